Context: an optimization exercise on an open-source flow, tuned for small area and a short achievable clock period. The choices shown serve that exercise and are no tape-out recipe. RTL that was checked went through simulation tests only; none was proved equivalent to the original. Order is by start time. A run may have started before the one above it ended, and the first run may already hold edits. Not every run is shown, and edits may drop behaviour that the tests do not exercise. Only the layout flow was run in runs 2, 6, 8 and 9; the RTL was not checked for function there.

$ cat design/flow/config.mk
export PLATFORM = sky130hd
export DESIGN_NAME = top_FPU
export DESIGN_NICKNAME = top_FPU
export VERILOG_FILES = /design/flow/design.v
export SDC_FILE = /design/flow/constraint.sdc
export NUM_CORES = 8
export LEC_CHECK = 0
export ABC_AREA = 1
export ABC_CLOCK_PERIOD_IN_PS = 1000000
export CAP_MARGIN = 20
export CORE_MARGIN = 2
export CORE_UTILIZATION = 45
export GPL_ROUTABILITY_DRIVEN = 0
export GPL_TIMING_DRIVEN = 0
export SLEW_MARGIN = 20
export SYNTH_HIERARCHICAL = 1
$ cat design/flow/constraint.sdc
create_clock -name core_clock -period 1000.0 [get_ports {clk}]
set_input_delay 200.0000 -clock core_clock [delete_from_list [all_inputs] [get_ports {clk}]]
set_output_delay 200.0000 -clock core_clock [all_outputs]
set_load 0.01 [all_outputs]
$ cat design/flow/design.v
`timescale 1ns / 1ps
module top_FPU ( clk, rst, operation, a_fpn, b_fpn, out );
  input  logic        clk;
  input  logic        rst;
  input  logic [1:0]  operation;
  input  logic [31:0] a_fpn;
  input  logic [31:0] b_fpn;
  output logic [31:0] out;
  localparam W = 27;    
  logic        sa, sb, ha, hb;
  logic [7:0]  ea, eb;
  logic [22:0] ma, mb;
  logic [23:0] Ma, Mb;
  assign sa = a_fpn[31];    assign sb = b_fpn[31];
  assign ea = a_fpn[30:23]; assign eb = b_fpn[30:23];
  assign ma = a_fpn[22:0];  assign mb = b_fpn[22:0];
  assign ha = |ea;          assign hb = |eb;
  assign Ma = {ha, ma};     assign Mb = {hb, mb};
  logic op_add, op_sub, op_mul, op_div;
  assign op_add = (operation == 2'd0);
  assign op_sub = (operation == 2'd1);
  assign op_mul = (operation == 2'd2);
  assign op_div = (operation == 2'd3);
  logic zero_a, zero_b, inf_a, inf_b, nan_a, nan_b;
  assign zero_a = (a_fpn[30:0] == 31'd0);
  assign zero_b = (b_fpn[30:0] == 31'd0);
  assign inf_a  = (ea == 8'd255) && (ma == 23'd0);
  assign inf_b  = (eb == 8'd255) && (mb == 23'd0);
  assign nan_a  = (ea == 8'd255) && (ma != 23'd0);
  assign nan_b  = (eb == 8'd255) && (mb != 23'd0);
  logic a_lt_b, mag_eq, e_lt, flag;
  assign a_lt_b = (a_fpn[30:0] < b_fpn[30:0]);
  assign mag_eq = (a_fpn[30:0] == b_fpn[30:0]);
  assign e_lt   = (ea < eb);
  assign flag   = (ma < mb);
  logic [7:0] d;    
  assign d = e_lt ? (eb - ea) : (ea - eb);
  function automatic [4:0] lzc24(input [23:0] v);
    integer j;
    begin
      lzc24 = 5'd23;
      for (j = 0; j < 24; j = j + 1)
        if (v[j]) lzc24 = 5'd23 - j[4:0];
    end
  endfunction
  logic [4:0] zb;
  assign zb = lzc24(Mb);
  logic [23:0] Msmall;
  assign Msmall = a_lt_b ? Ma : Mb;
  logic [23:0] V;
  logic [4:0]  sh;
  assign V  = op_div ? Ma : ((op_mul || d > 8'd24) ? 24'd0 : Msmall);
  assign sh = op_div ? (zb + {4'd0, flag}) : (5'd24 - d[4:0]);
  logic [47:0] X;
  assign X = {24'd0, V} << sh;
  logic [30:0] big;
  logic        sbig, ssmall;
  assign big    = a_lt_b ? b_fpn[30:0] : a_fpn[30:0];
  assign sbig   = a_lt_b ? sb : sa;
  assign ssmall = a_lt_b ? sa : sb;
  logic [7:0]  e_big;
  logic [23:0] Mbig;
  assign e_big = big[30:23];
  assign Mbig  = {|big[30:23], big[22:0]};
  logic sign_a_as, sign_b_as, eff_sub, sign_as;
  assign sign_a_as = sbig   ^ (op_sub &  e_lt);
  assign sign_b_as = ssmall ^ (op_sub & ~e_lt);
  assign eff_sub   = sign_a_as ^ sign_b_as;
  assign sign_as   = (mag_eq && eff_sub) ? 1'b0 : sign_a_as;
  logic [24:0] sum;
  assign sum = eff_sub ? ({1'b0, Mbig} - {1'b0, X[47:24]}) : ({1'b0, Mbig} + {1'b0, X[47:24]});
  logic [23:0] U, Un;
  logic [4:0]  zu;
  assign U  = op_div ? Mb : sum[23:0];
  assign zu = lzc24(U);
  assign Un = U << zu;
  logic [31:0] res_as;
  always_comb begin
    if (inf_a || inf_b) begin
      res_as = {(!a_lt_b && !mag_eq) ? sa : sb, 8'd255, 23'd0};
    end else if (sum[24]) begin
      res_as = {sign_as, e_big + 8'd1, sum[23:1]};
    end else if ((e_big >= 8'd127) && ((e_big - 8'd127) < {3'd0, zu})) begin
      res_as = {sign_as, 31'd0};
    end else begin
      res_as = {sign_as, e_big - {3'd0, zu}, Un[22:0]};
    end
  end
  logic [5:0] t;
  always_comb begin
    case (d)
      8'd24: t = 6'd3;
      8'd25: t = 6'd6;
      8'd26: t = 6'd9;
      8'd27: t = 6'd12;
      8'd28: t = 6'd15;
      8'd29: t = 6'd18;
      default: t = 6'd0;
    endcase
  end
  logic [5:0] mclr;
  assign mclr = {1'b0, zu} + t;
  logic [23:0] Nd;
  genvar gi, gb;
  generate
    for (gi = 0; gi < 24; gi = gi + 1) begin : g_nd
      assign Nd[gi] = Un[gi] & (mclr <= gi);
    end
  endgenerate
  logic bz;    
  assign bz = (mclr >= 6'd24);
  logic [23:0] Np;    
  assign Np = op_mul ? Ma : Nd;
  logic [W-1:0] S [0:48];
  logic [W-1:0] C [0:48];
  logic [47:0]  qp_r, qn_r;
  logic [47:0]  so, co, mo;
  assign S[0] = {4'd0, X[47:25]};
  assign C[0] = '0;
  generate
    for (gi = 0; gi < 48; gi = gi + 1) begin : g_row
      logic          inj;
      logic [W-1:0]  Ss, Cs, Mv, mj, sm;
      logic [3:0]    y;
      logic          pos, neg, qp, qn;
      if (gi <= 24) begin : g_inj
        assign inj = X[24 - gi];
      end else begin : g_noinj
        assign inj = 1'b0;
      end
      assign y   = S[gi][W-2:W-5] + C[gi][W-2:W-5];
      assign pos = ~y[3];
      assign neg = y[3] & ~(&y[2:0]);
      if (gi >= 24) begin : g_mul
        assign qp = op_mul ? 1'b0 : pos;
        assign qn = op_mul ? Mb[47 - gi] : neg;
      end else begin : g_div
        assign qp = ~op_mul & pos;
        assign qn = ~op_mul & neg;
      end
      assign Ss = {S[gi][W-2:0], qp};
      assign Cs = {C[gi][W-2:0], inj};
      assign Mv = {{(W-24){qp}}, (Np & {24{qn}}) | (~Np & {24{qp}})};
      for (gb = 0; gb < W; gb = gb + 1) begin : g_bit
        if ((gi == 0 && gb >= 24)) begin : g_w
          assign sm[gb] = Mv[gb];
          assign mj[gb] = 1'b0;
        end else if ((gb == 1 && gi > 0) || (gi == 0 && gb >= 1) || (gb == 0 && gi > 24)) begin : g_h
          fpu_ha u_ha (.a(Ss[gb]), .b(Mv[gb]), .s(sm[gb]), .co(mj[gb]));
        end else begin : g_f
          fpu_fa u_fa (.a(Ss[gb]), .b(Cs[gb]), .c(Mv[gb]), .s(sm[gb]), .co(mj[gb]));
        end
      end
      assign S[gi+1] = sm;
      assign C[gi+1] = {mj[W-2:0], 1'b0};
      assign so[gi] = S[gi][W-1];
      assign co[gi] = C[gi][W-1];
      assign mo[gi] = mj[W-1];
      assign qp_r[gi] = qp;
      assign qn_r[gi] = qn;
    end
  endgenerate
  logic [20:0] H1, H2, H3, Hx, Hy;
  generate
    for (gi = 0; gi < 21; gi = gi + 1) begin : g_h
      assign H1[gi] = so[47 - gi];
      assign H2[gi] = co[47 - gi];
      assign H3[gi] = mo[47 - gi];
    end
  endgenerate
  logic [20:0] hmj;
  generate
    for (gi = 0; gi < 21; gi = gi + 1) begin : g_hcsa
      fpu_fa u_fa (.a(H1[gi]), .b(H2[gi]), .c(H3[gi]), .s(Hx[gi]), .co(hmj[gi]));
    end
  endgenerate
  assign Hy = {hmj[19:0], 1'b0};
  logic [47:0] P;
  assign P = {Hx, S[48]} + {Hy, C[48]};
  logic [22:0] Qp, Qn, Wq, Wd;
  generate
    for (gi = 0; gi < 23; gi = gi + 1) begin : g_q
      assign Qp[gi] = qp_r[47 - gi];
      assign Qn[gi] = qn_r[47 - gi];
    end
  endgenerate
  assign Wq = Qp - Qn - {22'd0, P[W-1]};
  logic [5:0] cnt;
  assign cnt = 6'd23 + {5'd0, flag} - {d[4:0], 1'b0} - {1'b0, d[4:0]};
  generate
    for (gi = 0; gi < 23; gi = gi + 1) begin : g_wd
      assign Wd[gi] = bz | (Wq[gi] & ((d == 8'd0) ? 1'b0 : (d > 8'd7) ? 1'b1 : (cnt <= gi)));
    end
  endgenerate
  logic [31:0] res_div;
  always_comb begin
    if (zero_a) begin
      res_div = zero_b ? 32'hffffffff : 32'h0;
    end else if (inf_a) begin
      res_div = (zero_b || inf_b) ? 32'hffffffff : {sa, 8'd255, 23'd0};
    end else if (zero_b) begin
      res_div = {sa, 8'd255, 23'd0};
    end else if (inf_b) begin
      res_div = {sa ^ sb, 31'd0};
    end else if (d > 8'd29) begin
      res_div = 32'h0;
    end else begin
      res_div = {sa ^ sb, ea - eb + 8'd127 - {7'd0, flag}, Wd};
    end
  end
  logic [8:0]  em;
  logic [22:0] mant_m;
  assign em = {1'b0, ea} + {1'b0, eb} + {8'd0, P[47]} - 9'd127;
  assign mant_m = P[47] ? P[46:24] : P[45:23];
  logic [31:0] res_mul;
  always_comb begin
    if (zero_a || zero_b) begin
      res_mul = 32'h0;
    end else if (inf_a || inf_b) begin
      res_mul = {sa ^ sb, 8'd255, 23'd0};
    end else if (em[8] & !em[7]) begin
      res_mul = {sa ^ sb, 8'hFF, 23'd0};
    end else if (em[8] & em[7]) begin
      res_mul = {sa ^ sb, 31'd0};
    end else if (ma == 23'd0 && mb == 23'd0) begin
      res_mul = {sa ^ sb, em[7:0], 23'd0};
    end else begin
      res_mul = {sa ^ sb, em[7:0], mant_m};
    end
  end
  always_ff @(posedge clk) begin
    if (rst)
      out <= 32'h0;
    else if (nan_a || nan_b)
      out <= 32'hffffffff;
    else if (op_mul)
      out <= res_mul;
    else if (op_div)
      out <= res_div;
    else
      out <= res_as;
  end
endmodule
module fpu_fa (input logic a, input logic b, input logic c, output logic s, output logic co);
  assign s  = a ^ b ^ c;
  assign co = (a & b) | (a & c) | (b & c);
endmodule
module fpu_ha (input logic a, input logic b, output logic s, output logic co);
  assign s  = a ^ b;
  assign co = a & b;
endmodule
$ cat design/flow/run.sh
#!/bin/bash
# synth_recipe.tcl (not shown) runs the flow's synth.tcl, then flattens the netlist and writes it again
# the make line also repeats each setting of config.mk as NAME=value (left out here)
make -C /OpenROAD-flow-scripts/flow DESIGN_CONFIG=/design/flow/config.mk WORK_HOME=/design/flow/orfs CLKGATE_MAP_FILE= SYNTH_SCRIPT=/design/flow/synth_recipe.tcl finish
==> reports/metrics.cfg, run 1 <==
[status]
run_status = complete, no violations

[detailed_routing]
ant_nets = 0
via_count = 60490
drt_iter0_markers = 7794
via_per_inst = 6.177
wl_um = 261200
drt-pass1-iter-count = 9
remaining_drc_errors = 0
wl_per_cell_um = 26.67

[critical_path]
crit_buf_inv = 91
cp_slowest_cell = clkdlybuf4s50_1
cp_max_fo = 10
worstSetupEndpointType = register
crit_top_cell = fa_1
critPathKind = in -> reg
cp.arrival_ns = 345.26
start_kind = input pin
critical_path.max_stage_delay_ns = 1.06
crit_family = adder cells
crit_required_ns = 1000.19

[logic_synthesis]
synth_area_um2 = 60680
synthArstFlopShare_pct = 0
syn_avg_cell_area_um2 = 7.677
synth_edf_count = 0
synth.top_cells.by_count = 2,095 x nand2_1, 1,252 x fa_1, 1,069 x o21ai_0
synthFlopType = dfxtp_1
yosysMostFrequentCell = nand2_1
ys_types = 72
syn_inst = 7904
netlist_top_cells_area = fa_1 41%, nand2_1 13%, ha_1 9.1%, o21ai_0 8.8%, nand3_1 4.4%
yosys.area.top_type = fa_1
synth_top_area_share_pct = 41.31
ys_ff_latch = 32
synth_seq_area_share_pct = 1.056
yosysWarnings = 9

[global_routing]
grt_usage_pct = 37.70
gr-total-overflow = 0
grt_pass1_wl_um = 386400
grt_max_degree = 14
grt_pass1_vias = 58880
antenna_found_initial = 15

[floorplan]
dieArea_um2 = 137800
rows = 134
coreArea_um2 = 133600
fp.dieW_um = 371.2
die_h_um = 371.2
pin_count = 100
initial_core_util_pct = 45.41

[timing]
slew_viol_final = 0
finalSetupViolations = 0
slew_headroom_pct = 13.12
tns_ns = 0
hold_viol_final = 0
max_freq_mhz = 2.898
min_period_ns = 345.06
rsz0062_at_grt = false
tightest_slew_ns = 1.303
finalCritPeriodShare_pct = 34.51

[place]
place_hpwl_um = 221200
io_buffers = 99

[hold_path]
hold_path.class = in -> reg

[finish]
drive_above_1_share_pct = 6.291
top_register = out
fin_nets = 9774
syn2layout_area_growth_pct = 5.646
nFillCells = 13470
register_area_um2 = 640.6
top_regs = out: 32 flops
largest_reg_flops = 32
multiInputGateArea_um2 = 55160

[clock_tree]
cts_resized = 0
cts_hold_buffers = 0
cts-buffers-inserted = 5
path_clk_slew_ns = 0.05
postCtsSetupRepairBufs = 0
cts_tree = built
clock-sinks = 32
cts_max_level = 2
cts_buffer_depth = 2
root_buffer = clkbuf_16

[job]
drv_cap = 0

==> metal layers <==
layer / wire length [µm] / vias up / global-route usage [%]
met5: 107 / - / 0
met4: 19850 / 16 / 22.96
met3: 35480 / 813 / 12.69
met2: 107900 / 4153 / 54.39
met1: 97790 / 29450 / 48.69
li1: - / 26060 / -
==> area by class of cell <==
cell class / count / share of cell area, %
sequential: 32 / 0.9994
antenna: 14 / 0.05465
multi-input combinational: 6808 / 86.05
timing repair buffer: 100 / 1.558
inverter: 520 / 3.053
clock buffer: 7 / 0.2381
tap: 1768 / 3.451
buffer: 544 / 4.597
==> per-module statistics from Yosys, one instance, submodules excluded <==
module	flip-flops and latches	cell area, µm²
fpu_ha	0	12.51
top_FPU	32	35570
fpu_fa	0	20.02
==> final timing paths <==
path	start	end	slack, ns	depth (start not counted)
max	b_fpn[22]	out[8]$_SDFF_PP0_	654.94	551
min	rst	out[30]$_SDFF_PP0_	200.39	2
==> metrics by stage <==
stage | std cells | setup WS, ns | area, µm² | util, % | hold slack [ns]
CTS | 9779 | 658.10 | 64070 | 47.94 | 200.40
detailed placement | 9772 | 658.31 | 63910 | 47.83 | 200.66
global placement | 9771 | 659.02 | 63880 | 47.80 | 200.67
finish | 9793 | 654.94 | 64100 | 47.97 | 200.39
floorplan | 7904 | 691.89 | 60680 | - | 200.07
global route | 9779 | 648.73 | 64070 | 47.94 | 200.41
==> logic make-up (layout without fill, tap and decap cells) <==
logic type      count (synthesis)  after routing  share of synthesized area [%]
fa+ha+maj                    1695           1695                          50.44
other cells                     0             14                              0
buf+inv                      1064           1171                          8.063
compound gates               1783           1783                          15.75
flops                          32             32                          1.056
simple gates                 3117           3117                          21.60
xor+xnor                      213            213                          3.087
==> layout by cell type, fill, tap and decap left out, types with 6 or more instances in the layout <==
cell	Yosys	layout
or2_2	13	13
nand2_1	2095	2095
a211oi_1	12	12
fa_1	1252	1252
o21ai_2	60	60
buf_6	54	54
nand4_1	41	41
clkdlybuf4s50_1	0	99
clkbuf_1	262	257
o221ai_1	7	7
o211ai_1	15	15
nor3_2	7	9
inv_1	488	488
clkinv_1	9	9
xor2_1	121	121
buf_4	63	64
o31ai_1	8	8
diode_2	0	14
inv_2	21	21
nand3b_1	21	21
buf_1	12	8
a21oi_1	260	260
dfxtp_1	32	32
nor2_2	8	8
ha_1	443	443
o22ai_1	13	13
a31oi_1	18	18
a22oi_1	9	9
o21a_1	6	6
buf_2	136	140
nand3_2	19	19
xnor2_1	91	91
clkbuf_2	13	18
nor4_1	14	13
o21ai_0	1069	1069
nor3_1	21	19
nand2_2	56	56
nor2_1	264	264
nand3_1	539	539
o21ai_1	269	269
Power of run 1 is left out: the tool's default activity adds up to more than one toggle a clock period on the data nets, which glitch-free logic cannot reach.
==> run 2: changes to the inputs <==
--- a/design/flow/design.v
+++ b/design/flow/design.v
@@ -101,7 +101,7 @@
   logic [5:0] mclr;
   assign mclr = {1'b0, zu} + t;
   logic [23:0] Nd;
-  genvar gi, gb;
+  genvar gi;
   generate
     for (gi = 0; gi < 24; gi = gi + 1) begin : g_nd
       assign Nd[gi] = Un[gi] & (mclr <= gi);
@@ -120,7 +120,7 @@
   generate
     for (gi = 0; gi < 48; gi = gi + 1) begin : g_row
       logic          inj;
-      logic [W-1:0]  Ss, Cs, Mv, mj, sm;
+      logic [W-1:0]  Ss, Cs, Mv, mj;
       logic [3:0]    y;
       logic          pos, neg, qp, qn;
       if (gi <= 24) begin : g_inj
@@ -141,17 +141,8 @@
       assign Ss = {S[gi][W-2:0], qp};
       assign Cs = {C[gi][W-2:0], inj};
       assign Mv = {{(W-24){qp}}, (Np & {24{qn}}) | (~Np & {24{qp}})};
-      for (gb = 0; gb < W; gb = gb + 1) begin : g_bit
-        if ((gi == 0 && gb >= 24)) begin : g_w
-          assign sm[gb] = Mv[gb];
-          assign mj[gb] = 1'b0;
-        end else if ((gb == 1 && gi > 0) || (gi == 0 && gb >= 1) || (gb == 0 && gi > 24)) begin : g_h
-          fpu_ha u_ha (.a(Ss[gb]), .b(Mv[gb]), .s(sm[gb]), .co(mj[gb]));
-        end else begin : g_f
-          fpu_fa u_fa (.a(Ss[gb]), .b(Cs[gb]), .c(Mv[gb]), .s(sm[gb]), .co(mj[gb]));
-        end
-      end
-      assign S[gi+1] = sm;
+      assign mj = (Ss & Cs) | (Ss & Mv) | (Cs & Mv);
+      assign S[gi+1] = Ss ^ Cs ^ Mv;
       assign C[gi+1] = {mj[W-2:0], 1'b0};
       assign so[gi] = S[gi][W-1];
       assign co[gi] = C[gi][W-1];
@@ -168,13 +159,8 @@
       assign H3[gi] = mo[47 - gi];
     end
   endgenerate
-  logic [20:0] hmj;
-  generate
-    for (gi = 0; gi < 21; gi = gi + 1) begin : g_hcsa
-      fpu_fa u_fa (.a(H1[gi]), .b(H2[gi]), .c(H3[gi]), .s(Hx[gi]), .co(hmj[gi]));
-    end
-  endgenerate
-  assign Hy = {hmj[19:0], 1'b0};
+  assign Hx = H1 ^ H2 ^ H3;
+  assign Hy = {((H1[19:0] & H2[19:0]) | (H1[19:0] & H3[19:0]) | (H2[19:0] & H3[19:0])), 1'b0};
   logic [47:0] P;
   assign P = {Hx, S[48]} + {Hy, C[48]};
   logic [22:0] Qp, Qn, Wq, Wd;
@@ -241,11 +227,3 @@
       out <= res_as;
   end
 endmodule
-module fpu_fa (input logic a, input logic b, input logic c, output logic s, output logic co);
-  assign s  = a ^ b ^ c;
-  assign co = (a & b) | (a & c) | (b & c);
-endmodule
-module fpu_ha (input logic a, input logic b, output logic s, output logic co);
-  assign s  = a ^ b;
-  assign co = a & b;
-endmodule
--- a/design/flow/config.mk
+++ b/design/flow/config.mk
@@ -13,4 +13,3 @@
 export GPL_ROUTABILITY_DRIVEN = 0
 export GPL_TIMING_DRIVEN = 0
 export SLEW_MARGIN = 20
-export SYNTH_HIERARCHICAL = 1
==> run 2 against run 1 <==
Still clean on timing, DRC and antenna. Maximum frequency decreased by 4.5%. First-iteration DRC count rose by 7.8%. Utilization about the same. Area after synthesis increased by 0.99%. Largest cell class unchanged.
==> reports/metrics.cfg, run 2 <==
[timing]
slew_viol_final = 0  ; unchanged
min_period_ns = 361.24  ; +16.18 ns
finalCritPeriodShare_pct = 36.12  ; +1.6 points
rsz0062_at_grt = false
slew_headroom_pct = 10.25  ; -2.9 points
hold_viol_final = 0  ; unchanged
tns_ns = 0  ; unchanged
tightest_slew_ns = 1.346  ; +0.04308 ns
max_freq_mhz = 2.768  ; -4.5%
finalSetupViolations = 0  ; unchanged

[job]
drv_cap = 0  ; unchanged

[clock_tree]
cts_buffer_depth = 2  ; unchanged
path_clk_slew_ns = 0.06  ; about the same
cts_max_level = 2  ; unchanged
cts-buffers-inserted = 5  ; unchanged
postCtsSetupRepairBufs = 0  ; unchanged
cts_hold_buffers = 0  ; unchanged
clock-sinks = 32  ; unchanged
cts_tree = built
root_buffer = clkbuf_16
cts_resized = 0  ; unchanged

[global_routing]
grt_pass1_vias = 61010  ; +3.6%
grt_pass1_wl_um = 409700  ; +6.0%
gr-total-overflow = 0  ; unchanged
grt_usage_pct = 39.69  ; +2.0 points
grt_max_degree = 13  ; -1
antenna_found_initial = 24  ; +9

[hold_path]
hold_path.class = in -> reg
min-delay-start = rst
worstHoldEndpoint = out[9]$_SDFF_PP0_
holdPathStages = 2  ; unchanged

[floorplan]
fp.dieW_um = 373.0  ; +0.49%
rows = 135  ; +0.75%
coreArea_um2 = 135300  ; +1.3%
die_h_um = 373.0  ; +0.49%
dieArea_um2 = 139100  ; +0.98%
initial_core_util_pct = 45.29  ; -0.12 points
pin_count = 100  ; unchanged

[finish]
most-common-layout-cells = 1,873 x nand2_1, 1,379 x o21ai_0, 1,222 x fa_1
top_register = out
nFillCells = 13650  ; +1.3%
final_common_cell = nand2_1
drive_above_1_share_pct = 2.940  ; -3.4 points
finalInstanceArea_um2 = 64950  ; +1.3%
fin_nets = 10220  ; +4.6%
syn2layout_area_growth_pct = 5.993
largest_reg_flops = 32  ; unchanged
top_regs = out: 32 flops

[logic_synthesis]
ys_types = 67  ; -6.9%
yosys.area.top_type = fa_1
netlist_top_cells_area = fa_1 40%, nand2_1 11%, o21ai_0 11%, ha_1 9.5%, inv_1 7.3%
synthArstFlopShare_pct = 0  ; unchanged
synth_edf_count = 0  ; unchanged
yosysMostFrequentCell = nand2_1
synth.top_cells.by_count = 1,873 x nand2_1, 1,379 x o21ai_0, 1,222 x fa_1
synth_area_um2 = 61280  ; +0.99%
synthFlopType = dfxtp_1
synth_seq_area_share_pct = 1.045  ; -0.010 points
syn_avg_cell_area_um2 = 7.339  ; -4.4%
ys_ff_latch = 32  ; unchanged
synth_top_area_share_pct = 39.92  ; -1.4 points
syn_inst = 8349  ; +5.6%
yosysWarnings = 3  ; -6

[critical_path]
crit_family = adder cells
cp_slowest_cell = nor2_2
critical_path.max_stage_delay_ns = 0.99  ; -0.07 ns
cp.arrival_ns = 361.45  ; +16.19 ns
crit_buf_inv = 148  ; +63%
cp_max_fo = 12  ; +2
critPathKind = in -> reg
crit_required_ns = 1000.21  ; +0.02 ns
cp-startpoint = b_fpn[2]
path_depth = 614  ; +11%
worstSetupEndpointType = register
endpoint = out[22]$_SDFF_PP0_
start_kind = input pin
crit_top_cell = inv_1

[place]
io_buffers = 99  ; unchanged
dpl-instance-area_um2 = 64710  ; +1.2%
place_hpwl_um = 237800  ; +7.5%

[detailed_routing]
via_count = 63500  ; +5.0%
remaining_drc_errors = 0  ; unchanged
wl_um = 282300  ; +8.1%
drt_iter0_markers = 8405  ; +7.8%
drt-pass1-iter-count = 10  ; +1
wl_per_cell_um = 27.49  ; +3.1%
ant_nets = 0  ; unchanged
via_per_inst = 6.183  ; about the same

[status]
run_status = complete, no violations

run 2: kinds of logic after synthesis:
| logic type | share of synthesized area (%) |
|---|---|
| compound gates | 18.70 |
| xor+xnor | 2.514 |
| fa+ha+maj | 49.40 |
| buf+inv | 10.86 |
| flops | 1.045 |
| mux | 0.3267 |
| simple gates | 17.15 |
run 2: final cells by class:
type                       instances  area [µm²]  share of cell area (%)
multi-input combinational       6573       54050                   83.23
inverter                        1213        4553                   7.010
tap                             1781        2228                   3.431
buffer                           531        2132                   3.283
timing repair buffer             112        1122                   1.728
sequential                        32       640.6                  0.9863
clock buffer                       5       125.1                  0.1926
antenna                           20       50.05                 0.07706
clock inverter                     3       42.54                 0.06550
run 2: metal layers:
layer  track usage [%]  share of wire [%]  vias up
met5                 0              0.096        -
met2             56.26                 40     4787
li1                  -                  -    26960
met3             15.67                 15      986
met1             51.30                 37    30740
met4             22.27                7.3       28
run 2: stage by stage:
| step | hold WS [ns] | worst slack [ns] | cells | utilization (%) |
|---|---|---|---|---|
| floorplan | 200.07 | 684.79 | 8349 | - |
| global placement | 200.70 | 644.28 | 10230 | 47.67 |
| detailed placement | 200.70 | 644.24 | 10240 | 47.83 |
| CTS | 200.42 | 644.17 | 10250 | 47.95 |
| global route | 200.44 | 630.55 | 10250 | 47.97 |
| finish | 200.41 | 638.76 | 10270 | 48.00 |
Power of run 2 is not shown: the default activity estimate is doubtful for this run.
--- run 3: outline of the changes from run 2 ---
design/flow/design.v: 229 -> 4368 lines; modules unchanged: 0
  top_FPU: edited, 228 -> 4289 lines, shown in part
  hd_fa_1: new, 4 lines
  hd_fa_2: new, 4 lines
  hd_ha_1: new, 4 lines
  hd_o22ai_1: new, 3 lines
  hd_xor2_1: new, 3 lines
  hd_and2_1: new, 3 lines
  hd_maj3_1: new, 3 lines
  hd_nand4_1: new, 3 lines
  hd_nor2_1: new, 3 lines
  hd_nor2_4: new, 3 lines
  hd_nand2_1: new, 3 lines
  hd_nand2_4: new, 3 lines
  hd_or2_1: new, 3 lines
  hd_or2_4: new, 3 lines
  hd_xnor2_1: new, 3 lines
  hd_xnor2_4: new, 3 lines
  hd_inv_1: new, 3 lines
  hd_inv_2: new, 3 lines
  hd_inv_4: new, 3 lines
  hd_buf_2: new, 3 lines
  hd_buf_4: new, 3 lines
  hd_and4_1: new, 3 lines
  hd_o21ai_1: new, 3 lines
  hd_a21oi_1: new, 3 lines
  hd_a32oi_4: new, 3 lines
==> module top_FPU, changes in run 3, first 53 of 4248 lines <==
@@ -5,7 +5,6 @@
   input  logic [31:0] a_fpn;
   input  logic [31:0] b_fpn;
   output logic [31:0] out;
-  localparam W = 27;    
   logic        sa, sb, ha, hb;
   logic [7:0]  ea, eb;
   logic [22:0] ma, mb;
@@ -27,19 +26,22 @@
   assign inf_b  = (eb == 8'd255) && (mb == 23'd0);
   assign nan_a  = (ea == 8'd255) && (ma != 23'd0);
   assign nan_b  = (eb == 8'd255) && (mb != 23'd0);
-  logic a_lt_b, mag_eq, e_lt, flag;
-  assign a_lt_b = (a_fpn[30:0] < b_fpn[30:0]);
-  assign mag_eq = (a_fpn[30:0] == b_fpn[30:0]);
+  logic a_lt_b, mag_eq, e_lt, e_eq, flag, m_eq;
   assign e_lt   = (ea < eb);
+  assign e_eq   = (ea == eb);
   assign flag   = (ma < mb);
+  assign m_eq   = (ma == mb);
+  assign a_lt_b = e_lt | (e_eq & flag);      
+  assign mag_eq = e_eq & m_eq;               
   logic [7:0] d;    
   assign d = e_lt ? (eb - ea) : (ea - eb);
+  genvar gi;
   function automatic [4:0] lzc24(input [23:0] v);
     integer j;
     begin
       lzc24 = 5'd23;
       for (j = 0; j < 24; j = j + 1)
-        if (v[j]) lzc24 = 5'd23 - j[4:0];
+        if (v[j]) lzc24 = 23 - j;
     end
   endfunction
   logic [4:0] zb;
@@ -67,12 +69,20 @@
   assign eff_sub   = sign_a_as ^ sign_b_as;
   assign sign_as   = (mag_eq && eff_sub) ? 1'b0 : sign_a_as;
   logic [24:0] sum;
-  assign sum = eff_sub ? ({1'b0, Mbig} - {1'b0, X[47:24]}) : ({1'b0, Mbig} + {1'b0, X[47:24]});
-  logic [23:0] U, Un;
+  logic [24:0] as_c;
+  logic [23:0] as_y;
+  assign as_y = X[47:24] ^ {24{eff_sub}};
+  assign as_c[0] = eff_sub;
+  generate
+    for (gi = 0; gi < 24; gi = gi + 1) begin : g_as
+      hd_fa_1 u_fa (.A(Mbig[gi]), .B(as_y[gi]), .CIN(as_c[gi]), .COUT(as_c[gi+1]), .SUM(sum[gi]));
+    end
+  endgenerate
+  assign sum[24] = as_c[24] ^ eff_sub;
+  logic [23:0] Un;
   logic [4:0]  zu;
==> module hd_fa_1 as of run 3 <==
module hd_fa_1 (input logic A, input logic B, input logic CIN, output logic COUT, output logic SUM);
  assign SUM = A ^ B ^ CIN;
  assign COUT = (A & B) | (A & CIN) | (B & CIN);
endmodule
==> module hd_fa_2 as of run 3 <==
module hd_fa_2 (input logic A, input logic B, input logic CIN, output logic COUT, output logic SUM);
  assign SUM = A ^ B ^ CIN;
  assign COUT = (A & B) | (A & CIN) | (B & CIN);
endmodule
==> module hd_ha_1 as of run 3 <==
module hd_ha_1 (input logic A, input logic B, output logic COUT, output logic SUM);
  assign SUM = A ^ B;
  assign COUT = A & B;
endmodule
==> module hd_o22ai_1 as of run 3 <==
module hd_o22ai_1 (input logic A1, input logic A2, input logic B1, input logic B2, output logic Y);
  assign Y = ~((A1 | A2) & (B1 | B2));
endmodule
==> module hd_xor2_1 as of run 3 <==
module hd_xor2_1 (input logic A, input logic B, output logic X);
  assign X = A ^ B;
endmodule
==> module hd_and2_1 as of run 3 <==
module hd_and2_1 (input logic A, input logic B, output logic X);
  assign X = A & B;
endmodule
==> module hd_maj3_1 as of run 3 <==
module hd_maj3_1 (input logic A, input logic B, input logic C, output logic X);
  assign X = (A & B) | (A & C) | (B & C);
endmodule
==> module hd_nand4_1 as of run 3 <==
module hd_nand4_1 (input logic A, input logic B, input logic C, input logic D, output logic Y);
  assign Y = ~(A & B & C & D);
endmodule
==> module hd_nor2_1 as of run 3 <==
module hd_nor2_1 (input logic A, input logic B, output logic Y);
  assign Y = ~(A | B);
endmodule
==> module hd_nor2_4 as of run 3 <==
module hd_nor2_4 (input logic A, input logic B, output logic Y);
  assign Y = ~(A | B);
endmodule
==> module hd_nand2_1 as of run 3 <==
module hd_nand2_1 (input logic A, input logic B, output logic Y);
  assign Y = ~(A & B);
endmodule
==> module hd_nand2_4 as of run 3 <==
module hd_nand2_4 (input logic A, input logic B, output logic Y);
  assign Y = ~(A & B);
endmodule
==> module hd_or2_1 as of run 3 <==
module hd_or2_1 (input logic A, input logic B, output logic X);
  assign X = A | B;
endmodule
==> module hd_or2_4 as of run 3 <==
module hd_or2_4 (input logic A, input logic B, output logic X);
  assign X = A | B;
endmodule
==> module hd_xnor2_1 as of run 3 <==
module hd_xnor2_1 (input logic A, input logic B, output logic Y);
  assign Y = ~(A ^ B);
endmodule
==> module hd_xnor2_4 as of run 3 <==
module hd_xnor2_4 (input logic A, input logic B, output logic Y);
  assign Y = ~(A ^ B);
endmodule
==> module hd_inv_1 as of run 3 <==
module hd_inv_1 (input logic A, output logic Y);
  assign Y = ~A;
endmodule
==> module hd_inv_2 as of run 3 <==
module hd_inv_2 (input logic A, output logic Y);
  assign Y = ~A;
endmodule
==> module hd_inv_4 as of run 3 <==
module hd_inv_4 (input logic A, output logic Y);
  assign Y = ~A;
endmodule
==> module hd_buf_2 as of run 3 <==
module hd_buf_2 (input logic A, output logic X);
  assign X = A;
endmodule
==> module hd_buf_4 as of run 3 <==
module hd_buf_4 (input logic A, output logic X);
  assign X = A;
endmodule
==> module hd_and4_1 as of run 3 <==
module hd_and4_1 (input logic A, input logic B, input logic C, input logic D, output logic X);
  assign X = A & B & C & D;
endmodule
==> module hd_o21ai_1 as of run 3 <==
module hd_o21ai_1 (input logic A1, input logic A2, input logic B1, output logic Y);
  assign Y = ~((A1 | A2) & B1);
endmodule
==> module hd_a21oi_1 as of run 3 <==
module hd_a21oi_1 (input logic A1, input logic A2, input logic B1, output logic Y);
  assign Y = ~((A1 & A2) | B1);
endmodule
==> module hd_a32oi_4 as of run 3 <==
module hd_a32oi_4 (input logic A1, input logic A2, input logic A3, input logic B1, input logic B2, output logic Y);
  assign Y = ~((A1 & A2 & A3) | (B1 & B2));
endmodule
removed: design/flow/run.sh
==> design/flow/flow/run.sh (new file) <==
#!/bin/bash
set -euo pipefail
here=$(cd "$(dirname "${BASH_SOURCE[0]}")" && pwd)
work=$(cd "$here/.." && pwd)
cd "$work"
bash "$work/standard.sh" "SYNTH_CANONICALIZE_TCL=$here/canon.tcl" synth > "$work/synth.log" 2>&1
bash "$work/standard.sh" > "$work/layout.log" 2>&1
==> design/flow/flow/canon.tcl (new file) <==
# Hook run in ORFS's canonicalize step (SYNTH_CANONICALIZE_TCL): each hd_* leaf
# module of the design is one standard cell; replace its behavioural body by an
# instance of that cell, so that synthesis keeps the cell as chosen.
set my_flow_dir [file dirname [file normalize [info script]]]
delete hd_*
read_verilog -sv $my_flow_dir/cells.v
hierarchy -check -top $::env(DESIGN_NAME)
==> design/flow/flow/cells.v (new file) <==
module hd_fa_1 (input A, input B, input CIN, output COUT, output SUM);
  sky130_fd_sc_hd__fa_1 u (.A(A), .B(B), .CIN(CIN), .COUT(COUT), .SUM(SUM));
endmodule
module hd_fa_2 (input A, input B, input CIN, output COUT, output SUM);
  sky130_fd_sc_hd__fa_2 u (.A(A), .B(B), .CIN(CIN), .COUT(COUT), .SUM(SUM));
endmodule
module hd_ha_1 (input A, input B, output COUT, output SUM);
  sky130_fd_sc_hd__ha_1 u (.A(A), .B(B), .COUT(COUT), .SUM(SUM));
endmodule
module hd_o22ai_1 (input A1, input A2, input B1, input B2, output Y);
  sky130_fd_sc_hd__o22ai_1 u (.A1(A1), .A2(A2), .B1(B1), .B2(B2), .Y(Y));
endmodule
module hd_xor2_1 (input A, input B, output X);
  sky130_fd_sc_hd__xor2_1 u (.A(A), .B(B), .X(X));
endmodule
module hd_and2_1 (input A, input B, output X);
  sky130_fd_sc_hd__and2_1 u (.A(A), .B(B), .X(X));
endmodule
module hd_maj3_1 (input A, input B, input C, output X);
  sky130_fd_sc_hd__maj3_1 u (.A(A), .B(B), .C(C), .X(X));
endmodule
module hd_nand4_1 (input A, input B, input C, input D, output Y);
  sky130_fd_sc_hd__nand4_1 u (.A(A), .B(B), .C(C), .D(D), .Y(Y));
endmodule
module hd_nor2_1 (input A, input B, output Y);
  sky130_fd_sc_hd__nor2_1 u (.A(A), .B(B), .Y(Y));
endmodule
module hd_nor2_4 (input A, input B, output Y);
  sky130_fd_sc_hd__nor2_4 u (.A(A), .B(B), .Y(Y));
endmodule
module hd_nand2_1 (input A, input B, output Y);
  sky130_fd_sc_hd__nand2_1 u (.A(A), .B(B), .Y(Y));
endmodule
module hd_nand2_4 (input A, input B, output Y);
  sky130_fd_sc_hd__nand2_4 u (.A(A), .B(B), .Y(Y));
endmodule
module hd_or2_1 (input A, input B, output X);
  sky130_fd_sc_hd__or2_1 u (.A(A), .B(B), .X(X));
endmodule
module hd_or2_4 (input A, input B, output X);
  sky130_fd_sc_hd__or2_4 u (.A(A), .B(B), .X(X));
endmodule
module hd_xnor2_1 (input A, input B, output Y);
  sky130_fd_sc_hd__xnor2_1 u (.A(A), .B(B), .Y(Y));
endmodule
module hd_xnor2_4 (input A, input B, output Y);
  sky130_fd_sc_hd__xnor2_4 u (.A(A), .B(B), .Y(Y));
endmodule
module hd_inv_1 (input A, output Y);
  sky130_fd_sc_hd__inv_1 u (.A(A), .Y(Y));
endmodule
module hd_inv_2 (input A, output Y);
  sky130_fd_sc_hd__inv_2 u (.A(A), .Y(Y));
endmodule
module hd_inv_4 (input A, output Y);
  sky130_fd_sc_hd__inv_4 u (.A(A), .Y(Y));
endmodule
module hd_buf_2 (input A, output X);
  sky130_fd_sc_hd__buf_2 u (.A(A), .X(X));
endmodule
module hd_buf_4 (input A, output X);
  sky130_fd_sc_hd__buf_4 u (.A(A), .X(X));
endmodule
module hd_and4_1 (input A, input B, input C, input D, output X);
  sky130_fd_sc_hd__and4_1 u (.A(A), .B(B), .C(C), .D(D), .X(X));
endmodule
module hd_o21ai_1 (input A1, input A2, input B1, output Y);
  sky130_fd_sc_hd__o21ai_1 u (.A1(A1), .A2(A2), .B1(B1), .Y(Y));
endmodule
module hd_a21oi_1 (input A1, input A2, input B1, output Y);
  sky130_fd_sc_hd__a21oi_1 u (.A1(A1), .A2(A2), .B1(B1), .Y(Y));
endmodule
module hd_a32oi_4 (input A1, input A2, input A3, input B1, input B2, output Y);
  sky130_fd_sc_hd__a32oi_4 u (.A1(A1), .A2(A2), .A3(A3), .B1(B1), .B2(B2), .Y(Y));
endmodule
==> design/flow/standard.sh (new file) <==
#!/bin/bash
# synth_recipe.tcl (not shown) runs the flow's synth.tcl, then flattens the netlist and writes it again
# the make line also repeats each setting of config.mk as NAME=value (left out here)
make -C /OpenROAD-flow-scripts/flow DESIGN_CONFIG=/design/flow/config.mk WORK_HOME=/design/flow/orfs CLKGATE_MAP_FILE= SYNTH_SCRIPT=/design/flow/synth_recipe.tcl "${@:-finish}"
--- a/design/flow/config.mk
+++ b/design/flow/config.mk
@@ -9,7 +9,7 @@
 export ABC_CLOCK_PERIOD_IN_PS = 1000000
 export CAP_MARGIN = 20
 export CORE_MARGIN = 2
-export CORE_UTILIZATION = 45
+export CORE_UTILIZATION = 65
 export GPL_ROUTABILITY_DRIVEN = 0
 export GPL_TIMING_DRIVEN = 0
 export SLEW_MARGIN = 20
==> run 3 against run 2 <==
Routed wire length is 33% lower. First-iteration DRC count decreased by 22%. Utilization grew 21 points. Sequential cell count is the same. Cell count down 31%. Hold slack improved by 0.094 ns. Critical path type unchanged.
==> reports/metrics.cfg, run 3 <==
[clock_tree]
path_clk_slew_ns = 0.05  ; about the same
cts_max_level = 2  ; unchanged
cts_buffer_depth = 2  ; unchanged
cts_resized = 0  ; unchanged
clock-sinks = 32  ; unchanged
postCtsSetupRepairBufs = 0  ; unchanged
cts_hold_buffers = 0  ; unchanged
cts-buffers-inserted = 5  ; unchanged
root_buffer = clkbuf_16
cts_tree = built

[logic_synthesis]
synth.top_cells.by_count = 1,230 x fa_1, 1,171 x o22ai_1, 697 x nand2_1
ys_ff_latch = 32  ; unchanged
yosysWarnings = 1  ; -2
syn_inst = 5892  ; -29%
synth_area_um2 = 52280  ; -15%
synthArstFlopShare_pct = 0  ; unchanged
yosysMostFrequentCell = fa_1
ys_types = 63  ; -6.0%
yosys.area.top_type = fa_1
synth_seq_area_share_pct = 1.225  ; +0.18 points
synth_edf_count = 0  ; unchanged
synthFlopType = dfxtp_1
netlist_top_cells_area = fa_1 47%, o22ai_1 14%, ha_1 5.1%, nand2_1 5.0%, xor2_1 4.5%
synth_top_area_share_pct = 47.10  ; +7.2 points
syn_avg_cell_area_um2 = 8.873  ; +21%

[global_routing]
grtUsageMet2_pct = 69.47  ; +13 points
grt_pass1_vias = 50540  ; -17%
grt_max_degree = 37  ; +24
top_usage_layer = met2
gr-total-overflow = 0  ; unchanged
grt_pass1_wl_um = 291200  ; -29%
grt_usage_pct = 45.58  ; +5.9 points
antenna_found_initial = 8  ; -67%
grt_use_met3_pct = 13.33  ; -2.3 points
groute.layer.met1.usage_pct = 57.26  ; +6.0 points

[timing]
tightest_slew_ns = 1.145  ; -0.2013 ns
rsz0062_at_grt = false
tns_ns = 0  ; unchanged
finalCritPeriodShare_pct = 29.30  ; -6.8 points
hold_viol_final = 0  ; unchanged
slew_viol_final = 0  ; unchanged
min_period_ns = 292.95  ; -68.29 ns
slew_headroom_pct = 22.86  ; +13 points
timing.hold.ws_ns = 200.51  ; +0.09400 ns
max_freq_mhz = 3.414  ; +23%
finalSetupViolations = 0  ; unchanged

[finish]
nFillCells = 6722  ; -51%
most-common-layout-cells = 1,230 x fa_1, 1,168 x o22ai_1, 697 x nand2_1
top_regs = out: 32 flops
top_register = out
drive_above_1_share_pct = 7.176  ; +4.2 points
syn2layout_area_growth_pct = 5.686
final_util_pct = 69.04  ; +21 points
largest_reg_flops = 32  ; unchanged
final_common_cell = fa_1
fin_nets = 7532  ; -26%

[detailed_routing]
via_per_inst = 7.165  ; +16%
ant_nets = 0  ; unchanged
drt-pass1-iter-count = 11  ; +1
drt_iter0_markers = 6538  ; -22%
wl_um = 187900  ; -33%
wl_per_cell_um = 26.52  ; -3.5%
via_count = 50770  ; -20%
remaining_drc_errors = 0  ; unchanged

[critical_path]
crit_top_cell = a21oi_1
start_kind = input pin
crit_required_ns = 1000.18  ; -0.03 ns
critical_path.max_stage_delay_ns = 0.82  ; -0.17 ns
cp_max_fo = 23  ; +11
cp_slowest_cell = fa_1
critPathKind = in -> reg
cp.arrival_ns = 293.14  ; -68.31 ns
worstSetupEndpointType = register

[job]
drv_cap = 0  ; unchanged

[floorplan]
pin_count = 100  ; unchanged
fp.dieW_um = 287.6  ; -23%
dieArea_um2 = 82720  ; -41%
initial_core_util_pct = 65.33  ; +20 points
rows = 104  ; -23%
coreArea_um2 = 80030  ; -41%
die_h_um = 287.6  ; -23%

[hold_path]
holdPathStages = 2  ; unchanged
hold_path.class = in -> reg

[place]
place_hpwl_um = 155100  ; -35%
io_buffers = 99  ; unchanged

[status]
run_status = complete, no violations

==> run 3: metal layers <==
layer	share of wire (%)	up-vias	routed length, µm
met5	0.067	-	126
met4	8.4	10	15700
met3	12	865	23370
met2	44	3563	82470
met1	35	25130	66250
li1	-	21200	-
==> run 3: layout make-up <==
| type | count | area [µm²] | share of cell area [%] |
|---|---|---|---|
| multi-input cells | 5121 | 48550 | 87.86 |
| inverters | 445 | 1678 | 3.037 |
| plain buffers | 296 | 1639 | 2.966 |
| well taps | 1060 | 1326 | 2.400 |
| repair buffers | 119 | 1254 | 2.269 |
| flip-flops and latches | 32 | 640.6 | 1.159 |
| clock buffers | 7 | 152.6 | 0.2763 |
| diodes | 6 | 15.01 | 0.02717 |
==> run 3: cell families (layout without fill, tap and decap cells) <==
group | count (synthesis) | count (layout) | share of synthesized area (%)
AOI/OAI and AO/OA | 1978 | 1978 | 22.56
xor gates and xnor gates | 341 | 341 | 5.713
adders and majority gates | 1466 | 1466 | 52.64
buffers and inverters | 741 | 867 | 6.344
DFF | 32 | 32 | 1.225
muxes | 21 | 21 | 0.4021
other | 1 | 9 | 0.007173
and+or+nand+nor | 1312 | 1312 | 11.10
==> run 3: worst paths after layout <==
kind	slack, ns	end	start
worst max-delay path	707.05	out[19]$_SDFF_PP0_	a_fpn[23]
worst min-delay path	200.51	out[0]$_SDFF_PP0_	rst
==> run 3: worst max-delay path: cells and delay by family <==
kind | cells | cell delay (ns)
buf+inv | 19 | 5.22
compound gates | 107 | 20.62
xor+xnor | 49 | 11.88
fa+ha+maj | 54 | 29.76
simple gates | 136 | 25.53
==> run 3: stage by stage <==
step | area, µm² | std cells | setup WS (ns)
6_report | 55250 | 7086 | 707.05
3_5_place_dp | 55090 | 7073 | 708.53
5_1_grt | 55250 | 7084 | 700.96
2_1_floorplan | 52290 | 5894 | 724.47
4_1_cts | 55240 | 7080 | 708.69
3_3_place_gp | 54610 | 7053 | 709.93
Power of run 3 is left out: the tool's default activity adds up to more than one toggle a clock period on the data nets, which glitch-free logic cannot reach.
==> run 4: changes to the inputs <==
--- a/design/flow/config.mk
+++ b/design/flow/config.mk
@@ -9,7 +9,7 @@
 export ABC_CLOCK_PERIOD_IN_PS = 1000000
 export CAP_MARGIN = 20
 export CORE_MARGIN = 2
-export CORE_UTILIZATION = 65
+export CORE_UTILIZATION = 45
 export GPL_ROUTABILITY_DRIVEN = 0
 export GPL_TIMING_DRIVEN = 0
 export SLEW_MARGIN = 20
==> run 4 against run 3 <==
Global-route usage decreased by 12 points. Design area increased by 1.4%. First-iteration DRC count decreased by 14%. Clock-buffer cell count decreased by 1. Critical endpoint is now out[20]$_SDFF_PP0_. Highest routed layer unchanged.
==> reports/metrics.cfg, run 4 <==
[logic_synthesis]
synth_top_area_share_pct = 47.10  ; unchanged
synthFlopType = dfxtp_1
synthArstFlopShare_pct = 0  ; unchanged
yosysWarnings = 1  ; unchanged
synth_compound_area_share_pct = 22.56  ; unchanged
synth_xor_area_share_pct = 5.713  ; unchanged
synth-simple-area-share_pct = 11.10  ; unchanged
synth_area_um2 = 52280  ; unchanged
syn_avg_cell_area_um2 = 8.873  ; unchanged
netlist_top_cells_area = fa_1 47%, o22ai_1 14%, ha_1 5.1%, nand2_1 5.0%, xor2_1 4.5%
synth.top_cells.by_count = 1,230 x fa_1, 1,171 x o22ai_1, 697 x nand2_1
synth_seq_area_share_pct = 1.225  ; unchanged
yosysMostFrequentCell = fa_1
synth_edf_count = 0  ; unchanged
ys_types = 63  ; unchanged
synth.area.mux_share_pct = 0.4021  ; unchanged
ys_ff_latch = 32  ; unchanged
syn_inst = 5892  ; unchanged
yosys.area.top_type = fa_1
synth_top_family_by_area = adder cells
synth-adder-area-share_pct = 52.64  ; unchanged

[timing]
rsz0062_at_grt = false
hold_viol_final = 0  ; unchanged
tns_ns = 0  ; unchanged
slew_viol_final = 0  ; unchanged
min_period_ns = 294.03  ; +1.078 ns
finalSetupViolations = 0  ; unchanged
tightest_slew_ns = 1.193  ; +0.04828 ns
finalCritPeriodShare_pct = 29.40  ; +0.11 points
slew_headroom_pct = 19.61  ; -3.3 points
max_freq_mhz = 3.401  ; -0.37%

[critical_path]
crit_family = adder cells
start_kind = input pin
cp_slowest_cell = o21ai_0
critPathKind = in -> reg
critical_path.max_stage_delay_ns = 0.79  ; -0.03 ns
worstSetupEndpointType = register
cp_max_fo = 23  ; unchanged
crit_required_ns = 1000.17  ; about the same
cp.arrival_ns = 294.20  ; +1.06 ns
cp-startpoint = a_fpn[23]
crit_buf_inv = 25  ; +6

[clock_tree]
root_buffer = clkbuf_16
cts_tree = built
cts_resized = 0  ; unchanged
path_clk_slew_ns = 0.05  ; about the same
cts-buffers-inserted = 5  ; unchanged
cts_hold_buffers = 0  ; unchanged
cts_buffer_depth = 2  ; unchanged
postCtsSetupRepairBufs = 0  ; unchanged
clock-sinks = 32  ; unchanged
cts_max_level = 2  ; unchanged

[global_routing]
grt_usage_pct = 33.96  ; -12 points
antenna_found_initial = 7  ; -1
grt_pass1_vias = 50060  ; -0.95%
grt_max_degree = 37  ; unchanged
grt_pass1_wl_um = 311300  ; +6.9%
gr-total-overflow = 0  ; unchanged

[floorplan]
fp.dieW_um = 344.9  ; +20%
die_h_um = 344.9  ; +20%
pin_count = 100  ; unchanged
dieArea_um2 = 118900  ; +44%
coreArea_um2 = 115700  ; +45%
initial_core_util_pct = 45.17  ; -20 points
rows = 125  ; +20%

[detailed_routing]
ant_nets = 0  ; unchanged
wl_per_cell_um = 26.36  ; -0.59%
wl_um = 199100  ; +6.0%
remaining_drc_errors = 0  ; unchanged
drt-pass1-iter-count = 8  ; -3
via_per_inst = 6.533  ; -8.8%
via_count = 49340  ; -2.8%
drt_iter0_markers = 5634  ; -14%

[finish]
top_regs = out: 32 flops
largest_reg_flops = 32  ; unchanged
top_register = out
final_common_cell = fa_1
fin_nets = 7536  ; +0.053%
most-common-layout-cells = 1,230 x fa_1, 1,168 x o22ai_1, 697 x nand2_1
drive_above_1_share_pct = 7.254  ; +0.078 points
nFillCells = 11390  ; +69%
syn2layout_area_growth_pct = 7.132

[job]
drv_cap = 0  ; unchanged

[hold_path]
min-delay-start = rst
hold_path.class = in -> reg

[place]
place_hpwl_um = 166700  ; +7.5%
io_buffers = 99  ; unchanged

[status]
run_status = complete, no violations

-- run 4: worst paths after layout --
check	endpoint	depth (start not counted)
worst min-delay path	out[0]$_SDFF_PP0_	2
worst max-delay path	out[20]$_SDFF_PP0_	351
-- run 4: area by class of cell --
cell class | instances | area (µm²) | share of cell area (%)
clock buffer | 6 | 128.9 | 0.2301
clock inverter | 1 | 5.005 | 0.008936
antenna | 5 | 12.51 | 0.02234
timing repair buffer | 123 | 1379 | 2.462
buffer | 296 | 1640 | 2.929
tap | 1524 | 1907 | 3.404
inverter | 445 | 1678 | 2.996
multi-input combinational | 5121 | 48620 | 86.80
sequential | 32 | 640.6 | 1.144
-- run 4: per-layer routing --
layer  part of all wire, %  global-route usage, %
met1                    40                  46.82
met2                    44                  50.79
met3                   9.6                  7.025
met4                   6.4                  17.03
met5                 0.014                      0
-- run 4: through the flow --
| stage | util [%] | setup slack, ns | hold WS, ns | area [µm²] | std cells |
|---|---|---|---|---|---|
| final | 48.39 | 705.97 | 200.60 | 56010 | 7553 |
| after global routing | 48.39 | 700.23 | 200.57 | 56010 | 7552 |
| after CTS | 48.37 | 707.35 | 200.58 | 55990 | 7547 |
| after detailed placement | 48.26 | 707.28 | 200.74 | 55850 | 7540 |
| after global placement | 47.68 | 707.33 | 200.74 | 55190 | 7517 |
| after floorplan | - | 724.47 | 200.07 | 52290 | 5894 |
-- run 4: kinds of logic (layout without fill, tap and decap cells) --
group | Yosys count | count (layout)
other | 1 | 8
AO/OA/AOI/OAI | 1978 | 1978
buffers and inverters | 741 | 871
XOR/XNOR | 341 | 341
flip-flops | 32 | 32
AND/OR/NAND/NOR | 1312 | 1312
multiplexers | 21 | 21
adder cells (fa/ha/maj) | 1466 | 1466
Power of run 4 is left out for the same reason.
==> run 5: changes to the inputs <==
==> design/flow/run.sh (new file) <==
#!/bin/bash
# synth_recipe.tcl (not shown) runs the flow's synth.tcl, then flattens the netlist and writes it again
# the make line also repeats each setting of config.mk as NAME=value (left out here)
make -C /OpenROAD-flow-scripts/flow DESIGN_CONFIG=/design/flow/config.mk WORK_HOME=/design/flow/orfs CLKGATE_MAP_FILE= SYNTH_SCRIPT=/design/flow/synth_recipe.tcl finish
==> design/flow/config.mk (replaced) <==
export PLATFORM = sky130hd
export DESIGN_NAME = top_FPU
export DESIGN_NICKNAME = top_FPU
export VERILOG_FILES = /design/flow/design.v
export SDC_FILE = /design/flow/constraint.sdc
export NUM_CORES = 8
export LEC_CHECK = 0
export ABC_AREA = 0
export ABC_CLOCK_PERIOD_IN_PS = 1000000
export CAP_MARGIN = 20
export CORE_MARGIN = 2
export CORE_UTILIZATION = 65
export GPL_ROUTABILITY_DRIVEN = 0
export GPL_TIMING_DRIVEN = 0
export SLEW_MARGIN = 20
export SYNTH_HIERARCHICAL = 1
removed: design/flow/flow/run.sh
removed: design/flow/flow/canon.tcl
removed: design/flow/flow/cells.v
removed: design/flow/standard.sh
==> run 5 against run 4 <==
Synthesized cell count decreased by 2.9%. Design area increased by 1.8%. Non-clock buffer count increased by 8. Utilization increased by 21 points. Area after synthesis increased by 3.9%. Clock-buffer cell count decreased by 1. Via count increased by 5.6%. Global-route usage increased by 12 points.
==> reports/metrics.cfg, run 5 <==
[clock_tree]
cts_resized = 0  ; unchanged
clock-sinks = 32  ; unchanged
cts_hold_buffers = 0  ; unchanged
cts_tree = built
cts-buffers-inserted = 5  ; unchanged
path_clk_slew_ns = 0.06  ; about the same
root_buffer = clkbuf_16
cts_buffer_depth = 2  ; unchanged
postCtsSetupRepairBufs = 0  ; unchanged
cts_max_level = 2  ; unchanged

[global_routing]
gr-total-overflow = 0  ; unchanged
grtUsageMet2_pct = 63.93  ; +13 points
top_usage_layer = met2
grt_pass1_wl_um = 304700  ; -2.1%
groute.layer.met1.usage_pct = 61.02  ; +14 points
grt_pass1_vias = 51620  ; +3.1%
antenna_found_initial = 8  ; +1
grt_max_degree = 37  ; unchanged
grt_usage_pct = 45.54  ; +12 points
grt_use_met3_pct = 18.25  ; +11 points

[logic_synthesis]
syn_avg_cell_area_um2 = 9.494  ; +7.0%
yosys.area.top_type = fa_1
yosysMostFrequentCell = fa_1
synth_edf_count = 0  ; unchanged
synth_area_um2 = 54300  ; +3.9%
yosysWarnings = 7  ; +6
synth_seq_area_share_pct = 1.180  ; -0.045 points
synthArstFlopShare_pct = 0  ; unchanged
ys_types = 98  ; +56%
ys_ff_latch = 32  ; unchanged
netlist_top_cells_area = fa_1 45%, o22ai_1 14%, ha_1 4.9%, xor2_1 3.6%, buf_4 2.7%
synth.top_cells.by_count = 1,230 x fa_1, 1,176 x o22ai_1, 372 x nand2_1
synthFlopType = dfxtp_1
syn_inst = 5719  ; -2.9%
synth_top_area_share_pct = 45.35  ; -1.7 points

[timing]
tns_ns = 0  ; unchanged
rsz0062_at_grt = false
max_freq_mhz = 3.432  ; +0.90%
tightest_slew_ns = 1.209  ; +0.01591 ns
hold_viol_final = 0  ; unchanged
finalCritPeriodShare_pct = 29.14  ; -0.26 points
finalSetupViolations = 0  ; unchanged
slew_headroom_pct = 19.01  ; -0.60 points
min_period_ns = 291.40  ; -2.629 ns
slew_viol_final = 0  ; unchanged

[finish]
final_util_pct = 69.24  ; +21 points
final_common_cell = fa_1
top_register = out
nFillCells = 6721  ; -41%
fin_nets = 7347  ; -2.5%
drive_above_1_share_pct = 6.803  ; -0.45 points
most-common-layout-cells = 1,230 x fa_1, 1,174 x o22ai_1, 372 x nand2_1
top_regs = out: 32 flops
largest_reg_flops = 32  ; unchanged
syn2layout_area_growth_pct = 5.037

[critical_path]
critPathKind = in -> reg
cp_slowest_cell = fa_1
crit_required_ns = 1000.13  ; -0.04 ns
worstSetupEndpointType = register
cp_max_fo = 25  ; +8.7%
start_kind = input pin
cp.arrival_ns = 291.53  ; -2.67 ns
critical_path.max_stage_delay_ns = 0.84  ; +0.05 ns
crit_top_cell = a21oi_2

[floorplan]
coreArea_um2 = 82370  ; -29%
initial_core_util_pct = 65.91  ; +21 points
die_h_um = 293.0  ; -15%
fp.dieW_um = 293.0  ; -15%
dieArea_um2 = 85860  ; -28%
rows = 105  ; -16%
pin_count = 100  ; unchanged

[hold_path]
hold_path.class = in -> reg
worstHoldEndpoint = out[31]$_SDFF_PP0_
holdPathStages = 4  ; +2
min-delay-start = a_fpn[31]

[status]
run_status = complete, no violations

[place]
io_buffers = 97  ; -2.0%
place_hpwl_um = 158600  ; -4.8%

[detailed_routing]
remaining_drc_errors = 0  ; unchanged
wl_um = 194900  ; -2.1%
via_per_inst = 7.531  ; +15%
drt-pass1-iter-count = 17  ; +9
via_count = 52090  ; +5.6%
ant_nets = 0  ; unchanged
drt_iter0_markers = 7490  ; +33%
wl_per_cell_um = 28.17  ; +6.9%

[job]
drv_cap = 0  ; unchanged

run 5: per-module statistics from Yosys, one instance, submodules excluded, a selection:
module | area (µm²) | cells | times used
hd_a21oi_1 | 8.758 | 1 | 70
hd_and4_1 | 8.758 | 1 | 23
hd_fa_1 | 20.02 | 1 | 1224
hd_inv_1 | 3.754 | 1 | 24
hd_nand2_1 | 3.754 | 1 | 141
hd_nand4_1 | 6.256 | 1 | 24
hd_nor2_1 | 3.754 | 1 | 93
hd_o21ai_1 | 5.005 | 1 | 47
hd_or2_1 | 6.256 | 1 | 47
top_FPU | 14200 | 2139 | 1
run 5: metrics by stage:
stage               cells  area, µm²  hold slack [ns]  setup WS [ns]
finish               6917      57030           200.38         708.60
CTS                  6905      56980           200.33         710.60
global route         6907      57010           200.36         703.77
global placement     6888      56610           200.58         710.45
floorplan            5721      54300           200.14         727.65
detailed placement   6897      56810           200.62         710.45
run 5: worst max path at each step:
stage | start | endpoint | slack (ns) | cells after the start
CTS | a_fpn[23] | out[22]$_SDFF_PP0_ | 710.60 | 287
floorplan | a_fpn[23] | out[22]$_SDFF_PP0_ | 727.65 | 369
global route | a_fpn[23] | out[22]$_SDFF_PP0_ | 703.77 | 291
finish | a_fpn[24] | out[22]$_SDFF_PP0_ | 708.60 | 285
global placement | a_fpn[24] | out[22]$_SDFF_PP0_ | 710.45 | 284
detailed placement | a_fpn[23] | out[22]$_SDFF_PP0_ | 710.45 | 287
run 5: kinds of logic (layout without fill, tap and decap cells):
kind of cell / after synthesis / count (layout) / synth area share, %
AOI/OAI and AO/OA: 2059 / 2059 / 24.38
xor gates and xnor gates: 349 / 349 / 5.669
adders and majority gates: 1467 / 1467 / 50.76
buffers and inverters: 555 / 670 / 5.233
DFF: 32 / 32 / 1.180
muxes: 158 / 158 / 3.044
other: 1 / 14 / 0.006907
and+or+nand+nor: 1098 / 1098 / 9.727
run 5: layer usage:
layer | part of all wire, % | vias up
li1 | - | 21490
met3 | 15 | 862
met2 | 41 | 3964
met5 | 0.24 | -
met4 | 6.7 | 14
met1 | 37 | 25760
run 5: final cells by class:
class / count / area [µm²] / area share [%]
clock buffer: 5 / 125.1 / 0.2194
inverter: 235 / 882.1 / 1.547
timing repair buffer: 107 / 1084 / 1.900
tap: 1070 / 1339 / 2.347
antenna: 11 / 27.53 / 0.04827
buffer: 320 / 1961 / 3.438
sequential: 32 / 640.6 / 1.123
clock inverter: 3 / 42.54 / 0.07459
multi-input combinational: 5134 / 50930 / 89.30
run 5: critical path, delay by kind of cell:
kind | cells | cell delay [ns]
AO/OA/AOI/OAI | 77 | 13.55
AND/OR/NAND/NOR | 81 | 22.13
multiplexers | 1 | 0.14
XOR/XNOR | 49 | 13.74
buffers and inverters | 26 | 10.51
adder cells (fa/ha/maj) | 51 | 31.32
Power of run 5 is left out for the same reason.
==> run 6: too many edits to list; what changed since run 5 <==
design/flow/design.v: 4368 -> 4462 lines; modules unchanged: 25
  top_FPU: edited, 4289 -> 4383 lines, shown in part
==> module top_FPU, changes in run 6, first 37 of 7377 lines <==
@@ -196,7 +196,7 @@
   logic [47:0] so, co, mo;    
   logic [25:0] r0_s, r0_c, r0_m;
   logic r0_qp, r0_qpb, r0_qnb;
-  logic r0_qpb_l, r0_qnb_l;
+  logic r0_qpb_l, r0_qnb_l, r0_qph24, r0_qph25;
   assign r0_qp = op_div;
   hd_inv_4 u1 (.A(op_div), .Y(r0_qpb));
   hd_nand2_4 u2 (.A(op_mul), .B(Mb[23]), .Y(r0_qnb));
@@ -265,7 +265,7 @@
   assign mo[0] = r0_c[25];
   logic [25:0] r1_s, r1_c, r1_m;
   logic r1_qp, r1_qpb, r1_qnb;
-  logic r1_qpb_l, r1_qnb_l;
+  logic r1_qpb_l, r1_qnb_l, r1_qph24, r1_qph25;
   logic r1_p0, r1_p1, r1_p2, r1_p3, r1_g0b, r1_t1b, r1_g1b, r1_c2, r1_t2, r1_g2, r1_c3b, r1_y3, r1_zb;
   hd_xor2_1 u51 (.A(S1[22]), .B(C1[22]), .X(r1_p0));
   hd_xor2_1 u52 (.A(S1[23]), .B(C1[23]), .X(r1_p1));
@@ -286,64 +286,66 @@
   logic r1_y3b;
   hd_xor2_1 u66 (.A(r1_p3), .B(r1_c3b), .X(r1_y3b));
   hd_nor2_1 u67 (.A(r1_y3), .B(op_mul_g0), .Y(r1_qp));
-  hd_nand2_1 u68 (.A(r1_y3b), .B(mul_n_g0), .Y(r1_qpb));
-  hd_a21oi_1 u69 (.A1(r1_y3), .A2(r1_zbm), .B1(r1_mbj), .Y(r1_qnb));
-  hd_buf_4 u70 (.A(r1_qpb), .X(r1_qpb_l));
-  hd_buf_4 u71 (.A(r1_qnb), .X(r1_qnb_l));
+  hd_nor2_1 u68 (.A(r1_y3), .B(op_mul_g0), .Y(r1_qph24));
+  hd_nor2_1 u69 (.A(r1_y3), .B(op_mul_g0), .Y(r1_qph25));
+  hd_nand2_1 u70 (.A(r1_y3b), .B(mul_n_g0), .Y(r1_qpb));
+  hd_a21oi_1 u71 (.A1(r1_y3), .A2(r1_zbm), .B1(r1_mbj), .Y(r1_qnb));
+  hd_buf_4 u72 (.A(r1_qpb), .X(r1_qpb_l));
+  hd_buf_4 u73 (.A(r1_qnb), .X(r1_qnb_l));
   assign qp_r[1] = r1_qp;
   assign qn_r[1] = ~r1_qnb_l;
-  hd_o22ai_1 u72 (.A1(Npb_g0[0]), .A2(r1_qnb_l), .B1(Np_g0[0]), .B2(r1_qpb_l), .Y(r1_m[0]));
-  hd_o22ai_1 u73 (.A1(Npb_g0[1]), .A2(r1_qnb_l), .B1(Np_g0[1]), .B2(r1_qpb_l), .Y(r1_m[1]));
-  hd_o22ai_1 u74 (.A1(Npb_g0[2]), .A2(r1_qnb_l), .B1(Np_g0[2]), .B2(r1_qpb_l), .Y(r1_m[2]));
==> run 6 against run 5 <==
Now fails the layout checks on capacitance limit. Sequential cell count stayed put. Utilization about the same. Global-route usage increased by 0.22 points. Sequential share of layout area barely moved. Critical path type unchanged.
==> reports/metrics.cfg, run 6 <==
[detailed_routing]
remaining_drc_errors = 0  ; unchanged
drt-pass1-iter-count = 12  ; -5
via_per_inst = 7.515  ; -0.21%
wl_um = 198300  ; +1.8%
wl_per_cell_um = 27.95  ; -0.81%
via_count = 53340  ; +2.4%
drt_iter0_markers = 7277  ; -2.8%
ant_nets = 0  ; unchanged

[clock_tree]
cts_resized = 0  ; unchanged
cts_hold_buffers = 0  ; unchanged
cts_tree = built
clock-sinks = 32  ; unchanged
postCtsSetupRepairBufs = 0  ; unchanged
cts-buffers-inserted = 5  ; unchanged
root_buffer = clkbuf_16
cts_buffer_depth = 2  ; unchanged
path_clk_slew_ns = 0.05  ; about the same
cts_max_level = 2  ; unchanged

[timing]
tightest_slew_ns = 1.441  ; +0.2319 ns
max_freq_mhz = 3.363  ; -2.0%
tns_ns = 0  ; unchanged
rsz0062_at_grt = false
finalCritPeriodShare_pct = 29.73  ; +0.59 points
slew_viol_final = 0  ; unchanged
finalSetupViolations = 0  ; unchanged
hold_viol_final = 0  ; unchanged
min_period_ns = 297.34  ; +5.938 ns
slew_headroom_pct = 1.443  ; -18 points

[global_routing]
grt_usage_pct = 45.76  ; +0.22 points
gr-total-overflow = 0  ; unchanged
antenna_found_initial = 13  ; +5
grt_pass1_wl_um = 309500  ; +1.6%
grt_pass1_vias = 52620  ; +1.9%
grt_max_degree = 61  ; +65%

[critical_path]
worstSetupEndpointType = register
crit_family = compound AO/OA/AOI/OAI gates
cp_max_fo = 25  ; unchanged
crit_top_cell = a21oi_2
start_kind = input pin
path_depth = 365  ; +28%
critical_path.max_stage_delay_ns = 0.82  ; -0.02 ns
crit_required_ns = 1000.11  ; -0.02 ns
crit_buf_inv = 5  ; -81%
cp.arrival_ns = 297.45  ; +5.92 ns
cp-startpoint = a_fpn[23]
cp_slowest_cell = xnor2_1
critPathKind = in -> reg
endpoint = out[20]$_SDFF_PP0_

[floorplan]
rows = 106  ; +0.95%
initial_core_util_pct = 65.82  ; -0.092 points
fp.dieW_um = 295.6  ; +0.87%
die_h_um = 295.6  ; +0.87%
dieArea_um2 = 87360  ; +1.8%
pin_count = 100  ; unchanged
coreArea_um2 = 83950  ; +1.9%

[place]
io_buffers = 98  ; +1.0%
place_hpwl_um = 160300  ; +1.1%

[logic_synthesis]
syn_avg_cell_area_um2 = 9.485  ; about the same
synth_top_area_share_pct = 44.56  ; -0.79 points
yosysMostFrequentCell = fa_1
yosysWarnings = 7  ; unchanged
ys_ff_latch = 32  ; unchanged
syn_inst = 5826  ; +1.9%
yosys.area.top_type = fa_1
synthFlopType = dfxtp_1
synth_area_um2 = 55260  ; +1.8%
netlist_top_cells_area = fa_1 45%, o22ai_1 13%, ha_1 4.8%, xor2_1 4.3%, buf_4 2.7%
synth_seq_area_share_pct = 1.159  ; -0.021 points
ys_types = 119  ; +21%
synthArstFlopShare_pct = 0  ; unchanged
synth.top_cells.by_count = 1,230 x fa_1, 1,183 x o22ai_1, 364 x nand2_1
synth_edf_count = 0  ; unchanged

[finish]
most-common-layout-cells = 1,230 x fa_1, 1,181 x o22ai_1, 364 x nand2_1
final_common_cell = fa_1
top_regs = out: 32 flops
top_register = out
nFillCells = 6848  ; +1.9%
largest_reg_flops = 32  ; unchanged
fin_nets = 7459  ; +1.5%
syn2layout_area_growth_pct = 5.131  ; about the same
drive_above_1_share_pct = 7.683  ; +0.88 points
final_util_pct = 69.20  ; about the same

[job]
drv_cap = 1  ; +1

[hold_path]
min-delay-start = rst
hold_path.class = in -> reg

[status]
run_status = finished with violations
so.violations = capacitance limit

[run 6: cell count changes in the layout (fill, tap and decap cells not counted), moves of 12 or more]
cell / before / now
xor2_1: 226 / 273
and3_1: 14 / 26
nor2_1: 245 / 306
o211ai_1: 46 / 22
a31oi_1: 28 / 49
nand3_1: 79 / 66
a32oi_1: 29 / 6
buf_2: 14 / 31
o21ai_0: 189 / 142
[run 6: worst min-delay path, stage by stage]
cell	delay, ns
clkdlybuf4s50_1	0.58
a311o_1	0.15
a31oi_1	0.06
[run 6: worst min path at each step]
stage / endpoint / slack (ns) / depth (start not counted)
2_1_floorplan: out[5]$_SDFF_PP0_ / 200.16 / 2
3_3_place_gp: out[25] / 200.73 / 1
3_5_place_dp: out[26] / 200.73 / 1
4_1_cts: out[5]$_SDFF_PP0_ / 200.53 / 3
5_1_grt: out[5]$_SDFF_PP0_ / 200.56 / 3
6_report: out[5]$_SDFF_PP0_ / 200.58 / 3
[run 6: cell families after synthesis]
group | count (synthesis) | synth area share [%]
compound gates | 2035 | 24.09
fa+ha+maj | 1467 | 49.87
simple gates | 1168 | 10.29
buf+inv | 571 | 5.314
xor+xnor | 393 | 6.292
mux | 159 | 2.977
flops | 32 | 1.159
other cells | 1 | 0.006786
[run 6: routing by layer]
metal / routed length (µm) / global-route usage [%]
met3: 30850 / 21.10
met5: 313 / 1.220
met2: 80590 / 63.16
met1: 72450 / 59.79
met4: 14140 / 24.28
[run 6: cell type report]
| cell class | count | area [µm²] | share of cell area, % |
|---|---|---|---|
| tap | 1134 | 1419 | 2.442 |
| timing repair buffer | 112 | 1144 | 1.968 |
| sequential | 32 | 640.6 | 1.103 |
| clock inverter | 2 | 35.03 | 0.06030 |
| inverter | 243 | 912.1 | 1.570 |
| multi-input combinational | 5225 | 51750 | 89.08 |
| clock buffer | 6 | 128.9 | 0.2218 |
| buffer | 328 | 2026 | 3.487 |
| antenna | 15 | 37.54 | 0.06461 |
[run 6: Yosys stat by module (local to each module, per instance), a selection]
module,flops+latches,cell area [µm²],times used
hd_nor2_1,0,3.754,139
hd_a21oi_1,0,8.758,70
hd_inv_2,0,3.754,96
hd_or2_1,0,6.256,47
hd_maj3_1,0,11.26,22
hd_nand4_1,0,6.256,24
hd_and2_1,0,6.256,70
hd_xnor2_1,0,8.758,47
hd_nand2_1,0,3.754,141
hd_o22ai_1,0,6.256,1152
hd_buf_4,0,7.507,96
hd_nand2_4,0,3.754,1
hd_ha_1,0,12.51,93
hd_fa_1,0,20.02,1224
[run 6: through the flow]
stage	setup WS, ns	instances	cell area [µm²]	hold slack, ns
after floorplan	723.53	5828	55270	200.16
after global placement	704.30	7060	57670	200.73
after detailed placement	704.25	7072	57870	200.73
after CTS	704.30	7080	58040	200.53
after global routing	696.93	7083	58060	200.56
final	702.66	7097	58100	200.58
Power of run 6 is left out for the same reason.
--- run 7: outline of the changes from run 6 ---
design/flow/design.v: 4462 -> 4411 lines; modules unchanged: 25
  top_FPU: edited, 4383 -> 4332 lines, shown in part
==> module top_FPU, changes in run 7, first 40 of 7220 lines <==
@@ -122,7 +122,7 @@
   assign Np  = op_mul ? Ma : Nd;
   logic mul_n;
   assign mul_n = ~op_mul;
-  logic [23:0] Np_g0, Np_g1, Np_g2, Np_g3, Npb_g0, Npb_g1, Npb_g2, Npb_g3;
+  logic [23:0] Np_g0, Np_g1, Npb_g0, Npb_g1;
   logic op_mul_g0, op_mul_g1;
   hd_buf_4 u_om0 (.A(op_mul), .X(op_mul_g0));
   hd_buf_4 u_om1 (.A(op_mul), .X(op_mul_g1));
@@ -131,14 +131,10 @@
   hd_inv_4 u_mn1 (.A(op_mul), .Y(mul_n_g1));
   generate
     for (gi = 0; gi < 24; gi = gi + 1) begin : g_nbuf
-      hd_buf_2 u_b0 (.A(Np[gi]), .X(Np_g0[gi]));
-      hd_buf_2 u_b1 (.A(Np[gi]), .X(Np_g1[gi]));
-      hd_buf_2 u_b2 (.A(Np[gi]), .X(Np_g2[gi]));
-      hd_buf_2 u_b3 (.A(Np[gi]), .X(Np_g3[gi]));
+      hd_buf_4 u_b0 (.A(Np[gi]), .X(Np_g0[gi]));
+      hd_buf_4 u_b1 (.A(Np[gi]), .X(Np_g1[gi]));
       hd_inv_2 u_i0 (.A(Np[gi]), .Y(Npb_g0[gi]));
       hd_inv_2 u_i1 (.A(Np[gi]), .Y(Npb_g1[gi]));
-      hd_inv_2 u_i2 (.A(Np[gi]), .Y(Npb_g2[gi]));
-      hd_inv_2 u_i3 (.A(Np[gi]), .Y(Npb_g3[gi]));
     end
   endgenerate
   logic [25:0] S0, C0;
@@ -275,77 +271,76 @@
   hd_nor2_1 u56 (.A(S1[23]), .B(C1[23]), .Y(r1_t1b));
   hd_nand2_1 u57 (.A(S1[23]), .B(C1[23]), .Y(r1_g1b));
   hd_o21ai_1 u58 (.A1(r1_g0b), .A2(r1_t1b), .B1(r1_g1b), .Y(r1_c2));
-  hd_or2_1 u59 (.A(S1[24]), .B(C1[24]), .X(r1_t2));
-  hd_and2_1 u60 (.A(S1[24]), .B(C1[24]), .X(r1_g2));
-  hd_a21oi_1 u61 (.A1(r1_t2), .A2(r1_c2), .B1(r1_g2), .Y(r1_c3b));
-  hd_xnor2_1 u62 (.A(r1_p3), .B(r1_c3b), .Y(r1_y3));
+  hd_and2_1 u59 (.A(S1[24]), .B(C1[24]), .X(r1_g2));
+  hd_a21oi_1 u60 (.A1(r1_p2), .A2(r1_c2), .B1(r1_g2), .Y(r1_c3b));
+  hd_xnor2_1 u61 (.A(r1_p3), .B(r1_c3b), .Y(r1_y3));
   logic r1_z, r1_zbm, r1_mbj;
-  hd_and4_1 u63 (.A(r1_p0), .B(r1_p1), .C(r1_p2), .D(r1_p3), .X(r1_z));
-  hd_nor2_1 u64 (.A(r1_z), .B(op_mul_g0), .Y(r1_zbm));
==> run 7 against run 6 <==
The run now finishes clean. Die area is 2.2% lower. Worst setup slack worse by 1.4 ns. Synthesized cell count decreased by 2.7%. Critical path depth shrank 1. Largest cell class unchanged. Maximum frequency is 0.46% lower. First-iteration DRC count increased by 14%.
==> reports/metrics.cfg, run 7 <==
[logic_synthesis]
ys_ff_latch = 32  ; unchanged
synthFlopType = dfxtp_1
synth_seq_area_share_pct = 1.185  ; +0.026 points
yosysMostFrequentCell = fa_1
syn_avg_cell_area_um2 = 9.540  ; +0.58%
yosysWarnings = 7  ; unchanged
yosys.area.top_type = fa_1
netlist_top_cells_area = fa_1 46%, o22ai_1 14%, ha_1 5.0%, xor2_1 4.4%, nand2_1 2.6%
synthArstFlopShare_pct = 0  ; unchanged
synth.top_cells.by_count = 1,230 x fa_1, 1,174 x o22ai_1, 369 x nand2_1
synth_top_area_share_pct = 45.55  ; +0.99 points
syn_inst = 5666  ; -2.7%
synth_area_um2 = 54060  ; -2.2%
synth_edf_count = 0  ; unchanged
ys_types = 99  ; -17%

[critical_path]
crit_top_cell = a21oi_2
cp.arrival_ns = 298.84  ; +1.39 ns
cp_slowest_cell = clkinv_1
crit_required_ns = 1000.14  ; +0.03 ns
critPathKind = in -> reg
cp-startpoint = a_fpn[23]
cp_max_fo = 25  ; unchanged
critical_path.max_stage_delay_ns = 1.15  ; +0.33 ns
worstSetupEndpointType = register
start_kind = input pin

[timing]
min_period_ns = 298.70  ; +1.361 ns
hold_viol_final = 0  ; unchanged
tns_ns = 0  ; unchanged
slew_viol_final = 0  ; unchanged
finalSetupViolations = 0  ; unchanged
finalCritPeriodShare_pct = 29.87  ; +0.14 points
rsz0062_at_grt = false
slew_headroom_pct = 12.36  ; +11 points
tightest_slew_ns = 1.313  ; -0.1279 ns
max_freq_mhz = 3.348  ; -0.46%

[hold_path]
hold_path.class = in -> reg
min-delay-start = a_fpn[31]

[finish]
largest_reg_flops = 32  ; unchanged
top_register = out
most-common-layout-cells = 1,230 x fa_1, 1,174 x o22ai_1, 369 x nand2_1
finalInstanceArea_um2 = 56690  ; -2.4%
drive_above_1_share_pct = 5.934  ; -1.7 points
syn2layout_area_growth_pct = 4.877
fin_nets = 7292  ; -2.2%
nFillCells = 6792  ; -0.82%
top_regs = out: 32 flops
final_common_cell = fa_1

[floorplan]
rows = 105  ; -0.94%
dieArea_um2 = 85490  ; -2.2%
pin_count = 100  ; unchanged
coreArea_um2 = 82240  ; -2.0%
die_h_um = 292.4  ; -1.1%
fp.dieW_um = 292.4  ; -1.1%
initial_core_util_pct = 65.73  ; -0.095 points

[detailed_routing]
wl_um = 203000  ; +2.4%
via_count = 53190  ; -0.28%
via_per_inst = 7.761  ; +3.3%
drt_iter0_markers = 8284  ; +14%
drt-pass1-iter-count = 17  ; +5
ant_nets = 0  ; unchanged
wl_per_cell_um = 29.62  ; +6.0%
remaining_drc_errors = 0  ; unchanged

[place]
place_hpwl_um = 157800  ; -1.5%
io_buffers = 97  ; -1.0%
dpl-instance-area_um2 = 56440  ; -2.5%

[global_routing]
grt_max_degree = 116  ; +90%
grt_pass1_wl_um = 320200  ; +3.5%
gr-total-overflow = 0  ; unchanged
antenna_found_initial = 7  ; -6
grt_pass1_vias = 53090  ; +0.89%
grt_usage_pct = 48.09  ; +2.3 points

[clock_tree]
cts-buffers-inserted = 5  ; unchanged
cts_tree = built
path_clk_slew_ns = 0.05  ; about the same
cts_buffer_depth = 2  ; unchanged
cts_max_level = 2  ; unchanged
cts_resized = 0  ; unchanged
cts_hold_buffers = 0  ; unchanged
postCtsSetupRepairBufs = 0  ; unchanged
root_buffer = clkbuf_16
clock-sinks = 32  ; unchanged

[job]
drv_cap = 0  ; -1

[status]
run_status = complete, no violations

-- run 7: per-layer routing --
metal | track usage (%) | part of all wire (%) | up-vias
met4 | 21.71 | 6.1 | 10
met1 | 65.57 | 37 | 26190
li1 | - | - | 21420
met3 | 23.99 | 18 | 931
met5 | 0.2269 | 0.037 | -
met2 | 63.90 | 39 | 4640
-- run 7: path summary, 6_finish.rpt --
path | slack [ns] | depth (start not counted) | to
setup / recovery | 701.30 | 364 | out[12]$_SDFF_PP0_
hold / removal | 200.38 | 4 | out[31]$_SDFF_PP0_
-- run 7: stage by stage --
step	cells	setup slack (ns)	utilization, %	hold slack, ns
6_report	6853	701.30	68.93	200.38
5_1_grt	6851	694.46	68.93	200.41
4_1_cts	6845	704.36	68.80	200.35
3_5_place_dp	6838	704.37	68.63	200.64
3_3_place_gp	6835	706.09	68.55	200.64
2_1_floorplan	5668	723.72	-	200.14
-- run 7: kinds of logic (layout without fill, tap and decap cells) --
kind of cell	count (synthesis)	count (layout)	synth area share [%]
AO/OA/AOI/OAI	2060	2060	24.52
flip-flops	32	32	1.185
XOR/XNOR	397	397	6.472
buffers and inverters	455	567	4.215
adder cells (fa/ha/maj)	1467	1467	50.98
AND/OR/NAND/NOR	1097	1097	9.566
other	1	6	0.006937
multiplexers	157	157	3.053
-- run 7: Yosys stat by module (local to each module, per instance), excerpt --
| module | area [µm²] | flip-flops and latches |
|---|---|---|
| hd_buf_4 | 7.507 | 0 |
| hd_nand2_1 | 3.754 | 0 |
| top_FPU | 14210 | 32 |
| hd_nand2_4 | 3.754 | 0 |
| hd_maj3_1 | 11.26 | 0 |
| hd_o22ai_1 | 6.256 | 0 |
| hd_nor2_1 | 3.754 | 0 |
| hd_xnor2_1 | 8.758 | 0 |
| hd_nand4_1 | 6.256 | 0 |
| hd_o21ai_1 | 5.005 | 0 |
| hd_ha_1 | 12.51 | 0 |
-- run 7: cell type report --
cell class	count	area [µm²]	share of cell area (%)
multi-input combinational	5181	51170	90.26
buffer	270	1589	2.803
tap	1070	1339	2.362
timing repair buffer	105	1116	1.969
inverter	185	694.4	1.225
sequential	32	640.6	1.130
clock buffer	5	125.1	0.2207
clock inverter	2	12.51	0.02207
antenna	3	7.507	0.01324
-- run 7: critical path, delay by kind of cell --
kind,cells,cell delay [ns]
and+or+nand+nor,72,10.96
adders and majority gates,52,28.40
xor gates and xnor gates,50,21.55
buffers and inverters,8,3.51
AOI/OAI and AO/OA,181,33.92
muxes,1,0.34
Power of run 7 is left out for the same reason.
## Run 8: large edit since run 7, in outline
design/flow/design.v: 4411 -> 4459 lines; modules unchanged: 25
  top_FPU: edited, 4332 -> 4380 lines, shown in part
==> module top_FPU, changes in run 8, first 37 of 3783 lines <==
@@ -280,7 +280,7 @@
   hd_and2_1 u64 (.A(op_mul_g0), .B(Mb[22]), .X(r1_mbj));
   logic r1_y3b;
   hd_xor2_1 u65 (.A(r1_p3), .B(r1_c3b), .X(r1_y3b));
-  hd_nor2_1 u66 (.A(r1_y3), .B(op_mul_g0), .Y(r1_qp));
+  hd_and2_1 u66 (.A(r1_y3b), .B(mul_n_g0), .X(r1_qp));
   hd_nor2_1 u67 (.A(r1_y3), .B(op_mul_g0), .Y(r1_qph24));
   hd_nor2_1 u68 (.A(r1_y3), .B(op_mul_g0), .Y(r1_qph25));
   hd_nand2_1 u69 (.A(r1_y3b), .B(mul_n_g0), .Y(r1_qpb));
@@ -367,7 +367,7 @@
   hd_and2_1 u136 (.A(op_mul_g0), .B(Mb[21]), .X(r2_mbj));
   logic r2_y3b;
   hd_xor2_1 u137 (.A(r2_p3), .B(r2_c3b), .X(r2_y3b));
-  hd_nor2_1 u138 (.A(r2_y3), .B(op_mul_g0), .Y(r2_qp));
+  hd_and2_1 u138 (.A(r2_y3b), .B(mul_n_g0), .X(r2_qp));
   hd_nor2_1 u139 (.A(r2_y3), .B(op_mul_g0), .Y(r2_qph24));
   hd_nor2_1 u140 (.A(r2_y3), .B(op_mul_g0), .Y(r2_qph25));
   hd_nand2_1 u141 (.A(r2_y3b), .B(mul_n_g0), .Y(r2_qpb));
@@ -454,7 +454,7 @@
   hd_and2_1 u208 (.A(op_mul_g0), .B(Mb[20]), .X(r3_mbj));
   logic r3_y3b;
   hd_xor2_1 u209 (.A(r3_p3), .B(r3_c3b), .X(r3_y3b));
-  hd_nor2_1 u210 (.A(r3_y3), .B(op_mul_g0), .Y(r3_qp));
+  hd_and2_1 u210 (.A(r3_y3b), .B(mul_n_g0), .X(r3_qp));
   hd_nor2_1 u211 (.A(r3_y3), .B(op_mul_g0), .Y(r3_qph24));
   hd_nor2_1 u212 (.A(r3_y3), .B(op_mul_g0), .Y(r3_qph25));
   hd_nand2_1 u213 (.A(r3_y3b), .B(mul_n_g0), .Y(r3_qpb));
@@ -541,7 +541,7 @@
   hd_and2_1 u280 (.A(op_mul_g0), .B(Mb[19]), .X(r4_mbj));
   logic r4_y3b;
   hd_xor2_1 u281 (.A(r4_p3), .B(r4_c3b), .X(r4_y3b));
-  hd_nor2_1 u282 (.A(r4_y3), .B(op_mul_g0), .Y(r4_qp));
+  hd_and2_1 u282 (.A(r4_y3b), .B(mul_n_g0), .X(r4_qp));
   hd_nor2_1 u283 (.A(r4_y3), .B(op_mul_g0), .Y(r4_qph24));
   hd_nor2_1 u284 (.A(r4_y3), .B(op_mul_g0), .Y(r4_qph25));
   hd_nand2_1 u285 (.A(r4_y3b), .B(mul_n_g0), .Y(r4_qpb));
@@ -628,7 +628,7 @@
--- a/design/flow/config.mk
+++ b/design/flow/config.mk
@@ -9,7 +9,7 @@
 export ABC_CLOCK_PERIOD_IN_PS = 1000000
 export CAP_MARGIN = 20
 export CORE_MARGIN = 2
-export CORE_UTILIZATION = 65
+export CORE_UTILIZATION = 55
 export GPL_ROUTABILITY_DRIVEN = 0
 export GPL_TIMING_DRIVEN = 0
 export SLEW_MARGIN = 20
==> run 8 against run 7 <==
Synthesized cell count up 0.42%. Die area up 18%. Routed wire length up 4.4%. Still clean on timing, DRC and antenna. Sequential share of layout area about the same.
==> reports/metrics.cfg, run 8 <==
[critical_path]
cp-startpoint = a_fpn[23]
start_kind = input pin
path_depth = 369  ; +1.4%
critPathKind = in -> reg
crit_required_ns = 1000.11  ; -0.03 ns
crit_family = compound AO/OA/AOI/OAI gates
critical_path.max_stage_delay_ns = 1.23  ; +0.08 ns
crit_buf_inv = 8  ; unchanged
cp_max_fo = 25  ; unchanged
cp.arrival_ns = 293.59  ; -5.25 ns
crit_top_cell = a21oi_2
worstSetupEndpointType = register
endpoint = out[22]$_SDFF_PP0_
cp_slowest_cell = clkinv_1

[timing]
min_period_ns = 293.48  ; -5.220 ns
finalSetupViolations = 0  ; unchanged
hold_viol_final = 0  ; unchanged
max_freq_mhz = 3.407  ; +1.8%
finalCritPeriodShare_pct = 29.35  ; -0.52 points
tightest_slew_ns = 1.330  ; +0.01724 ns
rsz0062_at_grt = false
tns_ns = 0  ; unchanged
slew_headroom_pct = 10.49  ; -1.9 points
slew_viol_final = 0  ; unchanged

[detailed_routing]
remaining_drc_errors = 0  ; unchanged
wl_um = 211900  ; +4.4%
ant_nets = 0  ; unchanged
drt_iter0_markers = 7417  ; -10%
wl_per_cell_um = 29.85  ; +0.75%
via_count = 52050  ; -2.1%
drt-pass1-iter-count = 12  ; -5
via_per_inst = 7.331  ; -5.5%

[floorplan]
rows = 115  ; +9.5%
coreArea_um2 = 98130  ; +19%
dieArea_um2 = 101300  ; +18%
initial_core_util_pct = 55.36  ; -10 points
fp.dieW_um = 318.3  ; +8.9%
pin_count = 100  ; unchanged
die_h_um = 318.3  ; +8.9%

[logic_synthesis]
synthFlopType = dfxtp_1
syn_avg_cell_area_um2 = 9.547  ; about the same
ys_types = 99  ; unchanged
netlist_top_cells_area = fa_1 45%, o22ai_1 14%, ha_1 4.9%, xor2_1 4.4%, nand2_1 2.5%
ys_ff_latch = 32  ; unchanged
synth.top_cells.by_count = 1,230 x fa_1, 1,174 x o22ai_1, 369 x nand2_1
synthArstFlopShare_pct = 0  ; unchanged
yosys.area.top_type = fa_1
synth_seq_area_share_pct = 1.179  ; -0.0058 points
syn_inst = 5690  ; +0.42%
yosysWarnings = 7  ; unchanged
yosysMostFrequentCell = fa_1
synth_area_um2 = 54320  ; +0.50%
synth_top_area_share_pct = 45.33  ; -0.22 points
synth_edf_count = 0  ; unchanged

[finish]
top_regs = out: 32 flops
top_register = out
fin_nets = 7322  ; +0.41%
syn2layout_area_growth_pct = 5.691
drive_above_1_share_pct = 6.075  ; +0.14 points
most-common-layout-cells = 1,230 x fa_1, 1,174 x o22ai_1, 369 x nand2_1
final_common_cell = fa_1
largest_reg_flops = 32  ; unchanged

[global_routing]
top_usage_layer = met1
groute.layer.met1.usage_pct = 60.82  ; -4.7 points
grt_pass1_vias = 52020  ; -2.0%
gr-total-overflow = 0  ; unchanged
grt_pass1_wl_um = 331400  ; +3.5%
antenna_found_initial = 4  ; -3
grt_usage_pct = 42.07  ; -6.0 points
grt_use_met3_pct = 15.50  ; -8.5 points
grtUsageMet2_pct = 57.20  ; -6.7 points
grt_max_degree = 93  ; -20%

[clock_tree]
cts-buffers-inserted = 5  ; unchanged
root_buffer = clkbuf_16
cts_max_level = 2  ; unchanged
path_clk_slew_ns = 0.06  ; about the same
cts_buffer_depth = 2  ; unchanged
cts_resized = 0  ; unchanged
cts_tree = built
clock-sinks = 32  ; unchanged
postCtsSetupRepairBufs = 0  ; unchanged
cts_hold_buffers = 0  ; unchanged

[hold_path]
hold_path.class = in -> reg

[place]
io_buffers = 97  ; unchanged
place_hpwl_um = 167100  ; +5.9%

[job]
drv_cap = 0  ; unchanged

[status]
run_status = complete, no violations

run 8: cell count changes after synthesis, sizes merged:
cell / previous run / this run
xnor2: 122 / 146
nor2: 292 / 269
and2: 93 / 116
run 8: layer usage:
| layer | wire length (µm) | vias to the layer above |
|---|---|---|
| met1 | 85600 | 26180 |
| met5 | 50 | - |
| met2 | 84840 | 3737 |
| met3 | 30740 | 623 |
| li1 | - | 21510 |
| met4 | 10690 | 4 |
run 8: cell families after synthesis:
logic type	count (synthesis)	synth area share, %
compound gates	2060	24.40
fa+ha+maj	1467	50.73
simple gates	1097	9.625
buf+inv	455	4.194
xor+xnor	421	6.827
mux	157	3.038
flops	32	1.179
other cells	1	0.006903
run 8: worst min-delay path by stage:
stage / startpoint / endpoint / slack (ns) / cells after the start
floorplan: rst / out[2]$_SDFF_PP0_ / 200.14 / 2
global placement: a_fpn[31] / out[31]$_SDFF_PP0_ / 200.60 / 4
detailed placement: a_fpn[31] / out[31]$_SDFF_PP0_ / 200.63 / 4
CTS: a_fpn[31] / out[31]$_SDFF_PP0_ / 200.33 / 4
global route: a_fpn[31] / out[31]$_SDFF_PP0_ / 200.44 / 4
finish: a_fpn[31] / out[31]$_SDFF_PP0_ / 200.37 / 4
run 8: Yosys stat by module, one instance, submodules excluded, a selection:
| module | cells inside | area, µm² | copies in the design |
|---|---|---|---|
| top_FPU | 2137 | 14210 | 1 |
| hd_and4_1 | 1 | 8.758 | 23 |
| hd_xor2_1 | 1 | 8.758 | 259 |
| hd_buf_4 | 1 | 7.507 | 143 |
| hd_and2_1 | 1 | 6.256 | 93 |
| hd_nand4_1 | 1 | 6.256 | 24 |
| hd_nand2_4 | 1 | 3.754 | 1 |
| hd_nand2_1 | 1 | 3.754 | 141 |
| hd_nor2_1 | 1 | 3.754 | 116 |
| hd_inv_1 | 1 | 3.754 | 24 |
| hd_inv_2 | 1 | 3.754 | 48 |
run 8: layout make-up:
| cell class | count | area (µm²) |
|---|---|---|
| Clock inverter | 3 | 18.77 |
| Inverter | 185 | 694.4 |
| Buffer | 270 | 1585 |
| Antenna cell | 2 | 5.005 |
| Clock buffer | 5 | 125.1 |
| Tap cell | 1287 | 1610 |
| Sequential cell | 32 | 640.6 |
| Timing Repair Buffer | 111 | 1291 |
| Multi-Input combinational cell | 5205 | 51440 |
| Fill cell | 9026 | 40720 |
run 8: stage by stage:
step           setup WS, ns  area, µm²  cells  utilization (%)  hold slack [ns]
2_1_floorplan        724.72      54330   5692                -           200.14
4_1_cts              709.71      57200   7089            58.29           200.33
6_report             706.52      57420   7100            58.51           200.37
5_1_grt              700.35      57410   7098            58.50           200.44
3_5_place_dp         709.80      57060   7081            58.14           200.63
3_3_place_gp         709.52      56910   7076            58.00           200.60
Power of run 8 is left out for the same reason.
==> run 9: changes to the inputs <==
--- a/design/flow/design.v
+++ b/design/flow/design.v
@@ -96,29 +96,19 @@
       res_as = {sign_as, e_big - {3'd0, zu}, Un[22:0]};
     end
   end
-  logic [5:0] t;
-  always_comb begin
-    case (d)
-      8'd24: t = 6'd3;
-      8'd25: t = 6'd6;
-      8'd26: t = 6'd9;
-      8'd27: t = 6'd12;
-      8'd28: t = 6'd15;
-      8'd29: t = 6'd18;
-      default: t = 6'd0;
-    endcase
-  end
-  logic [5:0] mclr;
-  assign mclr = {1'b0, zb} + t;
-  logic [23:0] N0, Nd;
-  assign N0 = Mb << zb;      
+  logic [23:0] Mbm, Nd;
   generate
-    for (gi = 0; gi < 24; gi = gi + 1) begin : g_nd
-      assign Nd[gi] = N0[gi] & (mclr <= gi);
+    for (gi = 0; gi < 24; gi = gi + 1) begin : g_mbm
+      if (gi < 18) begin : g_clr
+        assign Mbm[gi] = Mb[gi] & (d < 8'd24 + gi / 3);
+      end else begin : g_keep
+        assign Mbm[gi] = Mb[gi];
+      end
     end
   endgenerate
+  assign Nd = Mbm << zb;     
   logic bz;    
-  assign bz = (mclr >= 6'd24);
+  assign bz = (Mbm == 24'd0);
   logic [23:0] Np;    
   assign Np  = op_mul ? Ma : Nd;
   logic mul_n;
==> run 9 against run 8 <==
Die area hardly changed. Synthesized cell count is 0.18% higher. Utilization is 0.15 points lower. Sequential share of layout area hardly changed. Worst setup slack better by 2.5 ns. Design area is 0.25% lower. Routed wire length is 4.7% higher.
==> reports/metrics.cfg, run 9 <==
[detailed_routing]
drt-pass1-iter-count = 12  ; unchanged
via_per_inst = 7.460  ; +1.8%
ant_nets = 0  ; unchanged
wl_met1_um = 84060  ; -1.8%
wl_per_cell_um = 31.24  ; +4.7%
wl_um = 221900  ; +4.7%
wl_met3_um = 31450  ; +2.3%
drt_iter0_markers = 7944  ; +7.1%
via_count = 52990  ; +1.8%
met2_wirelength_um = 91280  ; +7.6%
remaining_drc_errors = 0  ; unchanged
routed.top_layer = met5

[finish]
top_register = out
final_common_cell = fa_1
top_regs = out: 32 flops
drive_above_1_share_pct = 6.902  ; +0.83 points
largest_reg_flops = 32  ; unchanged
most-common-layout-cells = 1,229 x fa_1, 1,175 x o22ai_1, 355 x nand2_1
syn2layout_area_growth_pct = 5.349
fin_nets = 7314  ; -0.11%

[clock_tree]
root_buffer = clkbuf_16
cts-buffers-inserted = 5  ; unchanged
cts_resized = 0  ; unchanged
cts_buffer_depth = 2  ; unchanged
postCtsSetupRepairBufs = 0  ; unchanged
cts_hold_buffers = 0  ; unchanged
cts_max_level = 2  ; unchanged
clock-sinks = 32  ; unchanged
path_clk_slew_ns = 0.05  ; about the same
cts_tree = built

[global_routing]
gr-total-overflow = 0  ; unchanged
grt_pass1_wl_um = 338100  ; +2.0%
grt_max_degree = 93  ; unchanged
grt_pass1_vias = 53270  ; +2.4%
antenna_found_initial = 7  ; +3
grt_usage_pct = 43.48  ; +1.4 points

[floorplan]
rows = 115  ; unchanged
pin_count = 100  ; unchanged
coreArea_um2 = 98130  ; unchanged
initial_core_util_pct = 55.40  ; about the same
fp.dieW_um = 318.4  ; about the same
die_h_um = 318.4  ; about the same
dieArea_um2 = 101400  ; about the same

[logic_synthesis]
synth_area_um2 = 54360  ; about the same
synth.area.mux_share_pct = 2.562  ; -0.48 points
synth.top_cells.by_count = 1,229 x fa_1, 1,175 x o22ai_1, 355 x nand2_1
synth_top_family_by_area = adder cells
synthFlopType = dfxtp_1
synth-adder-area-share_pct = 50.52  ; -0.21 points
yosysWarnings = 7  ; unchanged
syn_inst = 5700  ; +0.18%
yosys.area.top_type = fa_1
synthArstFlopShare_pct = 0  ; unchanged
yosysMostFrequentCell = fa_1
synth_compound_area_share_pct = 24.43  ; +0.032 points
synth_seq_area_share_pct = 1.178  ; about the same
synth-simple-area-share_pct = 10.30  ; +0.67 points
netlist_top_cells_area = fa_1 45%, o22ai_1 14%, ha_1 4.8%, xor2_1 4.3%, nand2_1 2.5%
synth_edf_count = 0  ; unchanged
ys_ff_latch = 32  ; unchanged
synth_top_area_share_pct = 45.26  ; -0.071 points
ys_types = 109  ; +10%
synth_xor_area_share_pct = 6.718  ; -0.11 points
syn_avg_cell_area_um2 = 9.538  ; about the same

[critical_path]
crit_required_ns = 1000.16  ; +0.05 ns
cp_slowest_cell = nor4_1
worstSetupEndpointType = register
start_kind = input pin
critical_path.max_stage_delay_ns = 0.81  ; -0.42 ns
critPathKind = in -> reg
cp.arrival_ns = 291.18  ; -2.41 ns
cp_max_fo = 24  ; -4.0%
crit_top_cell = a21oi_2

[job]
drv_cap = 0  ; unchanged

[timing]
finalSetupViolations = 0  ; unchanged
tightest_slew_ns = 1.263  ; -0.06737 ns
tns_ns = 0  ; unchanged
hold_viol_final = 0  ; unchanged
finalCritPeriodShare_pct = 29.10  ; -0.25 points
slew_viol_final = 0  ; unchanged
min_period_ns = 291.02  ; -2.460 ns
max_freq_mhz = 3.436  ; +0.85%
rsz0062_at_grt = false
slew_headroom_pct = 14.91  ; +4.4 points

[place]
place_hpwl_um = 170100  ; +1.8%
io_buffers = 95  ; -2.1%

[status]
run_status = complete, no violations

[hold_path]
hold_path.class = in -> reg

[run 9: worst paths after layout]
check             startpoint                 end  slack (ns)  cells past startpoint
setup / recovery   b_fpn[28]  out[22]$_SDFF_PP0_      708.98                    363
hold / removal           rst  out[21]$_SDFF_PP0_      200.20                      4
[run 9: layer usage]
layer	GRT usage (%)	up-vias
met3	15.87	942
li1	-	21550
met2	61.87	3887
met4	21.42	12
met1	58.49	26600
met5	0	-
[run 9: cell families after synthesis]
family,Yosys count
xor gates and xnor gates,417
adders and majority gates,1460
muxes,134
and+or+nand+nor,1153
AOI/OAI and AO/OA,2040
DFF,32
other,1
buffers and inverters,463
[run 9: modules after synthesis, one instance, submodules excluded, a selection]
module      cells inside  flops+latches
hd_and2_1              1              0
hd_nand2_4             1              0
hd_ha_1                1              0
hd_fa_1                1              0
top_FPU             2147             32
hd_xor2_1              1              0
hd_nor2_1              1              0
hd_inv_2               1              0
hd_a21oi_1             1              0
hd_nand2_1             1              0
hd_inv_4               1              0
[run 9: cell type report]
type | count | area, µm²
plain buffers | 277 | 1634
clock buffers | 5 | 125.1
repair buffers | 100 | 1069
multi-input cells | 5207 | 51440
flip-flops and latches | 32 | 640.6
diodes | 6 | 15.01
inverters | 186 | 698.2
clock inverters | 3 | 42.54
fillers | 9097 | 40860
well taps | 1287 | 1610
[run 9: through the flow]
stage / std cells / cell area, µm² / utilization, % / worst slack, ns / hold slack [ns]
3_3_place_gp: 7084 / 56930 / 58.02 / 710.19 / 200.47
2_1_floorplan: 5702 / 54370 / - / 725.17 / 200.30
3_5_place_dp: 7086 / 57000 / 58.09 / 710.71 / 200.47
5_1_grt: 7097 / 57260 / 58.35 / 703.43 / 200.23
4_1_cts: 7094 / 57170 / 58.26 / 710.82 / 200.19
6_report: 7103 / 57270 / 58.36 / 708.98 / 200.20
[run 9: critical path: cells and delay by family]
family                   cells  cell delay [ns]
AO/OA/AOI/OAI              170            32.90
adder cells (fa/ha/maj)     51            27.41
AND/OR/NAND/NOR             89            15.29
XOR/XNOR                    47            13.04
buffers and inverters        6             2.38
Power of run 9 is left out for the same reason.
## Run 10: large edit since run 9, in outline
design/flow/design.v: 4449 -> 4307 lines; modules unchanged: 25
  top_FPU: edited, 4370 -> 4228 lines, shown in part
==> module top_FPU, changes in run 10, first 38 of 7335 lines <==
@@ -182,7 +182,7 @@
   logic [47:0] so, co, mo;    
   logic [25:0] r0_s, r0_c, r0_m;
   logic r0_qp, r0_qpb, r0_qnb;
-  logic r0_qpb_l, r0_qnb_l, r0_qph24, r0_qph25;
+  logic r0_qpb_l, r0_qnb_l;
   assign r0_qp = op_div;
   hd_inv_4 u1 (.A(op_div), .Y(r0_qpb));
   hd_nand2_4 u2 (.A(op_mul), .B(Mb[23]), .Y(r0_qnb));
@@ -251,7 +251,7 @@
   assign mo[0] = r0_c[25];
   logic [25:0] r1_s, r1_c, r1_m;
   logic r1_qp, r1_qpb, r1_qnb;
-  logic r1_qpb_l, r1_qnb_l, r1_qph24, r1_qph25;
+  logic r1_qpb_l, r1_qnb_l;
   logic r1_p0, r1_p1, r1_p2, r1_p3, r1_g0b, r1_t1b, r1_g1b, r1_c2, r1_t2, r1_g2, r1_c3b, r1_y3, r1_zb;
   hd_xor2_1 u51 (.A(S1[22]), .B(C1[22]), .X(r1_p0));
   hd_xor2_1 u52 (.A(S1[23]), .B(C1[23]), .X(r1_p1));
@@ -270,67 +270,65 @@
   hd_and2_1 u64 (.A(op_mul_g0), .B(Mb[22]), .X(r1_mbj));
   logic r1_y3b;
   hd_xor2_1 u65 (.A(r1_p3), .B(r1_c3b), .X(r1_y3b));
-  hd_and2_1 u66 (.A(r1_y3b), .B(mul_n_g0), .X(r1_qp));
-  hd_nor2_1 u67 (.A(r1_y3), .B(op_mul_g0), .Y(r1_qph24));
-  hd_nor2_1 u68 (.A(r1_y3), .B(op_mul_g0), .Y(r1_qph25));
-  hd_nand2_1 u69 (.A(r1_y3b), .B(mul_n_g0), .Y(r1_qpb));
-  hd_a21oi_1 u70 (.A1(r1_y3), .A2(r1_zbm), .B1(r1_mbj), .Y(r1_qnb));
-  hd_buf_4 u71 (.A(r1_qpb), .X(r1_qpb_l));
-  hd_buf_4 u72 (.A(r1_qnb), .X(r1_qnb_l));
+  hd_nor2_1 u66 (.A(r1_y3), .B(op_mul_g0), .Y(r1_qp));
+  hd_nand2_1 u67 (.A(r1_y3b), .B(mul_n_g0), .Y(r1_qpb));
+  hd_a21oi_1 u68 (.A1(r1_y3), .A2(r1_zbm), .B1(r1_mbj), .Y(r1_qnb));
+  hd_buf_4 u69 (.A(r1_qpb), .X(r1_qpb_l));
+  hd_buf_4 u70 (.A(r1_qnb), .X(r1_qnb_l));
   assign qp_r[1] = r1_qp;
   assign qn_r[1] = ~r1_qnb_l;
-  hd_o22ai_1 u73 (.A1(Npb_g0[0]), .A2(r1_qnb_l), .B1(Np_g0[0]), .B2(r1_qpb_l), .Y(r1_m[0]));
-  hd_o22ai_1 u74 (.A1(Npb_g0[1]), .A2(r1_qnb_l), .B1(Np_g0[1]), .B2(r1_qpb_l), .Y(r1_m[1]));
==> run 10 against run 9 <==
Still clean on timing, DRC and antenna. First-iteration DRC count fell by 4.3%. Sequential share of layout area hardly changed. Hold slack gained 0.088 ns. Critical path depth down 88. Utilization increased by 0.20 points. Clock-buffer cell count unchanged. Synthesized cell count decreased by 2.1%. Area after synthesis is 1.6% lower. Highest routed layer unchanged.
==> reports/metrics.cfg, run 10 <==
[timing]
tightest_slew_ns = 1.299  ; +0.03555 ns
hold_viol_final = 0  ; unchanged
slew_headroom_pct = 12.63  ; -2.3 points
finalSetupViolations = 0  ; unchanged
max_freq_mhz = 3.379  ; -1.7%
slew_viol_final = 0  ; unchanged
min_period_ns = 295.98  ; +4.957 ns
tns_ns = 0  ; unchanged
rsz0062_at_grt = false
finalCritPeriodShare_pct = 29.60  ; +0.50 points

[critical_path]
worstSetupEndpointType = register
crit_required_ns = 1000.15  ; about the same
crit_family = adder cells
cp_slowest_cell = nor4_1
critical_path.max_stage_delay_ns = 0.90  ; +0.09 ns
cp_max_fo = 24  ; unchanged
start_kind = input pin
crit_top_cell = a21oi_2
critPathKind = in -> reg
crit_buf_inv = 29  ; +23
cp.arrival_ns = 296.13  ; +4.95 ns

[floorplan]
die_h_um = 315.9  ; -0.79%
initial_core_util_pct = 55.41  ; about the same
pin_count = 100  ; unchanged
coreArea_um2 = 96570  ; -1.6%
dieArea_um2 = 99790  ; -1.6%
fp.dieW_um = 315.9  ; -0.79%
rows = 114  ; -0.87%

[finish]
final_common_cell = fa_1
syn2layout_area_growth_pct = 5.697
drive_above_1_share_pct = 7.018  ; +0.12 points
fin_nets = 7204  ; -1.5%
top_register = out
instances_no_fill = 6981  ; -1.7%
most-common-layout-cells = 1,229 x fa_1, 1,175 x o22ai_1, 355 x nand2_1
nFillCells = 8769  ; -3.6%
register_area_um2 = 640.6  ; unchanged
multiInputGateArea_um2 = 50590  ; -1.6%
finalInstanceArea_um2 = 56550  ; -1.3%
largest_reg_flops = 32  ; unchanged
top_regs = out: 32 flops

[detailed_routing]
drt_iter0_markers = 7601  ; -4.3%
drt-pass1-iter-count = 12  ; unchanged
wl_per_cell_um = 32.51  ; +4.1%
ant_nets = 0  ; unchanged
wl_um = 227000  ; +2.3%
remaining_drc_errors = 0  ; unchanged
via_count = 52880  ; -0.21%
via_per_inst = 7.574  ; +1.5%

[job]
drv_cap = 0  ; unchanged

[logic_synthesis]
syn_inst = 5582  ; -2.1%
netlist_top_cells_area = fa_1 46%, o22ai_1 14%, ha_1 4.9%, xor2_1 3.6%, nand2_1 2.5%
synth.top_cells.by_count = 1,229 x fa_1, 1,175 x o22ai_1, 355 x nand2_1
yosysWarnings = 7  ; unchanged
synth_area_um2 = 53500  ; -1.6%
yosysMostFrequentCell = fa_1
synth_edf_count = 0  ; unchanged
synthArstFlopShare_pct = 0  ; unchanged
ys_types = 109  ; unchanged
synth_top_area_share_pct = 45.98  ; +0.73 points
yosys.area.top_type = fa_1
synthFlopType = dfxtp_1
ys_ff_latch = 32  ; unchanged
syn_avg_cell_area_um2 = 9.585  ; +0.50%
synth_seq_area_share_pct = 1.197  ; +0.019 points

[clock_tree]
postCtsSetupRepairBufs = 0  ; unchanged
cts_max_level = 2  ; unchanged
cts-buffers-inserted = 5  ; unchanged
path_clk_slew_ns = 0.05  ; about the same
root_buffer = clkbuf_16
cts_buffer_depth = 2  ; unchanged
cts_resized = 0  ; unchanged
cts_tree = built
clock-sinks = 32  ; unchanged
cts_hold_buffers = 0  ; unchanged

[global_routing]
grt_pass1_wl_um = 345200  ; +2.1%
grt_usage_pct = 45.88  ; +2.4 points
grt_max_degree = 70  ; -25%
grt_pass1_vias = 52640  ; -1.2%
antenna_found_initial = 8  ; +1
gr-total-overflow = 0  ; unchanged

[status]
run_status = complete, no violations

[place]
dp_cells = 6960  ; -1.8%
io_buffers = 95  ; unchanged
dpl-instance-area_um2 = 56140  ; -1.5%
place_hpwl_um = 174800  ; +2.8%

[hold_path]
hold_path.class = in -> reg

run 10: cell count changes after synthesis, sizes merged:
| cell | before | now |
|---|---|---|
| xor2 | 268 | 220 |
| xnor2 | 149 | 125 |
| and2 | 106 | 83 |
| nor2 | 310 | 287 |
run 10: per-module statistics from Yosys, one instance, submodules excluded, excerpt:
module	cell area, µm²	flip-flops and latches	cells inside	times used
top_FPU	14250	32	2147	1
hd_and2_1	6.256	0	1	70
hd_fa_1	20.02	0	1	1224
hd_inv_4	3.754	0	1	2
hd_buf_4	7.507	0	1	143
hd_inv_2	3.754	0	1	48
hd_and4_1	8.758	0	1	23
hd_o22ai_1	6.256	0	1	1152
hd_ha_1	12.51	0	1	93
hd_nand4_1	6.256	0	1	24
run 10: routing by layer:
| layer | vias up | track usage [%] | part of all wire (%) |
|---|---|---|---|
| li1 | 21200 | - | - |
| met1 | 26720 | 61.14 | 37 |
| met2 | 4069 | 64.45 | 41 |
| met3 | 880 | 17.35 | 14 |
| met4 | 10 | 24.85 | 6.9 |
| met5 | - | 0.3314 | 0.064 |
run 10: logic make-up (layout without fill, tap and decap cells):
logic type	Yosys count	after routing	synth area share (%)
DFF	32	32	1.197
adders and majority gates	1460	1460	51.33
xor gates and xnor gates	345	345	5.648
and+or+nand+nor	1107	1107	10.03
muxes	134	134	2.603
AOI/OAI and AO/OA	2040	2040	24.82
buffers and inverters	463	579	4.357
other	1	8	0.007009
run 10: worst paths after layout:
check                 depth (start not counted)  startpoint  slack [ns]                 end
worst max-delay path                        275   b_fpn[28]      704.02  out[22]$_SDFF_PP0_
worst min-delay path                          4         rst      200.28  out[21]$_SDFF_PP0_
run 10: final cells by class:
class                           count  share of cell area (%)
Inverter                          186                   1.235
Multi-Input combinational cell   5089                   89.47
Clock inverter                      3                 0.07522
Antenna cell                        5                 0.02212
Sequential cell                    32                   1.133
Timing Repair Buffer              108                   2.135
Buffer                            277                   2.890
Clock buffer                        5                  0.2212
Tap cell                         1276                   2.823
run 10: stage by stage:
stage	hold WS, ns	setup slack [ns]	utilization, %
6_report	200.28	704.02	58.56
5_1_grt	200.32	699.80	58.55
4_1_cts	200.27	706.78	58.31
3_5_place_dp	200.56	706.63	58.14
3_3_place_gp	200.55	707.63	58.05
2_1_floorplan	200.30	727.82	-
Power of run 10 is left out for the same reason.
==> run 11: changes to the inputs <==
--- a/design/flow/config.mk
+++ b/design/flow/config.mk
@@ -9,7 +9,7 @@
 export ABC_CLOCK_PERIOD_IN_PS = 1000000
 export CAP_MARGIN = 20
 export CORE_MARGIN = 2
-export CORE_UTILIZATION = 55
+export CORE_UTILIZATION = 65
 export GPL_ROUTABILITY_DRIVEN = 0
 export GPL_TIMING_DRIVEN = 0
 export SLEW_MARGIN = 20
==> run 11 against run 10 <==
Still clean on timing, DRC and antenna. Critical path depth rose by 2. Maximum frequency rose by 0.11%. Design area shrank 0.76%. Sequential cell count unchanged. Sequential share of layout area hardly changed. Cell count down 3.1%. Critical path type unchanged. Largest cell class unchanged. Highest routed layer unchanged.
==> reports/metrics.cfg, run 11 <==
[detailed_routing]
ant_nets = 0  ; unchanged
drt-pass1-iter-count = 17  ; +5
drt_iter0_markers = 8706  ; +15%
remaining_drc_errors = 0  ; unchanged
wl_per_cell_um = 31.22  ; -4.0%
via_count = 53530  ; +1.2%
via_per_inst = 7.910  ; +4.4%
wl_um = 211300  ; -6.9%

[timing]
timing.hold.ws_ns = 200.26  ; -0.02000 ns
rsz0062_at_grt = false
hold_viol_final = 0  ; unchanged
finalSetupViolations = 0  ; unchanged
tns_ns = 0  ; unchanged
slew_viol_final = 0  ; unchanged
max_freq_mhz = 3.383  ; +0.11%
min_period_ns = 295.64  ; -0.3390 ns
slew_headroom_pct = 13.69  ; +1.1 points
tightest_slew_ns = 1.283  ; -0.01570 ns
finalCritPeriodShare_pct = 29.56  ; -0.034 points

[critical_path]
start_kind = input pin
crit_required_ns = 1000.10  ; -0.05 ns
worstSetupEndpointType = register
cp_slowest_cell = nor2_1
cp_max_fo = 24  ; unchanged
cp.arrival_ns = 295.74  ; -0.39 ns
critical_path.max_stage_delay_ns = 0.88  ; -0.02 ns
critPathKind = in -> reg

[clock_tree]
clock-sinks = 32  ; unchanged
cts_max_level = 2  ; unchanged
cts-buffers-inserted = 5  ; unchanged
cts_tree = built
cts_buffer_depth = 2  ; unchanged
cts_hold_buffers = 0  ; unchanged
root_buffer = clkbuf_16
path_clk_slew_ns = 0.05  ; about the same
cts_resized = 0  ; unchanged
postCtsSetupRepairBufs = 0  ; unchanged

[finish]
top_register = out
most-common-layout-cells = 1,229 x fa_1, 1,175 x o22ai_1, 355 x nand2_1
largest_reg_flops = 32  ; unchanged
final_util_pct = 68.57  ; +10 points
nFillCells = 6841  ; -22%
register_area_um2 = 640.6  ; unchanged
instances_no_fill = 6767  ; -3.1%
final_common_cell = fa_1
top_regs = out: 32 flops
fin_nets = 7196  ; -0.11%
syn2layout_area_growth_pct = 4.890
drive_above_1_share_pct = 6.746  ; -0.27 points
multiInputGateArea_um2 = 50580  ; about the same

[global_routing]
antenna_found_initial = 4  ; -4
gr-total-overflow = 0  ; unchanged
grt_pass1_vias = 52980  ; +0.66%
grt_max_degree = 70  ; unchanged
grt_usage_pct = 50.16  ; +4.3 points
grt_pass1_wl_um = 326900  ; -5.3%

[logic_synthesis]
synth_top_area_share_pct = 45.98  ; unchanged
syn_avg_cell_area_um2 = 9.585  ; unchanged
ys_ff_latch = 32  ; unchanged
synthArstFlopShare_pct = 0  ; unchanged
synth_area_um2 = 53500  ; unchanged
yosysWarnings = 7  ; unchanged
synth_seq_area_share_pct = 1.197  ; unchanged
synth_edf_count = 0  ; unchanged
synthFlopType = dfxtp_1
ys_types = 109  ; unchanged
yosysMostFrequentCell = fa_1
netlist_top_cells_area = fa_1 46%, o22ai_1 14%, ha_1 4.9%, xor2_1 3.6%, nand2_1 2.5%
synth.top_cells.by_count = 1,229 x fa_1, 1,175 x o22ai_1, 355 x nand2_1
yosys.area.top_type = fa_1
syn_inst = 5582  ; unchanged

[place]
place_hpwl_um = 163700  ; -6.4%
io_buffers = 95  ; unchanged
dp_cells = 6749  ; -3.0%

[floorplan]
rows = 105  ; -7.9%
dieArea_um2 = 84630  ; -15%
coreArea_um2 = 81850  ; -15%
initial_core_util_pct = 65.37  ; +10 points
die_h_um = 290.9  ; -7.9%
fp.dieW_um = 290.9  ; -7.9%
pin_count = 100  ; unchanged

[status]
run_status = complete, no violations

[job]
drv_cap = 0  ; unchanged

[hold_path]
hold_path.class = in -> reg

[run 11: cell families (layout without fill, tap and decap cells)]
family | Yosys count | in the layout | synth area share, %
xor gates and xnor gates | 345 | 345 | 5.648
muxes | 134 | 134 | 2.603
adders and majority gates | 1460 | 1460 | 51.33
DFF | 32 | 32 | 1.197
AOI/OAI and AO/OA | 2040 | 2040 | 24.82
and+or+nand+nor | 1107 | 1107 | 10.03
other | 1 | 8 | 0.007009
buffers and inverters | 463 | 571 | 4.357
[run 11: per-layer routing]
metal  vias to the layer above  global-route usage, %  share of wire (%)
li1                      21160                      -                  -
met1                     26470                  64.56                 34
met2                      4762                  70.12                 41
met3                      1115                  22.07                 16
met4                        16                  28.43                7.8
met5                         -                  4.368               0.21
[run 11: final cells by class]
class | count | area share, %
clock inverters | 3 | 0.07580
clock buffers | 5 | 0.2230
inverters | 186 | 1.244
diodes | 5 | 0.02230
flip-flops and latches | 32 | 1.142
repair buffers | 100 | 1.868
multi-input cells | 5089 | 90.13
well taps | 1070 | 2.386
plain buffers | 277 | 2.912
[run 11: per-module statistics from Yosys (local to each module, per instance), a selection]
| module | cells | area (µm²) | flip-flops and latches |
|---|---|---|---|
| hd_o22ai_1 | 1 | 6.256 | 0 |
| hd_nand2_4 | 1 | 3.754 | 0 |
| hd_and2_1 | 1 | 6.256 | 0 |
| hd_nand2_1 | 1 | 3.754 | 0 |
| hd_o21ai_1 | 1 | 5.005 | 0 |
| hd_maj3_1 | 1 | 11.26 | 0 |
| hd_a21oi_1 | 1 | 8.758 | 0 |
| hd_nor2_1 | 1 | 3.754 | 0 |
[run 11: path summary, 6_finish.rpt]
| kind | slack, ns | to | startpoint | depth (start not counted) |
|---|---|---|---|---|
| worst max-delay path | 704.36 | out[22]$_SDFF_PP0_ | b_fpn[28] | 277 |
| worst min-delay path | 200.26 | out[14]$_SDFF_PP0_ | rst | 3 |
[run 11: through the flow]
step                setup slack (ns)  instance area [µm²]
floorplan                     727.82                53510
global placement              708.29                55800
detailed placement            707.38                55820
CTS                           707.54                55990
global route                  700.06                56110
finish                        704.36                56120
[run 11: critical path, delay by kind of cell]
kind            cells  cell delay [ns]
compound gates     69            12.05
simple gates       41            19.08
fa+ha+maj          51            31.09
buf+inv            29            10.46
xor+xnor           87            22.83
Power of run 11 is left out for the same reason.
==> run 12: changes to the inputs <==
--- a/design/flow/config.mk
+++ b/design/flow/config.mk
@@ -9,7 +9,7 @@
 export ABC_CLOCK_PERIOD_IN_PS = 1000000
 export CAP_MARGIN = 20
 export CORE_MARGIN = 2
-export CORE_UTILIZATION = 65
+export CORE_UTILIZATION = 45
 export GPL_ROUTABILITY_DRIVEN = 0
 export GPL_TIMING_DRIVEN = 0
 export SLEW_MARGIN = 20
==> run 12 against run 11 <==
Still clean on timing, DRC and antenna. Utilization down 21 points. Cell count up 6.9%. Synthesized cell count unchanged. Largest cell class unchanged. Critical path type unchanged. Maximum frequency up 0.90%. Sequential share of layout area about the same. First-iteration DRC count down 19%. Area after synthesis unchanged. Non-clock buffer count unchanged.
==> reports/metrics.cfg, run 12 <==
[finish]
register_area_um2 = 640.6  ; unchanged
most-common-layout-cells = 1,229 x fa_1, 1,175 x o22ai_1, 355 x nand2_1
top_regs = out: 32 flops
final_common_cell = fa_1
nFillCells = 11440  ; +67%
fin_nets = 7196  ; unchanged
largest_reg_flops = 32  ; unchanged
multiInputGateArea_um2 = 50590  ; about the same
drive_above_1_share_pct = 7.187  ; +0.44 points
top_register = out
syn2layout_area_growth_pct = 5.923

[critical_path]
crit_top_cell = a21oi_2
start_kind = input pin
worstSetupEndpointType = register
critPathKind = in -> reg
critical_path.max_stage_delay_ns = 0.88  ; about the same
cp_slowest_cell = nor4_1
crit_buf_inv = 31  ; +6.9%
cp.arrival_ns = 293.09  ; -2.65 ns
crit_required_ns = 1000.09  ; about the same
crit_family = adder cells
cp_max_fo = 24  ; unchanged

[clock_tree]
cts_max_level = 2  ; unchanged
cts_resized = 0  ; unchanged
path_clk_slew_ns = 0.06  ; about the same
cts_buffer_depth = 2  ; unchanged
postCtsSetupRepairBufs = 0  ; unchanged
root_buffer = clkbuf_16
cts_hold_buffers = 0  ; unchanged
cts-buffers-inserted = 5  ; unchanged
clock-sinks = 32  ; unchanged
cts_tree = built

[timing]
min_period_ns = 293.00  ; -2.642 ns
tns_ns = 0  ; unchanged
slew_viol_final = 0  ; unchanged
max_freq_mhz = 3.413  ; +0.90%
tightest_slew_ns = 1.207  ; -0.07543 ns
rsz0062_at_grt = false
slew_headroom_pct = 19.41  ; +5.7 points
finalSetupViolations = 0  ; unchanged
finalCritPeriodShare_pct = 29.30  ; -0.26 points
hold_viol_final = 0  ; unchanged

[logic_synthesis]
yosysWarnings = 7  ; unchanged
syn_avg_cell_area_um2 = 9.585  ; unchanged
synth_seq_area_share_pct = 1.197  ; unchanged
synth.top_cells.by_count = 1,229 x fa_1, 1,175 x o22ai_1, 355 x nand2_1
synth_top_area_share_pct = 45.98  ; unchanged
syn_inst = 5582  ; unchanged
synthFlopType = dfxtp_1
synth_edf_count = 0  ; unchanged
yosys.area.top_type = fa_1
netlist_top_cells_area = fa_1 46%, o22ai_1 14%, ha_1 4.9%, xor2_1 3.6%, nand2_1 2.5%
synth_area_um2 = 53500  ; unchanged
synthArstFlopShare_pct = 0  ; unchanged
ys_ff_latch = 32  ; unchanged
ys_types = 109  ; unchanged
yosysMostFrequentCell = fa_1

[global_routing]
grt_pass1_wl_um = 340500  ; +4.2%
grt_pass1_vias = 53630  ; +1.2%
grt_usage_pct = 36.63  ; -14 points
grt_max_degree = 70  ; unchanged
antenna_found_initial = 7  ; +3
gr-total-overflow = 0  ; unchanged

[floorplan]
die_h_um = 348.8  ; +20%
dieArea_um2 = 121700  ; +44%
rows = 126  ; +20%
coreArea_um2 = 117900  ; +44%
initial_core_util_pct = 45.37  ; -20 points
pin_count = 100  ; unchanged
fp.dieW_um = 348.8  ; +20%

[detailed_routing]
ant_nets = 0  ; unchanged
drt_iter0_markers = 7033  ; -19%
drt-pass1-iter-count = 10  ; -7
wl_per_cell_um = 31.24  ; about the same
via_count = 52380  ; -2.2%
remaining_drc_errors = 0  ; unchanged
via_per_inst = 7.242  ; -8.4%
wl_um = 226000  ; +7.0%

[place]
place_hpwl_um = 175500  ; +7.2%
io_buffers = 95  ; unchanged

[status]
run_status = complete, no violations

[job]
drv_cap = 0  ; unchanged

[hold_path]
hold_path.class = in -> reg

## run 12: metal layers
layer | wire (µm) | part of all wire (%) | global-route usage, %
met5 | 65 | 0.029 | 0.2401
met4 | 18950 | 8.4 | 24.37
met2 | 98170 | 43 | 56.00
met3 | 26890 | 12 | 10.74
met1 | 81870 | 36 | 44.90
## run 12: area by class of cell
cell class | count | share of cell area (%)
Multi-Input combinational cell | 5089 | 89.27
Tap cell | 1536 | 3.391
Buffer | 277 | 2.883
Timing Repair Buffer | 100 | 1.806
Inverter | 186 | 1.232
Sequential cell | 32 | 1.130
Clock buffer | 7 | 0.2693
Antenna cell | 5 | 0.02208
## run 12: path summary, 6_finish.rpt
path	from	endpoint	slack, ns	cells after the start
min	rst	out[14]$_SDFF_PP0_	200.30	3
max	b_fpn[9]	out[5]$_SDFF_PP0_	707.00	283
## run 12: cells by family (layout without fill, tap and decap cells)
group           Yosys count  after routing  synth area share (%)
compound gates         2040           2040                 24.82
xor+xnor                345            345                 5.648
fa+ha+maj              1460           1460                 51.33
buf+inv                 463            570                 4.357
flops                    32             32                 1.197
mux                     134            134                 2.603
other cells               1              8              0.007009
simple gates           1107           1107                 10.03
## run 12: modules after synthesis, one instance, submodules excluded, a selection
module      times used  cells
top_FPU              1   2147
hd_nand2_4           1      1
hd_xor2_1          211      1
hd_fa_1           1224      1
hd_nor2_1           93      1
hd_o21ai_1          47      1
hd_a21oi_1          70      1
hd_nand4_1          24      1
hd_inv_1            24      1
hd_and4_1           23      1
hd_ha_1             93      1
hd_nand2_1         141      1
## run 12: through the flow
step                      hold WS (ns)  util [%]  setup slack, ns  std cells  cell area, µm²
after floorplan                 200.30         -           727.82       5584           53510
after global placement          200.55     47.81           709.33       7215           56380
after detailed placement        200.54     47.86           708.49       7217           56440
after CTS                       200.25     47.99           708.68       7224           56600
after global routing            200.33     48.05           703.09       7227           56660
final                           200.30     48.06           707.00       7232           56670
Power of run 12 is left out for the same reason.

[static timing again, ports no longer ideal]
How much do the figures lean on ideal ports? The routed layouts below were timed once more, with nothing changed but the port constraints.
Step 1, drivers: a clkbuf_16 drives clk and a buf_2 each remaining input, both assumed.
Step 2 also shifts input and output timing later by t, the mid clock arrival at the registers, as if the neighbouring blocks saw the same clock.
a / b / c = ideal ports / drivers / drivers and shift; a / b = the first two.
| run | t (ns) | setup WS [ns] | worst setup path after step 2 | clock arrival spread, ns | worst data-port slew with drivers (ns) |
|---|---|---|---|---|---|
| run 1 | 0.296 | 654.936 / 654.930 / 654.634 | input to register | 0.004 / 0.005 | 0.06 |
| run 2 | 0.304 | 638.758 / 638.755 / 638.451 | input to register | 0.006 / 0.006 | 0.06 |
| run 3 | 0.319 | 707.046 / 707.050 / 706.731 | input to register | 0.005 / 0.005 | 0.10 |
| run 4 | 0.298 | 705.968 / 705.968 / 705.670 | input to register | 0.002 / 0.002 | 0.13 |
| run 5 | 0.309 | 708.597 / 708.592 / 708.283 | input to register | 0.008 / 0.008 | 0.05 |
| run 6 | 0.304 | 702.659 / 702.669 / 702.365 | input to register | 0.004 / 0.004 | 0.04 |
| run 7 | 0.319 | 701.298 / 701.308 / 700.989 | input to register | 0.006 / 0.007 | 0.08 |
| run 8 | 0.324 | 706.518 / 706.532 / 706.209 | input to register | 0.007 / 0.007 | 0.06 |
| run 9 | 0.302 | 708.978 / 708.985 / 708.683 | input to register | 0.002 / 0.002 | 0.05 |
| run 10 | 0.311 | 704.021 / 704.033 / 703.722 | input to register | 0.003 / 0.002 | 0.11 |
| run 11 | 0.312 | 704.360 / 704.367 / 704.055 | input to register | 0.004 / 0.004 | 0.18 |
| run 12 | 0.338 | 707.002 / 707.026 / 706.688 | input to register | 0.007 / 0.007 | 0.19 |
For run 3, which loses most, drivers alone change the setup slack by +0.004 ns; drivers and shift together by -0.315 ns.
